Source: an optimization exercise on an open RTL-to-GDS flow (aim: small area). Production flows keep margins and buffers that such runs may drop.
RTL that was checked went through simulation tests only; none was proved equivalent to the original.
Order is by start time. A run may have started before the one above it ended, and the first run may already hold edits.
Some runs may be left out. An edit can pass the tests and still lose a function that they never use.
For run 1, only the layout was checked, not whether the RTL still works.
In runs 7 to 16 the design's own scripts or RTL, not TritonCTS, make the clock network.
The clock input has no modelled driver; a real chip could not lean on it and would need a root buffer or a full tree.

==> flow/config.mk <==
export PLATFORM = sky130hd
export DESIGN_NAME = top
export DESIGN_NICKNAME = top
export VERILOG_FILES = /design/flow/design.v
export SDC_FILE = /design/flow/constraint.sdc
export NUM_CORES = 4
export LEC_CHECK = 0
export CAP_MARGIN = 20
export CORE_MARGIN = 2
export CORE_UTILIZATION = 40
export SLEW_MARGIN = 20
==> flow/constraint.sdc <==
create_clock -name core_clock -period 10.0 [get_ports {clk}]
set_input_delay 2.0000 -clock core_clock [delete_from_list [all_inputs] [get_ports {clk}]]
set_output_delay 2.0000 -clock core_clock [all_outputs]
set_load 0.01 [all_outputs]
==> flow/design.v <==
module state_timebase #(
    parameter int INC_DEC_INTERVAL = 12000,
    parameter int INC_DEC_MAX      = 167,
    parameter int STATE_COUNT      = 6
)(
    input  logic       clk,            
    input  logic       rst_n,          
    input  logic [2:0] initial_state,  
    output logic       ms_tick,        
    output logic [2:0] current_state   
);
    logic [$clog2(INC_DEC_INTERVAL)-1:0] tick_counter;  
    logic [$clog2(INC_DEC_MAX)-1:0]      inc_dec_counter;  
    assign ms_tick = (tick_counter == INC_DEC_INTERVAL - 1);  
    always_ff @(posedge clk or negedge rst_n) begin
        if (!rst_n) begin
            tick_counter    <= '0;
            inc_dec_counter <= '0;
            current_state   <= initial_state % STATE_COUNT;
        end else begin
            tick_counter <= (tick_counter < INC_DEC_INTERVAL - 1)
                            ? tick_counter + 1
                            : '0;
            if (ms_tick) begin
                inc_dec_counter <= (inc_dec_counter < INC_DEC_MAX - 1)
                                   ? inc_dec_counter + 1
                                   : '0;
                if (inc_dec_counter == INC_DEC_MAX - 1)
                    current_state <= (current_state == STATE_COUNT - 1)
                                     ? 3'd0
                                     : current_state + 1;
            end
        end
    end
endmodule
module pwm_state_lookup #(
    parameter STATE_COUNT = 6
)(
    input  logic [2:0]  state,
    output logic [11:0] base_duty,
    output logic        ramp_enable
);
    always_comb begin
        case (state)
            3'd0: begin base_duty = 0;     ramp_enable = 0; end
            3'd1: begin base_duty = 0;     ramp_enable = 0; end
            3'd2: begin base_duty = 12'd1200;  ramp_enable = 1; end
            3'd3: begin base_duty = 12'd1200;  ramp_enable = 0; end
            3'd4: begin base_duty = 12'd1200;  ramp_enable = 0; end
            3'd5: begin base_duty = 0;     ramp_enable = 1; end
            default: begin base_duty = 0;  ramp_enable = 0; end
        endcase
    end
endmodule
module pwm_duty_engine #(
    parameter int PWM_INTERVAL = 1200,
    parameter int STEP_VAL     = 1200/167
)(
    input  logic       clk,             
    input  logic       rst_n,           
    input  logic       ms_tick,         
    input  logic [2:0] current_state,   
    output logic       variable_duty_pwm   
);
    localparam int DUTY_W = $clog2(PWM_INTERVAL);  
    logic [DUTY_W-1:0] pwm_counter;  
    logic [DUTY_W-1:0] duty_value;  
    logic [11:0] base_duty;
    logic        ramp_enable;
    pwm_state_lookup LUT_I (
        .state(current_state),
        .base_duty(base_duty),
        .ramp_enable(ramp_enable)
    );
    always_ff @(posedge clk or negedge rst_n)
        if (!rst_n) 
            pwm_counter <= '0;
        else 
            pwm_counter <= (pwm_counter < PWM_INTERVAL - 1) ? pwm_counter + 1 : '0;
    always_ff @(posedge clk or negedge rst_n) begin
        if (!rst_n) begin
            duty_value <= 0;
        end else if (ms_tick) begin
            if (ramp_enable) begin
                if (duty_value < base_duty)
                    duty_value <= duty_value + STEP_VAL;    
                else if (duty_value > base_duty)
                    duty_value <= duty_value - STEP_VAL;    
            end else begin
                duty_value <= base_duty;
            end
        end
    end
    assign variable_duty_pwm = (pwm_counter < duty_value);
endmodule
module top #(
    parameter int INC_DEC_INTERVAL = 10_000,     
    parameter int INC_DEC_MAX      = 200,        
    parameter int STATE_COUNT      = 6,          
    parameter int PWM_INTERVAL     = 1200,       
    parameter int STEP_VAL         = (PWM_INTERVAL / INC_DEC_MAX) > 0
                                   ? (PWM_INTERVAL / INC_DEC_MAX) : 1
) (
    input  logic clk,     
    input  logic SW,      
    output logic RGB_R,   
    output logic RGB_G,   
    output logic RGB_B,   
    output logic LED      
);
    wire rst_n = SW;
    logic ms_tick;
    logic [2:0] master_state;
    state_timebase #(
        .INC_DEC_INTERVAL(INC_DEC_INTERVAL),
        .INC_DEC_MAX     (INC_DEC_MAX),
        .STATE_COUNT     (STATE_COUNT)
    ) master_timebase (
        .clk          (clk),
        .rst_n        (rst_n),
        .initial_state(3'd0),
        .ms_tick      (ms_tick),
        .current_state(master_state)
    );
    logic [2:0] state_r, state_g, state_b;
    assign state_r = (master_state + 3'd4) % STATE_COUNT;  
    assign state_g = (master_state + 3'd2) % STATE_COUNT;  
    assign state_b = (master_state + 3'd0);                
    logic pwm_red, pwm_green, pwm_blue;
    pwm_duty_engine #(
        .PWM_INTERVAL (PWM_INTERVAL),
        .STEP_VAL     (STEP_VAL)
    ) red_engine (
        .clk               (clk),
        .rst_n             (rst_n),
        .ms_tick           (ms_tick),
        .current_state     (state_r),
        .variable_duty_pwm (pwm_red)
    );
    pwm_duty_engine #(
        .PWM_INTERVAL (PWM_INTERVAL),
        .STEP_VAL     (STEP_VAL)
    ) green_engine (
        .clk               (clk),
        .rst_n             (rst_n),
        .ms_tick           (ms_tick),
        .current_state     (state_g),
        .variable_duty_pwm (pwm_green)
    );
    pwm_duty_engine #(
        .PWM_INTERVAL (PWM_INTERVAL),
        .STEP_VAL     (STEP_VAL)
    ) blue_engine (
        .clk               (clk),
        .rst_n             (rst_n),
        .ms_tick           (ms_tick),
        .current_state     (state_b),
        .variable_duty_pwm (pwm_blue)
    );
    assign RGB_R = ~pwm_red;
    assign RGB_G = ~pwm_green;
    assign RGB_B = ~pwm_blue;
    assign LED = 1'b1;
endmodule
==> flow/run.sh <==
#!/bin/bash
# synth_recipe.tcl (not shown) runs the flow's synth.tcl, then flattens the netlist and writes it again
# the make line also repeats each setting of config.mk as NAME=value (left out here)
make -C /OpenROAD-flow-scripts/flow DESIGN_CONFIG=/design/flow/config.mk WORK_HOME=/design/flow/orfs CLKGATE_MAP_FILE= SYNTH_SCRIPT=/design/flow/synth_recipe.tcl finish
==> run_results.csv, run 1 <==
group,metric,value,unit
final_layout,multi_input_comb_area,3900,µm²
synth,synth.distinct_cells,65,
global_route,grt_antenna_before_repair,0,
timing,timing.slew.headroom,32.6,%
critical_path,critPathArrivalTime,2.81,ns
floorplanning,die_y,130,µm
synth,synth_sequential_area_ratio,34.8,%
clock_tree,insertion_delay,0.34,ns
flow_run,maxCapViolCount,0,
clock_tree,cts_buffer_depth,2,
route,number_of_detailed_route_iterations_in_the_first_pass,5,
global_route,largest_net_degree_at_the_start_of_global_routing,49,
timing,setup_viol,0,
synth,synthFlopType,"sky130_fd_sc_hd__dfrtp_1",
run_status,status,"no timing/DRC/antenna violations",
worst_hold_path,min-delay-path-class,"reg2reg",
final_layout,finalNetCount,777,
final_layout,post_route_cells_drive_above_1_share,4.43,%
synth,ys_async_rst_share,100,%
timing,rsz0062_at_grt,"no",
route,totalWireLength,12.9,mm
global_route,global_route_wire_length_before_repair,22.3,mm
clock_tree,post-cts-setup-buffers,0,
synth,netlist_area,6320,µm²
clock_tree,cts-resized-gates,0,
timing,final_min_period_over_clock_period,48.1,%
synth,synth_area_leader_cell,"sky130_fd_sc_hd__dfrtp_1",
global_route,grt_use_total,16.3,%
critical_path,timing_worst_setup_path_type,"reg2out",
placed_design,gp_congestion,0.864,
final_layout,final_core_utilization,44.6,%
route,drc,0,
clock_tree,clock_sinks,88,
final_layout,syn2layout_area_growth,8.18,%
synth,synth_edf_count,0,
timing,fin_worst_skew,0.00739,ns
floorplanning,num_io_pins,6,
synth,syn-instance-count,693,
critical_path,end_kind,"output pin",
floorplanning,placement_rows,45,
critical_path,timing.critical_path.required,8.00,ns
timing,finalCriticalPeriod,4.81,ns
timing,fin_tns_setup,0,ns
floorplanning,design.core.area,15300,µm²
synth,ys_seq_elements,88,
synth,post_synth_main_area_contributors,"sky130_fd_sc_hd__dfrtp_1, sky130_fd_sc_hd__ha_1, sky130_fd_sc_hd__xnor2_1",
synth,synthesis.nets,773,
clock_tree,cts_hold_buffers,0,
placed_design,io_buffer_count,4,
route,drtAntennaViolNets,0,
route,detailedRoute.firstIterationViolations,220,
final_layout,mostFrequentLayoutCell,"sky130_fd_sc_hd__dfrtp_1",
synth,yosysWarnings,4,
floorplanning,die-width,130,µm
clock_tree,clockRootBuffer,"sky130_fd_sc_hd__clkbuf_16",
clock_tree,tritoncts,"built",
critical_path,worst_setup_path_start_kind,"register",
clock_tree,ctsHtreeMaxLevel,3,
timing,timing.final.max_slew_violations,0,
clock_tree,cts_made_buffers,9,
route,detailroute.via_count,4937,
critical_path,worst-path-max-fanout,4,
global_route,overflow,0,
timing,max_freq,208,MHz
final_layout,antenna_cell_count,0,
floorplanning,die_area,16800,µm²
route,viasPerCell,5.42,
final_layout,final.fill_count,1461,
final_layout,mostFrequentLayoutCells,"sky130_fd_sc_hd__dfrtp_1, sky130_fd_sc_hd__ha_1, sky130_fd_sc_hd__nor2_1, sky130_fd_sc_hd__nand2_1, sky130_fd_sc_hd__o21ai_0",
timing,tightest_slew,1.01,ns
global_route,vias_in_the_first_global_route,4926,
route,avgRoutedWirePerCell,14.2,µm
floorplanning,initial_core_util,41.3,%
placed_design,place.detailed.hpwl,9.64,mm
clock_tree,cts.clk_slew.worst_paths,0.06,ns
timing,timing.final.hold_violations,0,
synth,syn_avg_cell_area,9.12,µm²
final_layout,area.sequential,2200,µm²
synth,synth.top_cell.area_share,34.8,%
kinds of logic (layout without fill, tap and decap cells):
kind of cell / Yosys count / count (layout) / synth area share [%]
adder cells (fa/ha/maj): 78 / 78 / 15.8
other: 1 / 1 / 0.0593
XOR/XNOR: 54 / 54 / 7.48
AO/OA/AOI/OAI: 160 / 160 / 17.1
buffers and inverters: 56 / 63 / 3.42
multiplexers: 8 / 8 / 1.39
flip-flops: 88 / 88 / 34.8
AND/OR/NAND/NOR: 248 / 248 / 19.9
routing by layer:
layer  vias to the layer above  wire length, µm  track usage, %
met1                      2382             6180            20.8
met2                        55             6210            27.6
met4                         0              277            7.40
met5                         -                0               0
li1                       2476                -               -
met3                        24              282            2.34
cells in the mapped netlist, types with 7 or more instances:
| cell | instances |
|---|---|
| sky130_fd_sc_hd__ha_1 | 75 |
| sky130_fd_sc_hd__xnor2_1 | 30 |
| sky130_fd_sc_hd__nand4_1 | 11 |
| sky130_fd_sc_hd__a21oi_1 | 26 |
| sky130_fd_sc_hd__nand2b_1 | 14 |
| sky130_fd_sc_hd__nand3_1 | 25 |
| sky130_fd_sc_hd__o21a_1 | 13 |
| sky130_fd_sc_hd__clkbuf_1 | 10 |
| sky130_fd_sc_hd__and3_1 | 15 |
| sky130_fd_sc_hd__o21ai_0 | 44 |
| sky130_fd_sc_hd__dfrtp_1 | 88 |
| sky130_fd_sc_hd__nor2_1 | 64 |
| sky130_fd_sc_hd__o31ai_1 | 10 |
| sky130_fd_sc_hd__inv_1 | 43 |
| sky130_fd_sc_hd__nor2b_1 | 19 |
| sky130_fd_sc_hd__nand2_1 | 55 |
| sky130_fd_sc_hd__or3_1 | 7 |
| sky130_fd_sc_hd__xor2_1 | 24 |
| sky130_fd_sc_hd__nor3_1 | 9 |
| sky130_fd_sc_hd__a211oi_1 | 15 |
| sky130_fd_sc_hd__a21o_1 | 16 |
critical path, cell delays in order (launching register included):
cell and delay (ns):
sky130_fd_sc_hd__dfrtp_1 0.40, sky130_fd_sc_hd__inv_1 0.12, sky130_fd_sc_hd__ha_1 0.31, sky130_fd_sc_hd__o21a_1 0.17, sky130_fd_sc_hd__o21a_1 0.15, sky130_fd_sc_hd__o21ai_0 0.15
sky130_fd_sc_hd__a211oi_1 0.10, sky130_fd_sc_hd__a2111oi_0 0.45, sky130_fd_sc_hd__o21bai_1 0.13, sky130_fd_sc_hd__clkdlybuf4s50_1 0.49
path summary, 6_finish.rpt:
| kind | start | to | slack [ns] | depth (start not counted) |
|---|---|---|---|---|
| setup / recovery | green_engine.duty_value[1]$_DFFE_PN0P_ | RGB_G | 5.19 | 9 |
| hold / removal | master_timebase.tick_counter[0]$_DFF_PN0_ | master_timebase.tick_counter[0]$_DFF_PN0_ | 0.45 | 1 |
| setup reg to reg | master_timebase.current_state[0]$_DFFE_PN0P_ | blue_engine.duty_value[10]$_DFFE_PN0P_ | 5.40 | 18 |
| hold reg to reg | master_timebase.tick_counter[0]$_DFF_PN0_ | master_timebase.tick_counter[0]$_DFF_PN0_ | 0.45 | 1 |
| max in group asynchronous | SW | red_engine.pwm_counter[4]$_DFF_PN0_ | 7.32 | 2 |
| min in group asynchronous | SW | blue_engine.pwm_counter[9]$_DFF_PN0_ | 1.63 | 1 |
metrics by stage:
stage	instances	cell area [µm²]	setup slack [ns]	hold WS, ns
floorplan	693	6320	5.66	0.424
global placement	897	6580	5.53	0.439
detailed placement	897	6580	5.42	0.442
CTS	911	6840	5.19	0.450
global route	911	6840	4.97	0.461
finish	911	6840	5.19	0.446
area by class of cell:
cell class,instances,share of cell area [%]
Multi-Input combinational cell,549,57.1
Inverter,43,2.36
Tap cell,211,3.86
Clock inverter,1,0.0732
Clock buffer,13,3.66
Timing Repair Buffer,6,0.769
Sequential cell,88,32.2
sequential cells by signal, indices dropped and copies added, names as in the netlist, 8 cells and up:
signal                           count
blue_engine.duty_value              10
blue_engine.pwm_counter             11
green_engine.duty_value             10
green_engine.pwm_counter            11
master_timebase.inc_dec_counter      8
master_timebase.tick_counter        14
red_engine.duty_value               10
red_engine.pwm_counter              11
Power of run 1 is not shown: the default activity estimate is doubtful for this run.
==> run 2: changes to the inputs <==
==> flow/design.v (replaced) <==
module top #(
    parameter int INC_DEC_INTERVAL = 10_000,
    parameter int INC_DEC_MAX      = 200,
    parameter int STATE_COUNT      = 6,
    parameter int PWM_INTERVAL     = 1200,
    parameter int STEP_VAL         = (PWM_INTERVAL / INC_DEC_MAX) > 0
                                   ? (PWM_INTERVAL / INC_DEC_MAX) : 1
) (
    input  logic clk,
    input  logic SW,
    output logic RGB_R,
    output logic RGB_G,
    output logic RGB_B,
    output logic LED
);
    wire rst_n = SW;
    logic [2:0] p1;        
    logic [7:0] p6;        
    logic [4:0] blk;       
    logic [7:0] J;         
    logic [2:0] m;         
    logic       started;   
    wire p1_1 = ~p1[1] &  p1[0];
    wire p1_3 =  p1[2] &  p1[0];
    wire p1_5 =  p1[2] & ~p1[1];
    wire blk_end = (p6 == 8'd66  && p1_3) ||
                   (p6 == 8'd133 && p1_1) ||
                   (p6 == 8'd199 && p1_5);
    wire tick    = blk_end && blk == 5'd24;
    wire odd     = m[0];
    wire last    = odd ? (J == 8'd1) : (J == 8'd199);
    always_ff @(posedge clk or negedge rst_n)
        if (!rst_n) begin
            p1      <= '0;
            p6      <= '0;
            blk     <= '0;
            J       <= '0;
            m       <= '0;
            started <= 1'b0;
        end else begin
            p1 <= {p1[1:0], ~p1[2]};
            if (p1_5)
                p6 <= (p6 == 8'd199) ? 8'd0 : p6 + 8'd1;
            if (blk_end)
                blk <= (blk == 5'd24) ? 5'd0 : blk + 5'd1;
            if (tick) begin
                started <= 1'b1;
                J <= odd ? J - 8'd1 : J + 8'd1;
                if (last)
                    m <= (m == 3'd5) ? 3'd0 : m + 3'd1;
            end
        end
    wire ramp = p6 < J;
    logic on_r, on_g, on_b;
    always_comb begin
        case (m)
            3'd0: begin on_r = started; on_g = ramp;  on_b = 1'b0; end
            3'd1: begin on_r = ramp;    on_g = 1'b1;  on_b = 1'b0; end
            3'd2: begin on_r = 1'b0;    on_g = 1'b1;  on_b = ramp; end
            3'd3: begin on_r = 1'b0;    on_g = ramp;  on_b = 1'b1; end
            3'd4: begin on_r = ramp;    on_g = 1'b0;  on_b = 1'b1; end
            default: begin on_r = 1'b1; on_g = 1'b0;  on_b = ramp; end
        endcase
    end
    assign RGB_R = ~on_r;
    assign RGB_G = ~on_g;
    assign RGB_B = ~on_b;
    assign LED   = 1'b1;
endmodule
==> run 2 against run 1 <==
Utilization is 0.051 points higher. Clock-buffer cell count down 10. Sequential share of layout area increased by 3.3 points. Clock skew up 0.00057 ns. Cell count decreased by 73%.
==> run_results.csv, run 2 <==
group,metric,value,unit
global_route,largest_net_degree_at_the_start_of_global_routing,29,
global_route,global_route_wire_length_before_repair,6.26,mm
route,drc,0,
clock_tree,clock_sinks,28,
final_layout,syn2layout_area_growth,6.20,%
clock_tree,cts.clk_slew.worst_paths,0.09,ns
route,avgRoutedWirePerCell,13.7,µm
clock_tree,cts-resized-gates,0,
timing,fin_tns_setup,0,ns
clock_tree,cts_buffer_depth,2,
synth,syn_avg_cell_area,9.38,µm²
critical_path,path_cells,"and2_1, ha_1, nor2b_1, a222oi_1, a211o_1, o21ai_0, a2bb2oi_1, clkdlybuf4s50_1",
timing,setup_viol,0,
synth,ys_seq_elements,28,
synth,synth_sequential_area_ratio,37.7,%
floorplanning,die-width,72.2,µm
timing,finalCriticalPeriod,4.65,ns
synth,ys_async_rst_share,100,%
critical_path,critPathArrivalTime,2.65,ns
synth,yosysWarnings,1,
critical_path,end_kind,"output pin",
global_route,grt_use_total,14.9,%
placed_design,gp_congestion,0.845,
critical_path,timing.critical_path.required,8.00,ns
timing,timing.final.hold_violations,0,
synth,netlist_area,1860,µm²
floorplanning,design.core.area,4410,µm²
final_layout,area.sequential,701,µm²
synth,synth.top_cell.area_share,37.7,%
synth,synth_area_leader_cell,"sky130_fd_sc_hd__dfrtp_1",
clock_tree,insertion_delay,0.27,ns
critical_path,timing_worst_setup_path_type,"reg2out",
synth,synth_edf_count,0,
synth,post_synth_main_area_contributors,"sky130_fd_sc_hd__dfrtp_1, sky130_fd_sc_hd__ha_1, sky130_fd_sc_hd__xnor2_1",
synth,synthFlopType,"sky130_fd_sc_hd__dfrtp_1",
floorplanning,num_io_pins,6,
floorplanning,die_area,5210,µm²
placed_design,io_buffer_count,4,
timing,timing.slew.headroom,56.8,%
synth,synth.distinct_cells,51,
global_route,grt_antenna_before_repair,0,
final_layout,antenna_cell_count,0,
clock_tree,cts_made_buffers,3,
critical_path,timing.critical_path.slowest_cell_delay,0.60,ns
final_layout,reg_top3,"J (8), p6 (8), blk (5)",
clock_tree,ctsHtreeMaxLevel,1,
final_layout,finalNetCount,218,
route,viasPerCell,5.48,
run_status,status,"no timing/DRC/antenna violations",
final_layout,final.fill_count,429,
floorplanning,die_y,72.2,µm
route,detailedRoute.firstIterationViolations,68,
synth,top_cells_by_count_synth,"sky130_fd_sc_hd__dfrtp_1, sky130_fd_sc_hd__inv_1, sky130_fd_sc_hd__ha_1",
clock_tree,cts_hold_buffers,0,
timing,final_min_period_over_clock_period,46.5,%
critical_path,worst-path-max-fanout,13,
timing,fin_worst_skew,0.00796,ns
route,drtAntennaViolNets,0,
clock_tree,tritoncts,"built",
synth,post-synth-top-count-cell,"sky130_fd_sc_hd__dfrtp_1",
synth,synthesis.nets,216,
placed_design,place.detailed.hpwl,2.57,mm
global_route,overflow,0,
critical_path,worst_setup_path_start_kind,"register",
floorplanning,placement_rows,24,
worst_hold_path,min-delay-path-class,"reg2reg",
flow_run,maxCapViolCount,0,
route,number_of_detailed_route_iterations_in_the_first_pass,5,
timing,rsz0062_at_grt,"no",
clock_tree,post-cts-setup-buffers,0,
route,totalWireLength,3.42,mm
clock_tree,clockRootBuffer,"sky130_fd_sc_hd__clkbuf_8",
final_layout,mostFrequentLayoutCell,"sky130_fd_sc_hd__dfrtp_1",
final_layout,post_route_cells_drive_above_1_share,8.08,%
route,detailroute.via_count,1369,
timing,tightest_slew,0.649,ns
global_route,vias_in_the_first_global_route,1370,
timing,max_freq,215,MHz
floorplanning,initial_core_util,42.1,%
critical_path,timing.critical_path.slowest_stage_cell,"sky130_fd_sc_hd__dfrtp_1",
timing,timing.final.max_slew_violations,0,
synth,syn-instance-count,198,
final_layout,mostFrequentLayoutCells,"sky130_fd_sc_hd__dfrtp_1, sky130_fd_sc_hd__inv_1, sky130_fd_sc_hd__ha_1, sky130_fd_sc_hd__nand3_1, sky130_fd_sc_hd__nand2_1",
final_layout,multi_input_comb_area,1050,µm²
[run 2: changes by cell type in the layout (fill, tap and decap cells not counted), sizes merged, moves of 15 or more]
| cell | delta |
|---|---|
| xor2 | -23 |
| inv | -26 |
| nand2 | -42 |
| o21ai | -41 |
| a211oi | -15 |
| nor2 | -53 |
| a21oi | -21 |
| dfrtp | -60 |
| ha | -59 |
| xnor2 | -18 |
| nor2b | -15 |
[run 2: cell type report]
type | instances | share of cell area [%]
Timing Repair Buffer | 5 | 2.41
Sequential cell | 28 | 35.5
Clock buffer | 3 | 2.09
Inverter | 17 | 3.23
Multi-Input combinational cell | 145 | 53.5
Tap cell | 52 | 3.30
[run 2: final timing paths]
check,startpoint,end,slack (ns),cells past startpoint
setup / recovery,m[0]$_DFFE_PN0P_,RGB_R,5.35,8
min in group asynchronous,SW,blk[4]$_DFFE_PN0P_,2.10,2
setup reg to reg,p6[0]$_DFFE_PN0P_,m[2]$_DFFE_PN0P_,7.74,7
hold / removal,p1[0]$_DFF_PN0_,p1[1]$_DFF_PN0_,0.42,0
hold reg to reg,p1[0]$_DFF_PN0_,p1[1]$_DFF_PN0_,0.42,0
max in group asynchronous,SW,p6[7]$_DFFE_PN0P_,7.63,2
[run 2: critical path: cells and delay by family (launching register included)]
family | cells | cell delay, ns
AO/OA/AOI/OAI | 4 | 0.76
adder cells (fa/ha/maj) | 1 | 0.20
buffers and inverters | 1 | 0.55
flip-flops | 1 | 0.60
AND/OR/NAND/NOR | 2 | 0.27
[run 2: kinds of logic after synthesis]
group | after synthesis | share of synthesized area (%)
multiplexers | 6 | 3.57
buffers and inverters | 25 | 5.52
flip-flops | 28 | 37.7
AO/OA/AOI/OAI | 36 | 13.9
XOR/XNOR | 13 | 6.13
adder cells (fa/ha/maj) | 16 | 10.8
AND/OR/NAND/NOR | 73 | 22.2
other | 1 | 0.202
[run 2: per-stage QoR]
stage	util, %	hold slack (ns)	setup slack, ns	instances	instance area (µm²)
floorplan	-	0.367	6.16	198	1860
finish	44.7	0.421	5.35	250	1970
CTS	44.7	0.421	5.35	250	1970
global placement	43.8	0.395	5.66	247	1930
global route	44.7	0.432	5.12	250	1970
detailed placement	43.8	0.395	5.68	247	1930
[run 2: per-layer routing]
| layer | track usage (%) | part of all wire, % | up-vias |
|---|---|---|---|
| li1 | - | - | 707 |
| met1 | 21.3 | 51 | 651 |
| met2 | 23.3 | 46 | 7 |
| met3 | 1.67 | 1.5 | 4 |
| met4 | 5.24 | 1.3 | 0 |
| met5 | 0 | 0 | - |
Power of run 2 is not shown: the default activity estimate is doubtful for this run.
==> run 3: changes to the inputs <==
==> flow/design.v (replaced) <==
module top #(
    parameter int INC_DEC_INTERVAL = 10_000,
    parameter int INC_DEC_MAX      = 200,
    parameter int STATE_COUNT      = 6,
    parameter int PWM_INTERVAL     = 1200,
    parameter int STEP_VAL         = (PWM_INTERVAL / INC_DEC_MAX) > 0
                                   ? (PWM_INTERVAL / INC_DEC_MAX) : 1
) (
    input  logic clk,
    input  logic SW,
    output logic RGB_R,
    output logic RGB_G,
    output logic RGB_B,
    output logic LED
);
    wire rst_n = SW;
    logic [2:0] p1;        
    logic [7:0] p6;        
    logic [4:0] blk;       
    logic [7:0] J;         
    logic       par;       
    logic [1:0] k;         
    wire p1_1 = ~p1[1] &  p1[0];
    wire p1_3 =  p1[2] &  p1[0];
    wire p1_5 =  p1[2] & ~p1[1];
    wire blk_end = (p6 == 8'd66  && p1_3) ||
                   (p6 == 8'd133 && p1_1) ||
                   (p6 == 8'd199 && p1_5);
    wire tick    = blk_end && blk == 5'd24;
    wire odd     = par;
    wire last    = odd ? (J == 8'd1) : (J == 8'd199);
    wire start   = k[1] & k[0];
    always_ff @(posedge clk or negedge rst_n)
        if (!rst_n) begin
            p1      <= '0;
            p6      <= '0;
            blk     <= '0;
            J       <= '0;
            par     <= 1'b0;
            k       <= 2'b11;
        end else begin
            p1 <= {p1[1:0], ~p1[2]};
            if (p1_5)
                p6 <= (p6 == 8'd199) ? 8'd0 : p6 + 8'd1;
            if (blk_end)
                blk <= (blk == 5'd24) ? 5'd0 : blk + 5'd1;
            if (tick) begin
                J <= odd ? J - 8'd1 : J + 8'd1;
                if (last)
                    par <= ~par;
                if (last || start)
                    k <= {k[0] & ~k[1], ~(k[1] | k[0])};
            end
        end
    wire ramp = p6 < J;
    wire k0 = ~(k[1] ^ k[0]);
    wire k1 = k[0] & ~k[1];
    wire k2 = k[1] & ~k[0];
    wire on_g = k0 ? ramp : (k1 ?  par : ~par);
    wire on_r = k1 ? ramp : (k2 ?  par : ~par & ~k[0]);
    wire on_b = k2 ? ramp : (k0 ?  par : ~par);
    assign RGB_R = ~on_r;
    assign RGB_G = ~on_g;
    assign RGB_B = ~on_b;
    assign LED   = 1'b1;
endmodule
==> flow/flow/run.sh (new file) <==
#!/bin/bash
# Layout flow: the standard synthesis, then an area-oriented re-synthesis
# of the combinational logic only (registers untouched, same names and cells),
# then the standard layout from floorplan to finish.
set -euo pipefail
HERE=$(pwd)
MAKE_ARGS=()
[[ -f flow/settings.sh ]] && source flow/settings.sh
R=$HERE/orfs/results/$FLOW_PLATFORM/top/base
YOSYS=$FLOW_HOME/../tools/install/yosys/bin/yosys
LIB=$FLOW_HOME/platforms/sky130hd/lib/sky130_fd_sc_hd__tt_025C_1v80.lib

bash standard.sh synth > std_synth.log 2>&1
cp $R/1_2_yosys.v $HERE/std_netlist.v

# Re-synthesise the combinational logic with a few random seeds, keep the smallest.
DU=$(grep -o -- "-dont_use [^ ]*" $HERE/orfs/logs/$FLOW_PLATFORM/top/base/1_2_yosys.log | sort -u | tr '\n' ' ')
SEEDS="${RESYN_SEEDS:-1 2 3 4}"
for s in $SEEDS; do
  echo "strash; &get -n; &deepsyn -T ${RESYN_TIME:-90} -S $s; &put; dch -f; amap" > resyn_$s.abc
  cat > resyn_$s.ys <<EOT
read_liberty -ignore_miss_func $LIB
read_verilog $HERE/std_netlist.v
hierarchy -top $FLOW_TOP
setattr -set keep_hierarchy 1 t:sky130_fd_sc_hd__df* t:sky130_fd_sc_hd__conb_1
flatten
delete t:\$scopeinfo
abc -liberty $LIB $DU -script $HERE/resyn_$s.abc
opt_clean -purge
tee -o resyn_$s.stat stat -liberty $LIB
select $FLOW_TOP
write_verilog -noattr -nohex -nodec -selected resyn_$s.v
EOT
  $YOSYS -s resyn_$s.ys > resyn_$s.log 2>&1 &
done
wait
best=""; bestA=""
for s in $SEEDS; do
  a=$(grep "Chip area for module" resyn_$s.stat | awk '{print $NF}') || true
  [[ -n "$a" ]] || continue
  if [[ -z "$bestA" ]] || awk -v a=$a -v b=$bestA 'BEGIN{exit !(a<b)}'; then best=$s; bestA=$a; fi
done
echo "best seed $best area $bestA" > resyn_choice.txt
cp resyn_$best.v $R/1_2_yosys.v
rm -f $R/1_synth.odb $R/1_synth.sdc

bash standard.sh "${MAKE_ARGS[@]}" finish > std_finish.log 2>&1
==> flow/flow/settings.sh (new file) <==
RESYN_TIME=20
==> flow/standard.sh (new file) <==
#!/bin/bash
# synth_recipe.tcl (not shown) runs the flow's synth.tcl, then flattens the netlist and writes it again
# the make line also repeats each setting of config.mk as NAME=value (left out here)
make -C /OpenROAD-flow-scripts/flow DESIGN_CONFIG=/design/flow/config.mk WORK_HOME=/design/flow/orfs CLKGATE_MAP_FILE= SYNTH_SCRIPT=/design/flow/synth_recipe.tcl "${@:-finish}"
--- a/flow/config.mk
+++ b/flow/config.mk
@@ -8,4 +8,5 @@
 export CAP_MARGIN = 20
 export CORE_MARGIN = 2
 export CORE_UTILIZATION = 40
+export CTS_BUF_LIST = sky130_fd_sc_hd__clkbuf_8
 export SLEW_MARGIN = 20
removed: flow/run.sh
==> run 3 against run 2 <==
Still clean on timing, DRC and antenna. Worst setup slack gained 0.013 ns. Synthesized cell count shrank 23%. Clock-buffer cell count is the same. Utilization up 2.7 points. Synthesized area fell by 30%. Wire length shrank 25%. Clock skew decreased by 0.0035 ns. Non-clock buffer count up 1. Sequential cell count fell by 1. Critical path depth is 4 higher. Cell count decreased by 17%. Critical path type unchanged. Highest routed layer unchanged.
==> run_results.csv, run 3 <==
group,metric,value,unit
run_status,status,"no timing/DRC/antenna violations",
timing,max_freq,216,MHz
final_layout,reg_top3,"J (8), p6 (8), blk (5)",
floorplanning,die_y,61.1,µm
timing,timing.final.hold_violations,0,
critical_path,timing.critical_path.slowest_stage_cell,"sky130_fd_sc_hd__clkdlybuf4s50_1",
timing,whs,0.422,ns
global_route,grt_antenna_before_repair,0,
route,drtAntennaViolNets,0,
route,viasPerCell,5.41,
flow_run,maxCapViolCount,0,
critical_path,path_cells,"clkinv_1, a211oi_1, o22ai_1, o21ai_0, o211ai_1, o221ai_1, o221ai_1, o221ai_1, o21ai_0, o22ai_1, o32ai_1, clkdlybuf4s50_1",
floorplanning,die_area,3740,µm²
final_layout,antenna_cell_count,0,
route,drc,0,
critical_path,worst-path-max-fanout,5,
critical_path,timing.critical_path.required,8.00,ns
route,detailedRoute.firstIterationViolations,66,
route,detailroute.via_count,1119,
synth,synthesis.nets,155,
placed_design,numPlacedInstances,203,
clock_tree,cts.clk_slew.worst_paths,0.09,ns
final_layout,post_route_cells_drive_above_1_share,4.29,%
critical_path,critical-path-top-cell-by-count,"sky130_fd_sc_hd__o221ai_1",
global_route,largest_net_degree_at_the_start_of_global_routing,28,
clock_tree,tritoncts,"built",
floorplanning,design.core.area,3080,µm²
floorplanning,placement_rows,20,
timing,setup_viol,0,
final_layout,final_cell_count_no_fill,207,
clock_tree,clockRootBuffer,"sky130_fd_sc_hd__clkbuf_8",
clock_tree,clock_sinks,27,
route,number_of_detailed_route_iterations_in_the_first_pass,4,
worst_hold_path,min-delay-path-class,"reg2reg",
timing,finalCriticalPeriod,4.63,ns
placed_design,place.detailed.hpwl,1.96,mm
final_layout,final.fill_count,310,
critical_path,end_kind,"output pin",
critical_path,critical_path.top_delay_family,"compound AO/OA/AOI/OAI gates",
global_route,grt_use_total,15.8,%
floorplanning,initial_core_util,42.4,%
route,totalWireLength,2.55,mm
timing,fin_tns_setup,0,ns
critical_path,cp_num_buf_inv,2,
critical_path,timing.critical_path.slowest_cell_delay,0.48,ns
synth,syn-instance-count,153,
placed_design,io_buffer_count,4,
route,avgRoutedWirePerCell,12.3,µm
clock_tree,cts_hold_buffers,0,
critical_path,critPathArrivalTime,2.63,ns
clock_tree,cts-resized-gates,0,
clock_tree,cts_buffer_depth,2,
placed_design,gp_congestion,0.785,
clock_tree,cts_made_buffers,3,
timing,rsz0062_at_grt,"no",
floorplanning,die-width,61.1,µm
critical_path,timing_worst_setup_path_type,"reg2out",
final_layout,final_core_utilization,47.4,%
global_route,global_route_wire_length_before_repair,4.41,mm
clock_tree,ctsHtreeMaxLevel,1,
final_layout,finalNetCount,166,
timing,fin_worst_skew,0.00442,ns
timing,final_min_period_over_clock_period,46.3,%
synth,netlist_area,1310,µm²
global_route,overflow,0,
final_layout,mostFrequentLayoutCells,"sky130_fd_sc_hd__clkinv_1, sky130_fd_sc_hd__dfrtp_1, sky130_fd_sc_hd__nor2_1, sky130_fd_sc_hd__nand2_1, sky130_fd_sc_hd__o21ai_0",
clock_tree,insertion_delay,0.27,ns
floorplanning,num_io_pins,6,
global_route,vias_in_the_first_global_route,1048,
synth,syn_avg_cell_area,8.53,µm²
clock_tree,post-cts-setup-buffers,0,
critical_path,worst_setup_path_start_kind,"register",
timing,timing.final.max_slew_violations,0,
final_layout,mostFrequentLayoutCell,"sky130_fd_sc_hd__clkinv_1",
final_layout,syn2layout_area_growth,11.9,%
synth,yosysWarnings,1,
==> run 3: layer usage <==
| metal | up-vias | wire, µm | global-route usage (%) |
|---|---|---|---|
| li1 | 560 | - | - |
| met1 | 532 | 1250 | 20.3 |
| met2 | 20 | 1160 | 26.3 |
| met3 | 7 | 82 | 1.89 |
| met4 | 0 | 58 | 7.45 |
| met5 | - | 0 | 0 |
==> run 3: final cells by class <==
cell class,instances,area [µm²],area share (%)
Multi-Input combinational cell,99,526,36.0
Clock inverter,1,3.75,0.257
Clock buffer,3,41.3,2.83
Timing Repair Buffer,6,55.1,3.77
Tap cell,44,55.1,3.77
Sequential cell,27,678,46.4
Inverter,27,101,6.94
==> run 3: path summary, 6_finish.rpt <==
| check | from | cells past startpoint | endpoint | slack [ns] |
|---|---|---|---|---|
| setup / recovery | J[1]$_DFFE_PN0P_ | 12 | RGB_G | 5.37 |
| hold / removal | p1[0]$_DFF_PN0_ | 0 | p1[1]$_DFF_PN0_ | 0.42 |
| setup reg to reg | p6[6]$_DFFE_PN0N_ | 14 | J[7]$_DFFE_PN0P_ | 7.04 |
| hold reg to reg | p1[0]$_DFF_PN0_ | 0 | p1[1]$_DFF_PN0_ | 0.42 |
| max in group asynchronous | SW | 2 | k[0]$_DFFE_PN1P_ | 7.61 |
| min in group asynchronous | SW | 2 | p6[6]$_DFFE_PN0N_ | 2.09 |
==> run 3: stage by stage <==
stage | cell area [µm²] | worst slack [ns]
floorplan | 1310 | 6.28
global placement | 1420 | 5.76
detailed placement | 1420 | 5.67
CTS | 1460 | 5.37
global route | 1460 | 5.09
finish | 1460 | 5.37
Power of run 3 is not shown: the default activity estimate is doubtful for this run.
==> run 4: changes to the inputs <==
--- a/flow/config.mk
+++ b/flow/config.mk
@@ -8,5 +8,7 @@
 export CAP_MARGIN = 20
 export CORE_MARGIN = 2
 export CORE_UTILIZATION = 40
-export CTS_BUF_LIST = sky130_fd_sc_hd__clkbuf_8
+export CTS_BUF_LIST = sky130_fd_sc_hd__clkbuf_16
+export CTS_CLUSTER_DIAMETER = 200
+export CTS_CLUSTER_SIZE = 30
 export SLEW_MARGIN = 20
==> run 4 against run 3 <==
Critical endpoint unchanged. Cell count unchanged. Design area up 2.3%. Maximum frequency down 1.4%. Non-clock buffer count stayed put. Largest cell class unchanged. Global-route usage is 0.18 points higher. Highest routed layer unchanged. Clock-buffer cell count stayed put. Via count fell by 2.6%. Still clean. Synthesized area did not move. Sequential cell count did not move.
==> run_results.csv, run 4 <==
group,metric,value,unit
run_status,status,"no timing/DRC/antenna violations",
critical_path,r2r-start,"p6[6]$_DFFE_PN0N_",
timing,finalCriticalPeriod,4.70,ns
critical_path,worst_setup_sp,"J[1]$_DFFE_PN0P_",
floorplanning,die_area,3740,µm²
critical_path,timing.critical_path.required,8.00,ns
clock_tree,tritoncts,"built",
timing,final_min_period_over_clock_period,47.0,%
floorplanning,die-width,61.1,µm
final_layout,syn2layout_area_growth,14.5,%
clock_tree,cts_buffer_depth,2,
critical_path,timing.rr.end,"J[7]$_DFFE_PN0P_",
placed_design,io_buffer_count,4,
worst_hold_path,hold_depth,0,
critical_path,critPathArrivalTime,2.70,ns
route,drtAntennaViolNets,0,
clock_tree,clockRootBuffer,"sky130_fd_sc_hd__clkbuf_16",
global_route,vias_in_the_first_global_route,1042,
final_layout,final_core_utilization,48.5,%
critical_path,critical_path.top_delay_family,"compound AO/OA/AOI/OAI gates",
critical_path,timing.critical_path.slowest_stage_cell,"sky130_fd_sc_hd__clkdlybuf4s50_1",
clock_tree,cts-resized-gates,0,
critical_path,cp_num_buf_inv,2,
timing,timing.final.max_slew_violations,0,
flow_run,maxCapViolCount,0,
final_layout,post_route_cells_drive_above_1_share,4.29,%
placed_design,place.detailed.hpwl,1.96,mm
synth,yosysWarnings,1,
route,viasPerCell,5.27,
floorplanning,placement_rows,20,
critical_path,critical-path-top-cell-by-count,"sky130_fd_sc_hd__o221ai_1",
global_route,grt_antenna_before_repair,0,
global_route,largest_net_degree_at_the_start_of_global_routing,28,
timing,timing.final.hold_violations,0,
global_route,busiest_layer,"met2",
final_layout,mostFrequentLayoutCells,"sky130_fd_sc_hd__clkinv_1, sky130_fd_sc_hd__dfrtp_1, sky130_fd_sc_hd__nor2_1, sky130_fd_sc_hd__nand2_1, sky130_fd_sc_hd__o21ai_0",
timing,max_freq,213,MHz
floorplanning,design.core.area,3080,µm²
final_layout,reg_top3,"J (8), p6 (8), blk (5)",
critical_path,timing.critical_path.slowest_cell_delay,0.48,ns
synth,synthesis.nets,155,
clock_tree,post-cts-setup-buffers,0,
global_route,grt_use_total,15.9,%
floorplanning,num_io_pins,6,
clock_tree,clock_sinks,27,
critical_path,worst_r2r_path_cells,14,
synth,netlist_area,1310,µm²
final_layout,antenna_cell_count,0,
route,totalWireLength,2.60,mm
clock_tree,ctsHtreeMaxLevel,1,
critical_path,end_kind,"output pin",
synth,syn-instance-count,153,
critical_path,rrSetupSlack,7.04,ns
timing,setup_viol,0,
timing,fin_worst_skew,0.00371,ns
global_route,gr-usage-met3,1.89,%
final_layout,final.fill_count,303,
clock_tree,cts_hold_buffers,0,
placed_design,post_dp_cell_area,1420,µm²
floorplanning,initial_core_util,42.4,%
critical_path,worst_setup_path_start_kind,"register",
global_route,global_route.usage.met1,21.3,%
timing,fin_tns_setup,0,ns
clock_tree,cts.clk_slew.worst_paths,0.06,ns
timing,rsz0062_at_grt,"no",
clock_tree,cts_made_buffers,3,
worst_hold_path,min-delay-path-class,"reg2reg",
final_layout,finalNetCount,166,
route,avgRoutedWirePerCell,12.6,µm
global_route,global_route_wire_length_before_repair,4.46,mm
critical_path,crit_path_capture,"RGB_G",
synth,syn_avg_cell_area,8.53,µm²
critical_path,worst-path-max-fanout,5,
critical_path,path_cells,"clkinv_1, a211oi_1, o22ai_1, o21ai_0, o211ai_1, o221ai_1, o221ai_1, o221ai_1, o21ai_0, o22ai_1, o32ai_1, clkdlybuf4s50_1",
placed_design,gp_congestion,0.785,
global_route,global_route.usage.met2,26.3,%
route,detailroute.via_count,1090,
final_layout,mostFrequentLayoutCell,"sky130_fd_sc_hd__clkinv_1",
final_layout,fin_area,1490,µm²
critical_path,crit_cells,12,
route,number_of_detailed_route_iterations_in_the_first_pass,4,
clock_tree,insertion_delay,0.26,ns
route,detailedRoute.firstIterationViolations,49,
global_route,overflow,0,
route,drc,0,
critical_path,timing_worst_setup_path_type,"reg2out",
floorplanning,die_y,61.1,µm
## run 4: cell types whose count changed in the layout (fill, tap and decap cells not counted)
| cell | change |
|---|---|
| sky130_fd_sc_hd__clkbuf_16 | +3 |
| sky130_fd_sc_hd__clkbuf_8 | -3 |
## run 4: final cells by class
cell class,count,area [µm²],area share [%]
clock buffers,3,75.1,5.03
clock inverters,1,3.75,0.251
inverters,27,101,6.78
multi-input cells,99,526,35.2
flip-flops and latches,27,678,45.4
well taps,44,55.1,3.69
repair buffers,6,55.1,3.69
## run 4: worst register-to-register path, delay by kind of cell, from the launching register on
kind | cells | cell delay [ns]
buffers and inverters | 4 | 0.65
AOI/OAI and AO/OA | 4 | 0.39
DFF | 1 | 0.42
and+or+nand+nor | 6 | 1.38
## run 4: worst min-delay path by stage
stage               slack [ns]            start               to
finish                    0.41  p1[1]$_DFF_PN0_  p1[2]$_DFF_PN0_
global route              0.44  p1[0]$_DFF_PN0_  p1[1]$_DFF_PN0_
CTS                       0.42  p1[1]$_DFF_PN0_  p1[2]$_DFF_PN0_
detailed placement        0.40  p1[1]$_DFF_PN0_  p1[2]$_DFF_PN0_
global placement          0.40  p1[0]$_DFF_PN0_  p1[1]$_DFF_PN0_
floorplan                 0.38  p1[0]$_DFF_PN0_  p1[1]$_DFF_PN0_
## run 4: per-layer routing
layer / wire [µm] / share of wire (%)
met1: 1290 / 50
met3: 78 / 3.0
met4: 40 / 1.5
met5: 0 / 0
met2: 1190 / 46
## run 4: metrics by stage
stage	hold slack, ns	instances	setup WS (ns)
final	0.414	207	5.30
after global routing	0.438	207	5.08
after CTS	0.420	207	5.35
after detailed placement	0.403	203	5.67
after global placement	0.397	203	5.76
after floorplan	0.375	153	6.28
Power of run 4 is not shown: the default activity estimate is doubtful for this run.
==> run 5: changes to the inputs <==
==> flow/flow/settings.sh (replaced) <==
RESYN_TIME=20
MAKE_ARGS=("BUFFER_PORTS_ARGS=-buffer_cell sky130_fd_sc_hd__buf_1")
--- a/flow/config.mk
+++ b/flow/config.mk
@@ -8,7 +8,5 @@
 export CAP_MARGIN = 20
 export CORE_MARGIN = 2
 export CORE_UTILIZATION = 40
-export CTS_BUF_LIST = sky130_fd_sc_hd__clkbuf_16
-export CTS_CLUSTER_DIAMETER = 200
-export CTS_CLUSTER_SIZE = 30
+export CTS_BUF_LIST = sky130_fd_sc_hd__clkbuf_8
 export SLEW_MARGIN = 20
==> run 5 against run 4 <==
Still clean. Worst hold slack improved by 0.011 ns. Maximum frequency rose by 7.7%. Die area stayed put. Design area is 3.7% lower. Critical path depth did not move. Global-route usage is 0.17 points higher. Sequential share of layout area rose by 1.7 points. Synthesized area did not move.
==> run_results.csv, run 5 <==
group,metric,value,unit
route,drc,0,
clock_tree,insertion_delay,0.28,ns
critical_path,timing.critical_path.slowest_stage_cell,"sky130_fd_sc_hd__dfrtp_1",
route,detailedRoute.firstIterationViolations,32,
critical_path,timing.critical_path.slowest_cell_delay,0.42,ns
synth,yosysWarnings,1,
timing,finalCriticalPeriod,4.36,ns
route,totalWireLength,2.52,mm
critical_path,timing_worst_setup_path_type,"reg2out",
floorplanning,num_io_pins,6,
final_layout,antenna_cell_count,0,
placed_design,gp_congestion,0.777,
clock_tree,cts.clk_slew.worst_paths,0.10,ns
clock_tree,cts_made_buffers,3,
global_route,overflow,0,
global_route,largest_net_degree_at_the_start_of_global_routing,28,
critical_path,worst-path-max-fanout,5,
timing,fin_worst_skew,0.00225,ns
timing,rsz0062_at_grt,"no",
critical_path,path_cells,"clkinv_1, a211oi_1, o22ai_1, o21ai_0, o211ai_1, o221ai_1, o221ai_1, o221ai_1, o21ai_0, o22ai_1, o32ai_1, buf_1",
floorplanning,design.core.area,3080,µm²
timing,setup_viol,0,
timing,timing.final.max_slew_violations,0,
critical_path,critPathArrivalTime,2.36,ns
final_layout,post_route_cells_drive_above_1_share,4.91,%
route,viasPerCell,5.31,
floorplanning,die_area,3740,µm²
global_route,vias_in_the_first_global_route,1075,
placed_design,io_buffer_count,4,
run_status,status,"no timing/DRC/antenna violations",
floorplanning,placement_rows,20,
synth,synthesis.nets,155,
floorplanning,die-width,61.1,µm
floorplanning,die_y,61.1,µm
timing,fin_tns_setup,0,ns
clock_tree,clockRootBuffer,"sky130_fd_sc_hd__clkbuf_8",
clock_tree,cts_hold_buffers,0,
floorplanning,initial_core_util,42.4,%
worst_hold_path,min-delay-path-class,"reg2reg",
timing,final_min_period_over_clock_period,43.6,%
final_layout,mostFrequentLayoutCell,"sky130_fd_sc_hd__clkinv_1",
global_route,grt_use_total,16.1,%
final_layout,reg_top3,"J (8), p6 (8), blk (5)",
synth,syn-instance-count,153,
final_layout,area.sequential,678,µm²
clock_tree,tritoncts,"built",
clock_tree,post-cts-setup-buffers,0,
clock_tree,cts_buffer_depth,2,
clock_tree,clock_sinks,27,
timing,timing.final.hold_violations,0,
synth,syn_avg_cell_area,8.53,µm²
synth,netlist_area,1310,µm²
timing,fin_ws,5.64,ns
final_layout,syn2layout_area_growth,10.3,%
global_route,grt_antenna_before_repair,0,
clock_tree,cts-resized-gates,0,
placed_design,place.detailed.hpwl,1.95,mm
critical_path,timing.critical_path.required,8.00,ns
route,detailroute.via_count,1099,
route,number_of_detailed_route_iterations_in_the_first_pass,4,
flow_run,maxCapViolCount,0,
critical_path,critical-path-top-cell-by-count,"sky130_fd_sc_hd__o221ai_1",
timing,max_freq,229,MHz
route,avgRoutedWirePerCell,12.2,µm
critical_path,end_kind,"output pin",
final_layout,mostFrequentLayoutCells,"sky130_fd_sc_hd__clkinv_1, sky130_fd_sc_hd__dfrtp_1, sky130_fd_sc_hd__nor2_1, sky130_fd_sc_hd__nand2_1, sky130_fd_sc_hd__o21ai_0",
placed_design,pre_cts_ws,6.02,ns
final_layout,finalNetCount,166,
final_layout,multi_input_comb_area,526,µm²
final_layout,final.fill_count,315,
clock_tree,ctsHtreeMaxLevel,1,
critical_path,worst_setup_path_start_kind,"register",
route,drtAntennaViolNets,0,
global_route,global_route_wire_length_before_repair,4.48,mm
run 5: through the flow:
stage / instances / util [%] / hold slack [ns] / area (µm²)
finish: 207 / 46.7 / 0.425 / 1440
global route: 207 / 46.7 / 0.438 / 1440
CTS: 207 / 46.7 / 0.430 / 1440
detailed placement: 203 / 45.2 / 0.411 / 1390
global placement: 203 / 45.2 / 0.396 / 1390
floorplan: 153 / - / 0.375 / 1310
run 5: metal layers:
metal | part of all wire, % | wire length [µm] | GRT usage (%)
met2 | 47 | 1190 | 26.9
met4 | 1.5 | 37 | 7.45
met3 | 1.8 | 46 | 2.10
met5 | 0 | 0 | 0
met1 | 49 | 1250 | 20.7
run 5: area by class of cell:
cell class | instances | area share (%)
inverter | 27 | 7.04
tap | 44 | 3.83
sequential | 27 | 47.1
clock buffer | 3 | 2.87
timing repair buffer | 6 | 2.09
clock inverter | 1 | 0.522
multi-input combinational | 99 | 36.5
run 5: final timing paths:
check                                     to               from  slack (ns)  depth (start not counted)
min                          p1[2]$_DFF_PN0_    p1[1]$_DFF_PN0_        0.43                          0
min in group asynchronous  p6[0]$_DFFE_PN0N_                 SW        1.70                          2
max                                    RGB_G   J[1]$_DFFE_PN0P_        5.64                         12
max in group asynchronous   k[0]$_DFFE_PN1P_                 SW        7.99                          2
min reg2reg                  p1[2]$_DFF_PN0_    p1[1]$_DFF_PN0_        0.43                          0
max reg2reg                 J[7]$_DFFE_PN0P_  p6[6]$_DFFE_PN0N_        7.11                         14
run 5: critical path, delay by kind of cell, from the launching register on:
kind / cells / cell delay [ns]
compound gates: 10 / 1.37
flops: 1 / 0.42
buf+inv: 2 / 0.30
Power of run 5 is not shown: the default activity estimate is doubtful for this run.
==> run 6: changes to the inputs <==
==> flow/flow/settings.sh (replaced) <==
MAKE_ARGS=("BUFFER_PORTS_ARGS=-buffer_cell sky130_fd_sc_hd__buf_1")
==> run 6 against run 5 <==
Sequential share of layout area unchanged. Cell count unchanged. Register-to-register slack about the same. Die area unchanged. Synthesized area unchanged.
==> run_results.csv, run 6 <==
group,metric,value,unit
final_layout,syn2layout_area_growth,10.3,%
route,viasPerCell,5.31,
final_layout,post_route_cells_drive_above_1_share,4.91,%
critical_path,timing_worst_setup_path_type,"reg2out",
global_route,grt_antenna_before_repair,0,
final_layout,finalNetCount,166,
final_layout,mostFrequentLayoutCells,"sky130_fd_sc_hd__clkinv_1, sky130_fd_sc_hd__dfrtp_1, sky130_fd_sc_hd__nor2_1, sky130_fd_sc_hd__nand2_1, sky130_fd_sc_hd__o21ai_0",
floorplanning,die_y,61.1,µm
route,drc,0,
global_route,largest_net_degree_at_the_start_of_global_routing,28,
clock_tree,cts-resized-gates,0,
route,drtAntennaViolNets,0,
clock_tree,post-cts-setup-buffers,0,
global_route,vias_in_the_first_global_route,1075,
global_route,overflow,0,
synth,netlist_area,1310,µm²
critical_path,worst_setup_path_start_kind,"register",
global_route,grt_use_total,16.1,%
critical_path,critPathArrivalTime,2.36,ns
clock_tree,clockRootBuffer,"sky130_fd_sc_hd__clkbuf_8",
clock_tree,ctsHtreeMaxLevel,1,
critical_path,timing.critical_path.required,8.00,ns
final_layout,reg_top3,"J (8), p6 (8), blk (5)",
floorplanning,design.core.area,3080,µm²
route,detailedRoute.firstIterationViolations,32,
flow_run,maxCapViolCount,0,
clock_tree,cts.clk_slew.worst_paths,0.10,ns
run_status,status,"no timing/DRC/antenna violations",
worst_hold_path,min-delay-path-class,"reg2reg",
global_route,global_route_wire_length_before_repair,4.48,mm
final_layout,final_core_utilization,46.7,%
placed_design,pre_cts_ws,6.02,ns
critical_path,timing.critical_path.slowest_cell_delay,0.42,ns
critical_path,worst_setup_sp,"J[1]$_DFFE_PN0P_",
final_layout,multi_input_comb_area,526,µm²
placed_design,gp_congestion,0.777,
critical_path,worst-path-max-fanout,5,
final_layout,area.sequential,678,µm²
critical_path,critical_path.top_delay_family,"compound AO/OA/AOI/OAI gates",
floorplanning,placement_rows,20,
critical_path,r2r-start,"p6[6]$_DFFE_PN0N_",
worst_hold_path,min-delay-start,"p1[1]$_DFF_PN0_",
critical_path,critical-path-top-cell-by-count,"sky130_fd_sc_hd__o221ai_1",
timing,timing.final.hold_violations,0,
final_layout,mostFrequentLayoutCell,"sky130_fd_sc_hd__clkinv_1",
placed_design,io_buffer_count,4,
timing,fin_ws,5.64,ns
timing,fin_tns_setup,0,ns
floorplanning,die-width,61.1,µm
timing,fin_worst_skew,0.00225,ns
synth,syn_avg_cell_area,8.53,µm²
critical_path,end_kind,"output pin",
timing,setup_viol,0,
clock_tree,cts_hold_buffers,0,
route,number_of_detailed_route_iterations_in_the_first_pass,4,
synth,synthesis.nets,155,
clock_tree,cts_made_buffers,3,
clock_tree,clock_sinks,27,
critical_path,timing.critical_path.slowest_stage_cell,"sky130_fd_sc_hd__dfrtp_1",
timing,final_min_period_over_clock_period,43.6,%
route,avgRoutedWirePerCell,12.2,µm
clock_tree,insertion_delay,0.28,ns
timing,rsz0062_at_grt,"no",
floorplanning,num_io_pins,6,
timing,timing.final.max_slew_violations,0,
timing,finalCriticalPeriod,4.36,ns
clock_tree,tritoncts,"built",
placed_design,place.detailed.hpwl,1.95,mm
critical_path,cp_num_buf_inv,2,
final_layout,final.fill_count,315,
critical_path,path_cells,"clkinv_1, a211oi_1, o22ai_1, o21ai_0, o211ai_1, o221ai_1, o221ai_1, o221ai_1, o21ai_0, o22ai_1, o32ai_1, buf_1",
clock_tree,cts_buffer_depth,2,
synth,syn-instance-count,153,
floorplanning,die_area,3740,µm²
route,totalWireLength,2.52,mm
floorplanning,initial_core_util,42.4,%
timing,max_freq,229,MHz
route,detailroute.via_count,1099,
final_layout,antenna_cell_count,0,
synth,yosysWarnings,1,
-- run 6: path summary, 6_finish.rpt --
check	slack (ns)	cells past startpoint	endpoint
min reg2reg	0.43	0	p1[2]$_DFF_PN0_
min in group asynchronous	1.70	2	p6[0]$_DFFE_PN0N_
max	5.64	12	RGB_G
min	0.43	0	p1[2]$_DFF_PN0_
max reg2reg	7.11	14	J[7]$_DFFE_PN0P_
max in group asynchronous	7.99	2	k[0]$_DFFE_PN1P_
-- run 6: per-layer routing --
layer,wire length (µm),track usage (%)
met5,0,0
met4,37,7.45
met3,46,2.10
met2,1190,26.9
met1,1250,20.7
-- run 6: area by class of cell --
| class | count | share of cell area [%] |
|---|---|---|
| clock buffers | 3 | 2.87 |
| multi-input cells | 99 | 36.5 |
| repair buffers | 6 | 2.09 |
| inverters | 27 | 7.04 |
| clock inverters | 1 | 0.522 |
| flip-flops and latches | 27 | 47.1 |
| well taps | 44 | 3.83 |
-- run 6: through the flow --
stage          cell area (µm²)  hold WS, ns  cells
3_5_place_dp              1390        0.411    203
4_1_cts                   1440        0.430    207
6_report                  1440        0.425    207
2_1_floorplan             1310        0.375    153
5_1_grt                   1440        0.438    207
3_3_place_gp              1390        0.396    203
Power of run 6 is not shown: the default activity estimate is doubtful for this run.
==> run 7: changes to the inputs <==
--- a/flow/design.v
+++ b/flow/design.v
@@ -26,7 +26,7 @@
     wire blk_end = (p6 == 8'd66  && p1_3) ||
                    (p6 == 8'd133 && p1_1) ||
                    (p6 == 8'd199 && p1_5);
-    wire tick    = blk_end && blk == 5'd24;
+    wire tick    = blk_end && blk == 5'd31;
     wire odd     = par;
     wire last    = odd ? (J == 8'd1) : (J == 8'd199);
     wire start   = k[1] & k[0];
@@ -34,7 +34,7 @@
         if (!rst_n) begin
             p1      <= '0;
             p6      <= '0;
-            blk     <= '0;
+            blk     <= 5'd7;
             J       <= '0;
             par     <= 1'b0;
             k       <= 2'b11;
@@ -43,7 +43,7 @@
             if (p1_5)
                 p6 <= (p6 == 8'd199) ? 8'd0 : p6 + 8'd1;
             if (blk_end)
-                blk <= (blk == 5'd24) ? 5'd0 : blk + 5'd1;
+                blk <= (blk == 5'd31) ? 5'd7 : blk + 5'd1;
             if (tick) begin
                 J <= odd ? J - 8'd1 : J + 8'd1;
                 if (last)
==> flow/flow/run.sh (replaced) <==
#!/bin/bash
# Layout flow: the standard synthesis, then an area-oriented re-synthesis
# of the combinational logic only (registers untouched: same names and
# cells), then the standard layout from floorplan to finish, with small
# port buffers and a flat clock tree of a few buffers.
set -euo pipefail
HERE=$(pwd)
RESYN_TIME=20
RESYN_ROUNDS="1 2 3 4 5 6 7 8"
CLOCK_BUF_CELL=sky130_fd_sc_hd__clkbuf_8
CLOCK_BUF_COUNT=2
[[ -f flow/settings.sh ]] && source flow/settings.sh
export CLOCK_BUF_CELL CLOCK_BUF_COUNT
R=$HERE/orfs/results/$FLOW_PLATFORM/top/base
YOSYS=$FLOW_HOME/../tools/install/yosys/bin/yosys
LIB=$FLOW_HOME/platforms/sky130hd/lib/sky130_fd_sc_hd__tt_025C_1v80.lib

bash standard.sh synth > std_synth.log 2>&1
cp $R/1_2_yosys.v $HERE/std_netlist.v

# Re-synthesise the combinational logic with several random seeds; keep the smallest.
DU=$(grep -o -- "-dont_use [^ ]*" $HERE/orfs/logs/$FLOW_PLATFORM/top/base/1_2_yosys.log | sort -u | tr '\n' ' ')
resyn() {
  local s=$1
  echo "strash; &get -n; &deepsyn -T $RESYN_TIME -S $s; &put; dch -f; amap" > resyn_$s.abc
  cat > resyn_$s.ys <<EOT
read_liberty -ignore_miss_func $LIB
read_verilog $HERE/std_netlist.v
hierarchy -top $FLOW_TOP
setattr -set keep_hierarchy 1 t:sky130_fd_sc_hd__df* t:sky130_fd_sc_hd__conb_1
flatten
delete t:\$scopeinfo
abc -liberty $LIB $DU -script $HERE/resyn_$s.abc
opt_clean -purge
tee -o resyn_$s.stat stat -liberty $LIB
select $FLOW_TOP
write_verilog -noattr -nohex -nodec -selected resyn_$s.v
EOT
  $YOSYS -s resyn_$s.ys > resyn_$s.log 2>&1 || true
}
n=0
for s in $RESYN_ROUNDS; do
  resyn $s &
  n=$((n+1)); if (( n % ${NUM_CORES:-4} == 0 )); then wait; fi
done
wait
best=""; bestA=""
for s in $RESYN_ROUNDS; do
  a=$(grep "Chip area for module" resyn_$s.stat 2>/dev/null | awk '{print $NF}') || true
  [[ -n "$a" ]] || continue
  echo "seed $s area $a" >> resyn_choice.txt
  if [[ -z "$bestA" ]] || awk -v a=$a -v b=$bestA 'BEGIN{exit !(a<b)}'; then best=$s; bestA=$a; fi
done
echo "best seed $best area $bestA" >> resyn_choice.txt
if [[ -n "$best" ]]; then
  cp resyn_$best.v $R/1_2_yosys.v
  rm -f $R/1_synth.odb $R/1_synth.sdc
fi

bash standard.sh "BUFFER_PORTS_ARGS=-buffer_cell sky130_fd_sc_hd__buf_1" \
  "POST_CTS_TCL=$HERE/flow/post_cts.tcl" finish > std_finish.log 2>&1
==> flow/flow/clockbuf.tcl (new file) <==
# Replace the clock tree that CTS built by N buffers of one cell type, each
# driven by the clock port and driving a group of sinks split by position.
proc replace_clock_tree { clk_name cell nbuf } {
  set block [ord::get_db_block]
  set clk_net [$block findNet $clk_name]
  set sinks {}
  set tree_insts {}
  set tree_nets {}
  set todo [list $clk_net]
  while {[llength $todo]} {
    set n [lindex $todo 0]; set todo [lrange $todo 1 end]
    foreach it [$n getITerms] {
      if {[$it isOutputSignal]} continue
      set inst [$it getInst]
      set m [[$inst getMaster] getName]
      if {[string match "sky130_fd_sc_hd__clkbuf_*" $m] || [string match "sky130_fd_sc_hd__clkinvlp_*" $m]} {
        if {[lsearch -exact $tree_insts $inst] < 0} { lappend tree_insts $inst }
        foreach o [$inst getITerms] {
          if {[$o isOutputSignal] && [$o getNet] ne "NULL"} { lappend todo [$o getNet]; lappend tree_nets [$o getNet] }
        }
      } else {
        lappend sinks $it
      }
    }
  }
  puts "replace_clock_tree: [llength $sinks] sinks, removing [llength $tree_insts] tree cells"
  # sort sinks by x (then split into nbuf groups of equal size)
  set keyed {}
  foreach it $sinks {
    set b [[$it getInst] getBBox]
    lappend keyed [list [expr {([$b xMin]+[$b xMax])/2}] [expr {([$b yMin]+[$b yMax])/2}] $it]
  }
  set keyed [lsort -integer -index 0 $keyed]
  foreach it $sinks { $it disconnect }
  foreach inst $tree_insts { odb::dbInst_destroy $inst }
  foreach n [lsort -unique $tree_nets] { odb::dbNet_destroy $n }
  set master [[ord::get_db] findMaster $cell]
  set total [llength $keyed]
  for {set g 0} {$g < $nbuf} {incr g} {
    set lo [expr {$g * $total / $nbuf}]
    set hi [expr {($g + 1) * $total / $nbuf - 1}]
    set grp [lrange $keyed $lo $hi]
    set sx 0; set sy 0
    foreach e $grp { set sx [expr {$sx + [lindex $e 0]}]; set sy [expr {$sy + [lindex $e 1]}] }
    set cx [expr {$sx / [llength $grp]}]; set cy [expr {$sy / [llength $grp]}]
    set buf [odb::dbInst_create $block $master clkbuf_leaf_$g]
    set leaf [odb::dbNet_create $block clknet_leaf_$g]
    $leaf setSigType CLOCK
    [$buf findITerm A] connect $clk_net
    [$buf findITerm X] connect $leaf
    foreach e $grp { [lindex $e 2] connect $leaf }
    $buf setLocation $cx $cy
    $buf setPlacementStatus PLACED
  }
}
==> flow/flow/post_cts.tcl (new file) <==
# Runs at the end of ORFS's CTS step (POST_CTS_TCL): swap the clock tree for
# a few clock buffers fed by the clock port, then legalise the placement.
source [file join [file dirname [info script]] clockbuf.tcl]
replace_clock_tree clk $::env(CLOCK_BUF_CELL) $::env(CLOCK_BUF_COUNT)
detailed_placement
check_placement -verbose
--- a/flow/config.mk
+++ b/flow/config.mk
@@ -8,5 +8,4 @@
 export CAP_MARGIN = 20
 export CORE_MARGIN = 2
 export CORE_UTILIZATION = 40
-export CTS_BUF_LIST = sky130_fd_sc_hd__clkbuf_8
 export SLEW_MARGIN = 20
removed: flow/flow/settings.sh
==> run 7 against run 6 <==
Wire length decreased by 5.4%. Worst hold slack got worse by 0.011 ns. First-iteration DRC count increased by 100%. Clock skew increased by 0.0077 ns. Worst setup slack improved by 0.11 ns. Register-to-register slack got worse by 0.43 ns. Design area decreased by 2.9%. Sequential cell count unchanged. Via count decreased by 4.8%. Global-route usage decreased by 0.30 points. Maximum frequency increased by 2.6%. Largest cell class unchanged. Highest routed layer unchanged.
==> run_results.csv, run 7 <==
group,metric,value,unit
critical_path,critical-path-top-cell-by-count,"sky130_fd_sc_hd__o21ai_0",
final_layout,post_route_cells_drive_above_1_share,4.94,%
route,detailroute.via_count,1046,
critical_path,critPathArrivalTime,2.25,ns
floorplanning,initial_core_util,42.3,%
synth,synthesis.nets,157,
route,avgRoutedWirePerCell,11.6,µm
timing,fin_tns_setup,0,ns
critical_path,timing.critical_path.slowest_cell_delay,0.45,ns
synth,yosysWarnings,1,
final_layout,mostFrequentLayoutCells,"sky130_fd_sc_hd__nor2_1, sky130_fd_sc_hd__clkinv_1, sky130_fd_sc_hd__dfrtp_1, sky130_fd_sc_hd__nand2_1",
floorplanning,die-width,60.8,µm
final_layout,antenna_cell_count,0,
timing,rsz0062_at_grt,"no",
timing,max_freq,235,MHz
route,drtAntennaViolNets,0,
floorplanning,design.core.area,3050,µm²
floorplanning,die_area,3700,µm²
global_route,grt_antenna_before_repair,0,
final_layout,area.sequential,682,µm²
clock_tree,cts.clk_slew.worst_paths,0.09,ns
timing,fin_worst_skew,0.00999,ns
critical_path,timing.critical_path.slowest_stage_cell,"sky130_fd_sc_hd__dfrtp_1",
critical_path,timing_worst_setup_path_type,"reg2out",
timing,setup_viol,0,
timing,timing.final.hold_violations,0,
floorplanning,die_y,60.8,µm
route,number_of_detailed_route_iterations_in_the_first_pass,5,
critical_path,rrSetupSlack,6.68,ns
clock_tree,clock_sinks,27,
route,detailedRoute.firstIterationViolations,64,
flow_run,maxCapViolCount,0,
timing,timing.final.max_slew_violations,0,
global_route,overflow,0,
clock_tree,insertion_delay,0.15,ns
critical_path,path_cells,"clkinv_1, nor2_1, o22ai_1, a222oi_1, a221oi_1, a221oi_1, a21oi_1, o21ai_0, o221ai_1, o21ai_0, o21ai_0, buf_1",
run_status,status,"no timing/DRC/antenna violations",
final_layout,mostFrequentLayoutCell,"sky130_fd_sc_hd__nor2_1",
placed_design,place.detailed.hpwl,1.83,mm
route,totalWireLength,2.39,mm
floorplanning,num_io_pins,6,
critical_path,worst-path-max-fanout,6,
final_layout,multi_input_comb_area,513,µm²
critical_path,end_kind,"output pin",
timing,finalCriticalPeriod,4.25,ns
synth,syn-instance-count,155,
final_layout,syn2layout_area_growth,8.13,%
final_layout,reg_top3,"J (8), p6 (8), blk (5)",
critical_path,timing.critical_path.required,8.00,ns
global_route,largest_net_degree_at_the_start_of_global_routing,28,
final_layout,final.fill_count,313,
worst_hold_path,min-delay-path-class,"reg2reg",
route,drc,0,
global_route,grt_use_total,15.8,%
global_route,vias_in_the_first_global_route,996,
synth,netlist_area,1290,µm²
timing,final_min_period_over_clock_period,42.5,%
placed_design,gp_congestion,0.849,
final_layout,finalNetCount,166,
placed_design,io_buffer_count,4,
route,viasPerCell,5.08,
global_route,global_route_wire_length_before_repair,4.37,mm
synth,syn_avg_cell_area,8.34,µm²
critical_path,worst_setup_path_start_kind,"register",
floorplanning,placement_rows,20,
[run 7: changes by cell type in the layout (fill, tap and decap cells not counted), sizes merged, moves of 2 or more]
cell	change
dfrtp	-3
nor2	+8
o32ai	-2
a211oi	-2
a21oi	+5
o211ai	-2
dfstp	+3
o221ai	-2
nand3	-2
a221oi	+2
o22ai	-3
[run 7: through the flow]
stage	cell area [µm²]	hold WS (ns)	setup WS (ns)	instances	utilization, %
after global routing	1400	0.438	5.44	206	45.8
final	1400	0.414	5.75	206	45.8
after floorplan	1290	0.375	6.22	155	-
after detailed placement	1370	0.398	5.93	204	44.9
after global placement	1370	0.395	6.01	204	44.9
[run 7: worst paths after layout]
path,end,cells after the start,start
worst max-delay path,RGB_G,12,J[0]$_DFFE_PN0P_
worst min-delay path,p1[1]$_DFF_PN0_,0,p1[0]$_DFF_PN0_
worst max register to register,J[7]$_DFFE_PN0P_,17,p6[7]$_DFFE_PN0N_
worst min register to register,p1[1]$_DFF_PN0_,0,p1[0]$_DFF_PN0_
max in group asynchronous,blk[0]$_DFFE_PN1P_,2,SW
min in group asynchronous,par$_DFFE_PN0P_,2,SW
[run 7: area by class of cell]
cell class	instances	share of cell area, %
flip-flops and latches	27	48.8
multi-input cells	102	36.7
inverters	26	6.98
well taps	44	3.94
plain buffers	2	1.97
repair buffers	5	1.61
[run 7: worst max-delay path: cells and delay by family, from the launching register on]
family	cells	cell delay [ns]
AND/OR/NAND/NOR	1	0.14
buffers and inverters	2	0.33
AO/OA/AOI/OAI	9	1.18
flip-flops	1	0.45
[run 7: per-layer routing]
layer / vias to the layer above / share of wire [%] / global-route usage [%] / routed length, µm
met3: 2 / 3.2 / 3.84 / 76
met1: 474 / 50 / 21.4 / 1180
met4: 0 / 1.1 / 3.73 / 27
met2: 15 / 46 / 25.8 / 1100
met5: - / 0 / 0 / 0
li1: 555 / - / - / -
Power of run 7 is not shown: the default activity estimate is doubtful for this run.
==> run 8: changes to the inputs <==
==> flow/flow/settings.sh (new file) <==
RESYN_ROUNDS="2"
CLOCK_BUF_CELL=sky130_fd_sc_hd__clkbuf_4
CLOCK_BUF_COUNT=3
==> flow/config.mk (replaced) <==
export PLATFORM = sky130hd
export DESIGN_NAME = top
export DESIGN_NICKNAME = top
export VERILOG_FILES = /design/flow/design.v
export SDC_FILE = /design/flow/constraint.sdc
export NUM_CORES = 4
export LEC_CHECK = 0
export CAP_MARGIN = 0
export CORE_MARGIN = 2
export CORE_UTILIZATION = 75
export SLEW_MARGIN = 0
==> run 8 against run 7 <==
Worst hold slack improved by 0.0055 ns. Die area fell by 44%. Via count rose by 12%. Worst setup slack got worse by 0.061 ns. Design area fell by 2.9%. Clock skew rose by 0.0011 ns. Cell count fell by 13%. Synthesized cell count did not move. Register-to-register slack got worse by 0.34 ns. Maximum frequency fell by 1.4%. Critical path type unchanged. Largest cell class unchanged.
==> run_results.csv, run 8 <==
group,metric,value,unit
critical_path,timing.critical_path.required,8.00,ns
floorplanning,num_io_pins,6,
timing,finalCriticalPeriod,4.31,ns
critical_path,r2r-start,"p6[7]$_DFFE_PN0N_",
critical_path,worst_setup_sp,"J[0]$_DFFE_PN0P_",
run_status,status,"no timing/DRC/antenna violations",
floorplanning,initial_core_util,82.9,%
critical_path,timing_worst_setup_path_type,"reg2out",
final_layout,mostFrequentLayoutCells,"sky130_fd_sc_hd__nor2_1, sky130_fd_sc_hd__clkinv_1, sky130_fd_sc_hd__dfrtp_1, sky130_fd_sc_hd__nand2_1",
critical_path,worst_setup_path_start_kind,"register",
timing,fin_tns_setup,0,ns
route,detailedRoute.firstIterationViolations,53,
global_route,vias_in_the_first_global_route,1084,
placed_design,gp_congestion,0.899,
route,drc,0,
synth,synthesis.nets,157,
floorplanning,die-width,45.5,µm
timing,final_min_period_over_clock_period,43.1,%
timing,setup_viol,0,
clock_tree,cts.clk_slew.worst_paths,0.09,ns
final_layout,antenna_cell_count,0,
floorplanning,design.core.area,1560,µm²
timing,max_freq,232,MHz
clock_tree,insertion_delay,0.16,ns
floorplanning,die_y,45.5,µm
synth,syn-instance-count,155,
final_layout,finalNetCount,167,
global_route,largest_net_degree_at_the_start_of_global_routing,28,
timing,rsz0062_at_grt,"no",
synth,netlist_area,1290,µm²
critical_path,rrSetupSlack,6.34,ns
worst_hold_path,hold_depth,0,
final_layout,mostFrequentLayoutCell,"sky130_fd_sc_hd__nor2_1",
final_layout,syn2layout_area_growth,5.03,%
critical_path,worst-path-max-fanout,6,
critical_path,critPathArrivalTime,2.31,ns
final_layout,reg_top3,"J (8), p6 (8), blk (5)",
synth,syn_avg_cell_area,8.34,µm²
timing,whs,0.420,ns
global_route,global_route_wire_length_before_repair,4.65,mm
route,totalWireLength,2.61,mm
route,number_of_detailed_route_iterations_in_the_first_pass,4,
global_route,overflow,0,
floorplanning,die_area,2070,µm²
flow_run,maxCapViolCount,0,
global_route,grt_use_total,31.7,%
critical_path,end_kind,"output pin",
clock_tree,clock_sinks,27,
global_route,grt_antenna_before_repair,0,
route,drtAntennaViolNets,0,
placed_design,io_buffer_count,4,
final_layout,post_route_cells_drive_above_1_share,5.52,%
route,avgRoutedWirePerCell,14.6,µm
timing,timing.final.hold_violations,0,
route,detailroute.via_count,1167,
timing,timing.final.max_slew_violations,0,
route,viasPerCell,6.52,
timing,fin_worst_skew,0.0111,ns
placed_design,place.detailed.hpwl,1.99,mm
synth,yosysWarnings,1,
critical_path,timing.rr.end,"J[7]$_DFFE_PN0P_",
worst_hold_path,min-delay-path-class,"reg2reg",
floorplanning,placement_rows,14,
critical_path,crit_path_capture,"RGB_G",
critical_path,worst_r2r_path_cells,17,
-- run 8: critical path: stages (launching register included) --
cell and delay, ns:
sky130_fd_sc_hd__dfrtp_1 0.45, sky130_fd_sc_hd__clkinv_1 0.20, sky130_fd_sc_hd__nor2_1 0.15, sky130_fd_sc_hd__o22ai_1 0.09, sky130_fd_sc_hd__a222oi_1 0.26, sky130_fd_sc_hd__a221oi_1 0.08, sky130_fd_sc_hd__a221oi_1 0.22, sky130_fd_sc_hd__a21oi_1 0.07
sky130_fd_sc_hd__o21ai_0 0.09, sky130_fd_sc_hd__o221ai_1 0.13, sky130_fd_sc_hd__o21ai_0 0.15, sky130_fd_sc_hd__o21ai_0 0.13, sky130_fd_sc_hd__buf_1 0.14
-- run 8: worst min path at each step --
stage	startpoint	end	slack, ns
5_1_grt	p1[0]$_DFF_PN0_	p1[1]$_DFF_PN0_	0.43
2_1_floorplan	p1[0]$_DFF_PN0_	p1[1]$_DFF_PN0_	0.38
3_3_place_gp	p1[0]$_DFF_PN0_	p1[1]$_DFF_PN0_	0.40
6_report	p1[1]$_DFF_PN0_	p1[2]$_DFF_PN0_	0.42
3_5_place_dp	p1[0]$_DFF_PN0_	p1[1]$_DFF_PN0_	0.40
-- run 8: layout make-up --
class | instances | area [µm²]
buffer | 3 | 22.5
timing repair buffer | 5 | 22.5
inverter | 26 | 97.6
tap | 16 | 20.0
multi-input combinational | 102 | 513
fill | 88 | 201
sequential | 27 | 682
-- run 8: per-layer routing --
| layer | up-vias | GRT usage [%] | part of all wire, % |
|---|---|---|---|
| met2 | 72 | 49.9 | 47 |
| met1 | 517 | 39.8 | 42 |
| met3 | 16 | 9.52 | 7.4 |
| li1 | 562 | - | - |
| met4 | 0 | 14.7 | 3.8 |
| met5 | - | 0 | 0 |
-- run 8: metrics by stage --
| stage | std cells | util (%) | cell area [µm²] | setup WS [ns] |
|---|---|---|---|---|
| 2_1_floorplan | 155 | - | 1290 | 6.22 |
| 3_3_place_gp | 176 | 85.6 | 1340 | 6.04 |
| 3_5_place_dp | 176 | 85.6 | 1340 | 5.94 |
| 5_1_grt | 179 | 87.1 | 1360 | 5.55 |
| 6_report | 179 | 87.1 | 1360 | 5.69 |
Power of run 8 is not shown: the default activity estimate is doubtful for this run.
==> run 9: changes to the inputs <==
==> flow/flow/settings.sh (replaced) <==
RESYN_ROUNDS="2"
CLOCK_BUF_CELL=sky130_fd_sc_hd__clkbuf_16
CLOCK_BUF_COUNT=1
==> run 9 against run 8 <==
Cell count is 1.1% lower. Global-route usage fell by 0.084 points. Synthesized area unchanged. Register-to-register slack better by 0.11 ns. Still clean. Critical path depth unchanged. Synthesized cell count stayed put. Sequential share of layout area down 0.092 points. Wire length up 1.9%. Worst hold slack improved by 0.0036 ns. Clock skew shrank 0.0071 ns. Die area unchanged. Design area grew 0.18%.
==> run_results.csv, run 9 <==
group,metric,value,unit
route,detailedRoute.firstIterationViolations,68,
route,detail_route.wirelength.met1,1.11,mm
synth,syn-instance-count,155,
clock_tree,clock_sinks,27,
flow_run,maxCapViolCount,0,
route,sum_of_met3_wire_segment_lengths_after_detailed_routing,193,µm
timing,max_freq,230,MHz
critical_path,timing.critical_path.slowest_cell_delay,0.45,ns
final_layout,antenna_cell_count,0,
route,viasPerCell,6.50,
critical_path,critical-path-top-cell-by-count,"sky130_fd_sc_hd__o21ai_0",
global_route,largest_net_degree_at_the_start_of_global_routing,28,
synth,yosysWarnings,1,
route,drc,0,
worst_hold_path,min-delay-path-class,"reg2reg",
route,drtAntennaViolNets,0,
run_status,status,"no timing/DRC/antenna violations",
placed_design,numPlacedInstances,176,
floorplanning,placement_rows,14,
floorplanning,die_area,2070,µm²
final_layout,syn2layout_area_growth,5.23,%
global_route,global_route_wire_length_before_repair,4.71,mm
clock_tree,insertion_delay,0.16,ns
final_layout,final.fill_count,87,
critical_path,path_cells,"clkinv_1, nor2_1, o22ai_1, a222oi_1, a221oi_1, a221oi_1, a21oi_1, o21ai_0, o221ai_1, o21ai_0, o21ai_0, buf_1",
placed_design,place.detailed.hpwl,1.99,mm
floorplanning,die_y,45.5,µm
floorplanning,die-width,45.5,µm
final_layout,final_cell_count_no_fill,177,
final_layout,finalNetCount,165,
placed_design,io_buffer_count,4,
global_route,vias_in_the_first_global_route,1103,
route,number_of_detailed_route_iterations_in_the_first_pass,4,
critical_path,timing_worst_setup_path_type,"reg2out",
route,routed.top_layer,"met4",
timing,final_min_period_over_clock_period,43.5,%
timing,rsz0062_at_grt,"no",
floorplanning,initial_core_util,82.9,%
route,avgRoutedWirePerCell,15.0,µm
synth,netlist_area,1290,µm²
final_layout,reg_top3,"J (8), p6 (8), blk (5)",
critical_path,end_kind,"output pin",
floorplanning,num_io_pins,6,
route,detailroute.via_count,1151,
critical_path,timing.critical_path.required,8.00,ns
global_route,overflow,0,
synth,syn_avg_cell_area,8.34,µm²
critical_path,worst-path-max-fanout,6,
final_layout,mostFrequentLayoutCell,"sky130_fd_sc_hd__nor2_1",
route,met2RoutedLength,1.28,mm
timing,fin_tns_setup,0,ns
final_layout,mostFrequentLayoutCells,"sky130_fd_sc_hd__nor2_1, sky130_fd_sc_hd__clkinv_1, sky130_fd_sc_hd__dfrtp_1, sky130_fd_sc_hd__nand2_1",
timing,fin_worst_skew,0.00402,ns
timing,timing.final.hold_violations,0,
critical_path,timing.critical_path.slowest_stage_cell,"sky130_fd_sc_hd__dfrtp_1",
timing,finalCriticalPeriod,4.35,ns
final_layout,post_route_cells_drive_above_1_share,4.35,%
timing,timing.final.max_slew_violations,0,
clock_tree,cts.clk_slew.worst_paths,0.10,ns
placed_design,gp_congestion,0.899,
critical_path,worst_setup_path_start_kind,"register",
critical_path,critPathArrivalTime,2.35,ns
route,totalWireLength,2.66,mm
timing,setup_viol,0,
floorplanning,design.core.area,1560,µm²
synth,synthesis.nets,157,
global_route,grt_use_total,31.6,%
global_route,grt_antenna_before_repair,0,
[run 9: changes by cell type in the layout (fill, tap and decap cells not counted), sizes merged]
cell and change:
clkbuf -2
[run 9: area by class of cell]
type,instances,area [µm²],area share (%)
Sequential cell,27,682,50.1
Multi-Input combinational cell,102,513,37.7
Inverter,26,97.6,7.18
Buffer,1,25.0,1.84
Timing Repair Buffer,5,22.5,1.66
Tap cell,16,20.0,1.47
[run 9: per-stage QoR]
stage / utilization [%] / cell area (µm²) / setup WS [ns] / hold WS (ns)
2_1_floorplan: - / 1290 / 6.22 / 0.375
3_3_place_gp: 85.6 / 1340 / 6.04 / 0.403
3_5_place_dp: 85.6 / 1340 / 5.94 / 0.403
5_1_grt: 87.2 / 1360 / 5.50 / 0.435
6_report: 87.2 / 1360 / 5.65 / 0.424
[run 9: routing by layer]
metal / vias up / GRT usage [%]
met2: 62 / 50.1
met3: 14 / 7.54
met1: 528 / 40.4
li1: 547 / -
met5: - / 0
met4: 0 / 15.3
[run 9: path summary, 6_finish.rpt]
kind,cells after the start,start,slack [ns],to
max in group asynchronous,2,SW,7.89,k[0]$_DFFE_PN1P_
setup reg to reg,17,p6[7]$_DFFE_PN0N_,6.45,J[7]$_DFFE_PN0P_
min in group asynchronous,2,SW,1.81,par$_DFFE_PN0P_
setup / recovery,12,J[0]$_DFFE_PN0P_,5.65,RGB_G
hold reg to reg,0,p1[0]$_DFF_PN0_,0.42,p1[1]$_DFF_PN0_
hold / removal,0,p1[0]$_DFF_PN0_,0.42,p1[1]$_DFF_PN0_
[run 9: critical path: cells and delay by family, from the launching register on]
kind                   cells  cell delay [ns]
buffers and inverters      2             0.34
DFF                        1             0.45
and+or+nand+nor            1             0.15
AOI/OAI and AO/OA          9             1.24
Power of run 9 is not shown: the default activity estimate is doubtful for this run.
==> run 10: changes to the inputs <==
==> flow/flow/settings.sh (replaced) <==
RESYN_ROUNDS="2"
CLOCK_BUF_CELL=sky130_fd_sc_hd__clkbuf_4
CLOCK_BUF_COUNT=3
--- a/flow/config.mk
+++ b/flow/config.mk
@@ -8,4 +8,5 @@
 export CAP_MARGIN = 0
 export CORE_MARGIN = 2
 export CORE_UTILIZATION = 75
+export GPL_TIMING_DRIVEN = 0
 export SLEW_MARGIN = 0
==> run 10 against run 9 <==
Via count fell by 2.4%. Critical path depth is the same. Register-to-register slack better by 0.06 ns. Synthesized cell count stayed put. First-iteration DRC count fell by 10%. Worst hold slack better by 0.014 ns. Clock skew increased by 0.024 ns.
==> run_results.csv, run 10 <==
group,metric,value,unit
critical_path,r2r-start,"p6[7]$_DFFE_PN0N_",
final_layout,mostFrequentLayoutCells,"sky130_fd_sc_hd__nor2_1, sky130_fd_sc_hd__clkinv_1, sky130_fd_sc_hd__dfrtp_1, sky130_fd_sc_hd__nand2_1",
synth,yosysWarnings,1,
timing,fin_tns_setup,0,ns
final_layout,finalNetCount,166,
route,totalWireLength,2.77,mm
final_layout,fin_area,1360,µm²
critical_path,timing.critical_path.required,8.00,ns
floorplanning,die-width,45.5,µm
clock_tree,cts.clk_slew.worst_paths,0.10,ns
timing,timing.final.hold_violations,0,
global_route,busiest_layer,"met2",
final_layout,post_route_cells_drive_above_1_share,6.13,%
worst_hold_path,hold_depth,0,
critical_path,rrSetupSlack,6.51,ns
global_route,grt_antenna_before_repair,0,
route,drtAntennaViolNets,0,
final_layout,final_cell_count_no_fill,179,
timing,timing.slew.headroom,57.8,%
final_layout,mostFrequentLayoutCell,"sky130_fd_sc_hd__nor2_1",
global_route,gr-usage-met3,6.75,%
timing,fin_worst_skew,0.0276,ns
critical_path,timing_worst_setup_path_type,"reg2out",
global_route,global_route.usage.met1,36.1,%
critical_path,worst_setup_path_start_kind,"register",
clock_tree,insertion_delay,0.18,ns
global_route,overflow,0,
critical_path,timing.critical_path.slowest_stage_cell,"sky130_fd_sc_hd__dfrtp_1",
global_route,global_route_wire_length_before_repair,4.39,mm
final_layout,area.sequential,682,µm²
run_status,status,"no timing/DRC/antenna violations",
final_layout,syn2layout_area_growth,4.94,%
global_route,grt_use_total,30.6,%
floorplanning,die_area,2070,µm²
synth,netlist_area,1290,µm²
timing,tightest_slew,0.633,ns
final_layout,final.fill_count,86,
final_layout,antenna_cell_count,0,
critical_path,critical-path-top-cell-by-count,"sky130_fd_sc_hd__o21ai_0",
floorplanning,die_y,45.5,µm
route,detailedRoute.firstIterationViolations,61,
timing,rsz0062_at_grt,"no",
placed_design,post_dp_cell_area,1330,µm²
route,detailroute.via_count,1123,
flow_run,maxCapViolCount,0,
route,avgRoutedWirePerCell,15.5,µm
clock_tree,clock_sinks,27,
floorplanning,placement_rows,14,
route,number_of_detailed_route_iterations_in_the_first_pass,4,
critical_path,worst-path-max-fanout,6,
critical_path,timing.critical_path.slowest_cell_delay,0.46,ns
critical_path,critPathArrivalTime,2.61,ns
global_route,largest_net_degree_at_the_start_of_global_routing,28,
placed_design,gp_congestion,0.916,
timing,finalCriticalPeriod,4.61,ns
global_route,global_route.usage.met2,52.7,%
synth,syn_avg_cell_area,8.34,µm²
worst_hold_path,min-delay-path-class,"reg2reg",
placed_design,place.detailed.hpwl,1.99,mm
final_layout,multi_input_comb_area,513,µm²
synth,synthesis.nets,157,
floorplanning,initial_core_util,82.9,%
timing,timing.final.max_slew_violations,0,
floorplanning,num_io_pins,6,
worst_hold_path,min_delay_worst_endpoint,"p1[2]$_DFF_PN0_",
critical_path,worst_r2r_path_cells,17,
timing,setup_viol,0,
timing,final_min_period_over_clock_period,46.1,%
timing,whs,0.438,ns
critical_path,timing.rr.end,"J[7]$_DFFE_PN0P_",
critical_path,path_cells,"clkinv_1, nor2_1, o22ai_1, a222oi_1, a221oi_1, a221oi_1, a21oi_1, o21ai_0, o221ai_1, o21ai_0, o21ai_0, buf_1",
final_layout,reg_top3,"J (8), p6 (8), blk (5)",
critical_path,end_kind,"output pin",
floorplanning,design.core.area,1560,µm²
timing,max_freq,217,MHz
placed_design,io_buffer_count,4,
global_route,vias_in_the_first_global_route,1022,
placed_design,numPlacedInstances,175,
route,drc,0,
route,viasPerCell,6.27,
synth,syn-instance-count,155,
worst_hold_path,min-delay-start,"p1[1]$_DFF_PN0_",
## run 10: layout make-up
type / count / share of cell area [%]
flip-flops and latches: 27 / 50.3
repair buffers: 4 / 1.20
well taps: 16 / 1.48
multi-input cells: 102 / 37.8
inverters: 26 / 7.20
clock inverters: 1 / 0.369
plain buffers: 3 / 1.66
## run 10: worst max-delay path, delay by kind of cell (launching register included)
| kind | cells | cell delay, ns |
|---|---|---|
| AO/OA/AOI/OAI | 9 | 1.44 |
| AND/OR/NAND/NOR | 1 | 0.18 |
| buffers and inverters | 2 | 0.35 |
| flip-flops | 1 | 0.46 |
## run 10: per-layer routing
metal / vias to the layer above / share of wire [%]
met3: 15 / 5.0
met2: 51 / 50
met5: - / 0
met1: 505 / 41
met4: 0 / 4.2
li1: 552 / -
## run 10: how the worst max path moves through the flow
stage | slack, ns | end | start | depth (start not counted)
floorplan | 6.22 | RGB_B | J[0]$_DFFE_PN0P_ | 11
global placement | 5.88 | RGB_G | J[0]$_DFFE_PN0P_ | 12
detailed placement | 5.71 | RGB_G | J[0]$_DFFE_PN0P_ | 12
global route | 5.34 | RGB_G | J[0]$_DFFE_PN0P_ | 12
finish | 5.39 | RGB_G | J[0]$_DFFE_PN0P_ | 12
## run 10: stage by stage
stage	utilization, %	setup slack [ns]
after floorplan	-	6.22
after global routing	87.0	5.34
after detailed placement	85.2	5.71
final	87.0	5.39
after global placement	85.2	5.88
Power of run 10 is not shown: the default activity estimate is doubtful for this run.
==> run 11: changes to the inputs <==
--- a/flow/flow/run.sh
+++ b/flow/flow/run.sh
@@ -6,11 +6,12 @@
 set -euo pipefail
 HERE=$(pwd)
 RESYN_TIME=20
-RESYN_ROUNDS="1 2 3 4 5 6 7 8"
+RESYN_ROUNDS="1 2 3 4 5 6 7 8 9 10 11 12 13 14 15 16"
 CLOCK_BUF_CELL=sky130_fd_sc_hd__clkbuf_8
 CLOCK_BUF_COUNT=2
+INPUT_BUF_CELL=sky130_fd_sc_hd__buf_2
 [[ -f flow/settings.sh ]] && source flow/settings.sh
-export CLOCK_BUF_CELL CLOCK_BUF_COUNT
+export CLOCK_BUF_CELL CLOCK_BUF_COUNT INPUT_BUF_CELL
 R=$HERE/orfs/results/$FLOW_PLATFORM/top/base
 YOSYS=$FLOW_HOME/../tools/install/yosys/bin/yosys
 LIB=$FLOW_HOME/platforms/sky130hd/lib/sky130_fd_sc_hd__tt_025C_1v80.lib
@@ -57,5 +58,6 @@
   rm -f $R/1_synth.odb $R/1_synth.sdc
 fi
 
-bash standard.sh "BUFFER_PORTS_ARGS=-buffer_cell sky130_fd_sc_hd__buf_1" \
+bash standard.sh "BUFFER_PORTS_ARGS=-outputs -buffer_cell sky130_fd_sc_hd__buf_1" \
+  "PRE_GLOBAL_PLACE_TCL=$HERE/flow/pre_place.tcl" \
   "POST_CTS_TCL=$HERE/flow/post_cts.tcl" finish > std_finish.log 2>&1
==> flow/flow/pre_place.tcl (new file) <==
# Runs before ORFS's global placement (PRE_GLOBAL_PLACE_TCL): buffer the input
# ports with a cell strong enough to drive the reset net; ORFS then buffers
# the output ports with BUFFER_PORTS_ARGS.
buffer_ports -inputs -buffer_cell $::env(INPUT_BUF_CELL)
--- a/flow/config.mk
+++ b/flow/config.mk
@@ -8,5 +8,4 @@
 export CAP_MARGIN = 0
 export CORE_MARGIN = 2
 export CORE_UTILIZATION = 75
-export GPL_TIMING_DRIVEN = 0
 export SLEW_MARGIN = 0
==> run 11 against run 10 <==
Still clean. Sequential share of layout area up 0.37 points. Maximum frequency rose by 5.0%. Sequential cell count did not move. Utilization shrank 0.64 points. Via count rose by 1.7%. Die area unchanged. First-iteration DRC count decreased by 8.2%. Critical path type unchanged. Critical endpoint unchanged. Largest cell class unchanged.
==> run_results.csv, run 11 <==
group,metric,value,unit
clock_tree,cts.clk_slew.worst_paths,0.10,ns
floorplanning,die-width,45.5,µm
critical_path,timing.critical_path.required,8.00,ns
timing,fin_worst_skew,0.0181,ns
global_route,grt_antenna_before_repair,0,
route,met2RoutedLength,1.30,mm
route,detailroute.via_count,1142,
critical_path,end_kind,"output pin",
route,number_of_detailed_route_iterations_in_the_first_pass,4,
critical_path,timing_worst_setup_path_type,"reg2out",
route,avgRoutedWirePerCell,14.7,µm
global_route,global_route_wire_length_before_repair,4.40,mm
global_route,largest_net_degree_at_the_start_of_global_routing,28,
route,totalWireLength,2.60,mm
synth,syn_avg_cell_area,8.34,µm²
placed_design,gp_congestion,0.876,
final_layout,mostFrequentLayoutCell,"sky130_fd_sc_hd__nor2_1",
timing,fin_tns_setup,0,ns
final_layout,syn2layout_area_growth,4.16,%
clock_tree,insertion_delay,0.16,ns
route,routed.top_layer,"met4",
route,drc,0,
route,detail_route.wirelength.met1,1.09,mm
floorplanning,placement_rows,14,
critical_path,critPathArrivalTime,2.39,ns
final_layout,mostFrequentLayoutCells,"sky130_fd_sc_hd__nor2_1, sky130_fd_sc_hd__clkinv_1, sky130_fd_sc_hd__dfrtp_1, sky130_fd_sc_hd__nand2_1",
run_status,status,"no timing/DRC/antenna violations",
critical_path,worst_setup_path_start_kind,"register",
critical_path,worst-path-max-fanout,6,
final_layout,final_core_utilization,86.4,%
floorplanning,die_y,45.5,µm
route,viasPerCell,6.45,
worst_hold_path,min-delay-path-class,"reg2reg",
route,sum_of_met3_wire_segment_lengths_after_detailed_routing,197,µm
route,drtAntennaViolNets,0,
critical_path,rrSetupSlack,6.66,ns
synth,yosysWarnings,1,
synth,syn-instance-count,155,
floorplanning,num_io_pins,6,
final_layout,antenna_cell_count,0,
synth,synthesis.nets,157,
timing,timing.final.max_slew_violations,0,
timing,setup_viol,0,
global_route,vias_in_the_first_global_route,1036,
timing,finalCriticalPeriod,4.39,ns
final_layout,post_route_cells_drive_above_1_share,4.97,%
global_route,overflow,0,
flow_run,maxCapViolCount,0,
global_route,grt_use_total,30.0,%
floorplanning,die_area,2070,µm²
timing,max_freq,228,MHz
timing,final_min_period_over_clock_period,43.9,%
synth,netlist_area,1290,µm²
timing,timing.final.hold_violations,0,
route,detailedRoute.firstIterationViolations,56,
clock_tree,clock_sinks,27,
placed_design,place.detailed.hpwl,1.95,mm
timing,rsz0062_at_grt,"no",
final_layout,reg_top3,"J (8), p6 (8), blk (5)",
floorplanning,initial_core_util,82.9,%
final_layout,finalNetCount,165,
floorplanning,design.core.area,1560,µm²
placed_design,io_buffer_count,4,
run 11: changes by cell type in the layout (fill, tap and decap cells not counted), sizes merged:
| cell | change |
|---|---|
| clkinv | -1 |
| clkbuf | -1 |
run 11: routing by layer:
| layer | vias to the layer above | track usage, % |
|---|---|---|
| li1 | 551 | - |
| met1 | 529 | 37.7 |
| met2 | 57 | 50.4 |
| met3 | 5 | 7.54 |
| met4 | 0 | 10.0 |
| met5 | - | 0 |
run 11: final cells by class:
type	count	area [µm²]
multi-input cells	102	513
well taps	16	20.0
flip-flops and latches	27	682
fillers	81	213
repair buffers	3	11.3
inverters	26	97.6
plain buffers	3	22.5
run 11: worst paths after layout:
kind	startpoint	endpoint	cells after the start
worst max register to register	p6[7]$_DFFE_PN0N_	J[7]$_DFFE_PN0P_	17
worst max-delay path	J[0]$_DFFE_PN0P_	RGB_G	12
min in group asynchronous	SW	J[7]$_DFFE_PN0P_	0
worst min register to register	p1[1]$_DFF_PN0_	p1[2]$_DFF_PN0_	0
max in group asynchronous	SW	blk[0]$_DFFE_PN1P_	0
worst min-delay path	p1[1]$_DFF_PN0_	p1[2]$_DFF_PN0_	0
run 11: critical path, cell delays in order, from the launching register on:
cell                       delay (ns)
sky130_fd_sc_hd__dfrtp_1         0.46
sky130_fd_sc_hd__clkinv_1        0.21
sky130_fd_sc_hd__nor2_1          0.15
sky130_fd_sc_hd__o22ai_1         0.10
sky130_fd_sc_hd__a222oi_1        0.26
sky130_fd_sc_hd__a221oi_1        0.08
sky130_fd_sc_hd__a221oi_1        0.21
sky130_fd_sc_hd__a21oi_1         0.06
sky130_fd_sc_hd__o21ai_0         0.09
sky130_fd_sc_hd__o221ai_1        0.14
sky130_fd_sc_hd__o21ai_0         0.16
sky130_fd_sc_hd__o21ai_0         0.15
sky130_fd_sc_hd__buf_1           0.14
run 11: through the flow:
step / hold WS, ns / worst slack, ns / instances / area, µm²
after floorplan: 0.375 / 6.22 / 155 / 1290
after global placement: 0.404 / 6.04 / 174 / 1320
after detailed placement: 0.397 / 5.85 / 174 / 1320
after global routing: 0.431 / 5.34 / 177 / 1350
final: 0.425 / 5.61 / 177 / 1350
Power of run 11 is not shown: the default activity estimate is doubtful for this run.
==> run 12: changes to the inputs <==
==> flow/flow/run.sh (replaced) <==
#!/bin/bash
# Layout flow: the standard synthesis; then an iterated, area-oriented
# re-synthesis of the combinational logic only (registers untouched: same
# names and cells); then the standard layout from floorplan to finish,
# with small port buffers and a flat clock tree of a few buffers.
set -euo pipefail
HERE=$(pwd)
RESYN_ROUNDS=8
RESYN_PAR=${NUM_CORES:-4}
RESYN_TIME=20
CLOCK_BUF_CELL=sky130_fd_sc_hd__clkbuf_4
CLOCK_BUF_COUNT=3
INPUT_BUF_CELL=sky130_fd_sc_hd__buf_2
[[ -f flow/settings.sh ]] && source flow/settings.sh
export CLOCK_BUF_CELL CLOCK_BUF_COUNT INPUT_BUF_CELL
R=$HERE/orfs/results/$FLOW_PLATFORM/top/base
export YOSYS=$FLOW_HOME/../tools/install/yosys/bin/yosys
export LIB=$FLOW_HOME/platforms/$FLOW_PLATFORM/lib/sky130_fd_sc_hd__tt_025C_1v80.lib
export TOP=$FLOW_TOP

bash standard.sh synth > std_synth.log 2>&1
cp $R/1_2_yosys.v $HERE/std_netlist.v

# Same dont-use list as the standard synthesis gave ABC.
export DU=$(grep -o -- "-dont_use [^ ]*" $HERE/orfs/logs/$FLOW_PLATFORM/top/base/1_2_yosys.log | sort -u | tr '\n' ' ')
bash flow/resyn.sh $HERE/std_netlist.v $HERE/resyn_netlist.v $HERE/resyn $RESYN_ROUNDS $RESYN_PAR $RESYN_TIME > resyn.log 2>&1
cp $HERE/resyn/choice.txt resyn_choice.txt
if grep -q "^module $FLOW_TOP" $HERE/resyn_netlist.v; then
  cp $HERE/resyn_netlist.v $R/1_2_yosys.v
  rm -f $R/1_synth.odb $R/1_synth.sdc
fi

bash standard.sh "BUFFER_PORTS_ARGS=-outputs -buffer_cell sky130_fd_sc_hd__buf_1" \
  "PRE_GLOBAL_PLACE_TCL=$HERE/flow/pre_place.tcl" \
  "POST_CTS_TCL=$HERE/flow/post_cts.tcl" finish > std_finish.log 2>&1
==> flow/flow/resyn.sh (new file) <==
#!/bin/bash
# Iterated re-synthesis of the combinational logic of a mapped netlist.
# usage: resyn.sh IN.v OUT.v WORKDIR ROUNDS PAR TIME
# Each round re-runs ABC (deepsyn + area mapping) with PAR different seeds
# on the best netlist so far and keeps the smallest result. Registers and
# the tie cell are kept as they are.
set -uo pipefail
IN=$1; OUT=$2; W=$3; ROUNDS=$4; PAR=$5; T=$6
YOSYS=${YOSYS:-$FLOW_HOME/../tools/install/yosys/bin/yosys}
LIB=${LIB:-$FLOW_HOME/platforms/sky130hd/lib/sky130_fd_sc_hd__tt_025C_1v80.lib}
DU=${DU:-}
TOP=${TOP:-top}
mkdir -p $W
cp $IN $W/best.v
bestA=""
seed=1
for ((r = 1; r <= ROUNDS; r++)); do
  for ((p = 0; p < PAR; p++)); do
    s=$seed; seed=$((seed + 1))
    echo "strash; &get -n; &deepsyn -T $T -S $((s % 101)); &put; dch -f; amap" > $W/r$s.abc
    cat > $W/r$s.ys <<EOT
read_liberty -ignore_miss_func $LIB
read_verilog $W/best.v
hierarchy -top $TOP
setattr -set keep_hierarchy 1 t:sky130_fd_sc_hd__df* t:sky130_fd_sc_hd__conb_1
flatten
delete t:\$scopeinfo
abc -liberty $LIB $DU -script $W/r$s.abc
opt_clean -purge
tee -o $W/r$s.stat stat -liberty $LIB
select $TOP
write_verilog -noattr -nohex -nodec -selected $W/r$s.v
EOT
    $YOSYS -s $W/r$s.ys > $W/r$s.log 2>&1 &
  done
  wait
  for ((s2 = seed - PAR; s2 < seed; s2++)); do
    a=$(grep "Chip area for module" $W/r$s2.stat 2>/dev/null | awk '{print $NF}')
    [[ -n "$a" ]] || continue
    echo "round $r seed $s2 area $a" >> $W/choice.txt
    if [[ -z "$bestA" ]] || awk -v a=$a -v b=$bestA 'BEGIN{exit !(a<b)}'; then bestA=$a; cp $W/r$s2.v $W/best.v; echo "  new best $a" >> $W/choice.txt; fi
  done
done
cp $W/best.v $OUT
echo "final $bestA" >> $W/choice.txt
removed: flow/flow/settings.sh
==> run 12 against run 11 <==
Sequential cell count unchanged. Cell count down 2.3%. Global-route usage grew 0.12 points. Register-to-register slack better by 0.32 ns. Worst setup slack gained 0.098 ns. Die area down 0.53%. Critical path type unchanged. Worst hold slack improved by 0.0025 ns. Design area shrank 0.56%. Synthesized area down 0.58%. Clock skew down 0.0055 ns. Synthesized cell count shrank 2.6%. First-iteration DRC count is the same.
==> run_results.csv, run 12 <==
group,metric,value,unit
critical_path,rrSetupSlack,6.98,ns
final_layout,final.fill_count,84,
route,number_of_detailed_route_iterations_in_the_first_pass,5,
route,detailroute.via_count,1113,
floorplanning,num_io_pins,6,
critical_path,worst_setup_path_start_kind,"register",
route,totalWireLength,2.53,mm
critical_path,crit_path_capture,"RGB_B",
floorplanning,die_y,45.4,µm
synth,netlist_area,1280,µm²
clock_tree,clock_sinks,27,
route,viasPerCell,6.43,
route,avgRoutedWirePerCell,14.6,µm
timing,fin_worst_skew,0.0126,ns
timing,timing.final.hold_violations,0,
clock_tree,cts.clk_slew.worst_paths,0.09,ns
placed_design,gp_congestion,0.853,
route,detailedRoute.firstIterationViolations,56,
critical_path,worst_r2r_path_cells,13,
global_route,overflow,0,
final_layout,finalNetCount,161,
timing,timing.final.max_slew_violations,0,
clock_tree,insertion_delay,0.16,ns
critical_path,end_kind,"output pin",
critical_path,critPathArrivalTime,2.29,ns
final_layout,syn2layout_area_growth,4.19,%
synth,yosysWarnings,1,
run_status,status,"no timing/DRC/antenna violations",
timing,fin_tns_setup,0,ns
placed_design,io_buffer_count,4,
final_layout,reg_top3,"J (8), p6 (8), blk (5)",
timing,setup_viol,0,
worst_hold_path,min-delay-path-class,"reg2reg",
final_layout,antenna_cell_count,0,
floorplanning,die_area,2060,µm²
critical_path,timing.critical_path.required,8.00,ns
global_route,global_route_wire_length_before_repair,4.40,mm
timing,max_freq,233,MHz
global_route,largest_net_degree_at_the_start_of_global_routing,28,
route,drtAntennaViolNets,0,
global_route,grt_antenna_before_repair,0,
synth,syn-instance-count,151,
critical_path,r2r-start,"p6[7]$_DFFE_PN0N_",
final_layout,mostFrequentLayoutCells,"sky130_fd_sc_hd__nor2_1, sky130_fd_sc_hd__dfrtp_1, sky130_fd_sc_hd__clkinv_1, sky130_fd_sc_hd__a21oi_1",
final_layout,post_route_cells_drive_above_1_share,5.10,%
global_route,grt_use_total,30.1,%
floorplanning,placement_rows,14,
synth,syn_avg_cell_area,8.51,µm²
flow_run,maxCapViolCount,0,
timing,final_min_period_over_clock_period,42.9,%
critical_path,worst-path-max-fanout,4,
floorplanning,initial_core_util,82.4,%
synth,synthesis.nets,153,
timing,finalCriticalPeriod,4.29,ns
floorplanning,design.core.area,1560,µm²
placed_design,place.detailed.hpwl,1.87,mm
critical_path,timing.rr.end,"J[7]$_DFFE_PN0P_",
critical_path,worst_setup_sp,"p6[1]$_DFFE_PN0N_",
route,drc,0,
timing,rsz0062_at_grt,"no",
global_route,vias_in_the_first_global_route,1078,
floorplanning,die-width,45.4,µm
critical_path,timing_worst_setup_path_type,"reg2out",
final_layout,mostFrequentLayoutCell,"sky130_fd_sc_hd__nor2_1",
-- run 12: worst max-delay path, cell delays in order (launching register included) --
cell and delay (ns):
sky130_fd_sc_hd__dfrtp_1 0.43, sky130_fd_sc_hd__clkinv_1 0.13, sky130_fd_sc_hd__nor2_1 0.17, sky130_fd_sc_hd__o32ai_1 0.11, sky130_fd_sc_hd__a222oi_1 0.28, sky130_fd_sc_hd__a211oi_1 0.09
sky130_fd_sc_hd__a211oi_1 0.17, sky130_fd_sc_hd__a221oi_1 0.07, sky130_fd_sc_hd__o22ai_1 0.19, sky130_fd_sc_hd__clkinv_1 0.11, sky130_fd_sc_hd__a211oi_1 0.22, sky130_fd_sc_hd__buf_1 0.17
-- run 12: layout make-up --
| cell class | instances | area [µm²] | area share (%) |
|---|---|---|---|
| flip-flops and latches | 27 | 682 | 50.9 |
| multi-input cells | 102 | 520 | 38.9 |
| inverters | 22 | 82.6 | 6.17 |
| plain buffers | 3 | 22.5 | 1.68 |
| well taps | 16 | 20.0 | 1.50 |
| repair buffers | 3 | 11.3 | 0.841 |
-- run 12: worst min-delay path by stage --
stage,endpoint,cells after the start,start,slack [ns]
final,p1[1]$_DFF_PN0_,0,p1[0]$_DFF_PN0_,0.43
after global routing,p1[1]$_DFF_PN0_,0,p1[0]$_DFF_PN0_,0.45
after detailed placement,p1[2]$_DFF_PN0_,0,p1[1]$_DFF_PN0_,0.41
after global placement,p1[1]$_DFF_PN0_,0,p1[0]$_DFF_PN0_,0.39
after floorplan,p1[2]$_DFF_PN0_,0,p1[1]$_DFF_PN0_,0.38
-- run 12: metrics by stage --
stage	setup WS, ns	instance area (µm²)	util, %	std cells	hold WS [ns]
after floorplan	6.20	1280	-	151	0.375
after global placement	6.02	1320	84.4	170	0.388
after detailed placement	6.01	1320	84.4	170	0.409
after global routing	5.55	1340	85.9	173	0.448
final	5.71	1340	85.9	173	0.427
-- run 12: metal layers --
layer,up-vias,track usage [%],share of wire [%]
met3,7,9.13,6.0
met4,0,9.41,1.9
met2,45,50.7,50
met5,-,0,0
met1,519,37.1,42
li1,542,-,-
Power of run 12 is not shown: the default activity estimate is doubtful for this run.
==> run 13: changes to the inputs <==
==> flow/flow/settings.sh (new file) <==
RESYN_ROUNDS=2
--- a/flow/config.mk
+++ b/flow/config.mk
@@ -7,5 +7,6 @@
 export LEC_CHECK = 0
 export CAP_MARGIN = 0
 export CORE_MARGIN = 2
-export CORE_UTILIZATION = 75
+export CORE_UTILIZATION = 40
+export PLACE_DENSITY = 0.85
 export SLEW_MARGIN = 0
==> run 13 against run 12 <==
Design area up 3.2%. First-iteration DRC count up 30%. Synthesized area up 0.58%. Worst hold slack worse by 0.0021 ns. Critical path type unchanged. Sequential share of layout area down 1.6 points. Still clean. Utilization down 41 points. Sequential cell count unchanged.
==> run_results.csv, run 13 <==
group,metric,value,unit
critical_path,critPathArrivalTime,2.32,ns
global_route,global_route_wire_length_before_repair,4.01,mm
route,drc,0,
global_route,overflow,0,
timing,timing.final.max_slew_violations,0,
critical_path,end_kind,"output pin",
timing,max_freq,232,MHz
timing,finalCriticalPeriod,4.32,ns
final_layout,reg_top3,"J (8), p6 (8), blk (5)",
placed_design,gp_congestion,0.896,
final_layout,syn2layout_area_growth,6.87,%
placed_design,place.detailed.hpwl,1.81,mm
timing,rsz0062_at_grt,"no",
final_layout,antenna_cell_count,0,
timing,fin_worst_skew,0.00939,ns
critical_path,worst_setup_path_start_kind,"register",
worst_hold_path,min-delay-path-class,"reg2reg",
floorplanning,num_io_pins,6,
clock_tree,clock_sinks,27,
critical_path,timing.critical_path.required,8.00,ns
run_status,status,"no timing/DRC/antenna violations",
timing,fin_tns_setup,0,ns
timing,whs,0.425,ns
final_layout,mostFrequentLayoutCells,"sky130_fd_sc_hd__nor2_1, sky130_fd_sc_hd__clkinv_1, sky130_fd_sc_hd__dfrtp_1, sky130_fd_sc_hd__nand2_1",
clock_tree,insertion_delay,0.16,ns
clock_tree,cts.clk_slew.worst_paths,0.09,ns
route,detailroute.via_count,1076,
floorplanning,initial_core_util,42.3,%
global_route,vias_in_the_first_global_route,930,
flow_run,maxCapViolCount,0,
timing,timing.final.hold_violations,0,
placed_design,io_buffer_count,4,
timing,final_min_period_over_clock_period,43.2,%
synth,yosysWarnings,1,
critical_path,timing_worst_setup_path_type,"reg2out",
floorplanning,die-width,60.8,µm
final_layout,finalNetCount,165,
route,totalWireLength,2.34,mm
final_layout,final_core_utilization,45.2,%
final_layout,mostFrequentLayoutCell,"sky130_fd_sc_hd__nor2_1",
floorplanning,placement_rows,20,
global_route,grt_antenna_before_repair,0,
synth,netlist_area,1290,µm²
final_layout,post_route_cells_drive_above_1_share,4.97,%
critical_path,critical-path-top-cell-by-count,"sky130_fd_sc_hd__o21ai_0",
route,avgRoutedWirePerCell,11.4,µm
route,detailedRoute.firstIterationViolations,73,
synth,syn-instance-count,155,
floorplanning,design.core.area,3050,µm²
floorplanning,die_y,60.8,µm
global_route,grt_use_total,14.4,%
synth,syn_avg_cell_area,8.34,µm²
route,number_of_detailed_route_iterations_in_the_first_pass,4,
floorplanning,die_area,3700,µm²
route,viasPerCell,5.25,
global_route,largest_net_degree_at_the_start_of_global_routing,28,
route,drtAntennaViolNets,0,
critical_path,path_cells,"clkinv_1, nor2_1, o22ai_1, a222oi_1, a221oi_1, a221oi_1, a21oi_1, o21ai_0, o221ai_1, o21ai_0, o21ai_0, buf_1",
critical_path,timing.critical_path.slowest_stage_cell,"sky130_fd_sc_hd__dfrtp_1",
timing,setup_viol,0,
synth,synthesis.nets,157,
critical_path,timing.critical_path.slowest_cell_delay,0.44,ns
critical_path,worst-path-max-fanout,6,
[run 13: final timing paths]
kind,from,endpoint,slack (ns),depth (start not counted)
hold / removal,p1[1]$_DFF_PN0_,p1[2]$_DFF_PN0_,0.43,0
setup reg to reg,p6[7]$_DFFE_PN0N_,J[7]$_DFFE_PN0P_,6.76,17
hold reg to reg,p1[1]$_DFF_PN0_,p1[2]$_DFF_PN0_,0.43,0
max in group asynchronous,SW,blk[0]$_DFFE_PN1P_,8.30,0
min in group asynchronous,SW,blk[3]$_DFFE_PN0P_,1.51,0
setup / recovery,J[0]$_DFFE_PN0P_,RGB_G,5.68,12
[run 13: final cells by class]
cell class | count | area, µm²
multi-input combinational | 102 | 513
inverter | 26 | 97.6
tap | 44 | 55.1
fill | 300 | 1670
buffer | 3 | 22.5
timing repair buffer | 3 | 11.3
sequential | 27 | 682
[run 13: through the flow]
stage	setup WS, ns	instance area (µm²)	instances
5_1_grt	5.39	1380	205
2_1_floorplan	6.22	1290	155
3_5_place_dp	5.90	1360	202
6_report	5.68	1380	205
3_3_place_gp	6.05	1360	202
[run 13: critical path: cells and delay by family, from the launching register on]
kind	cells	cell delay (ns)
and+or+nand+nor	1	0.15
DFF	1	0.44
buffers and inverters	2	0.33
AOI/OAI and AO/OA	9	1.25
[run 13: routing by layer]
layer / vias up / GRT usage (%) / wire length (µm)
met5: - / 0 / 0
met2: 33 / 24.3 / 1090
met3: 5 / 3.84 / 141
met1: 489 / 18.3 / 1070
li1: 549 / - / -
met4: 0 / 3.73 / 32
Power of run 13 is not shown: the default activity estimate is doubtful for this run.
==> run 14: changes to the inputs <==
==> flow/flow/settings.sh (replaced) <==
RESYN_ROUNDS=2
CLOCK_BUF_CELL=sky130_fd_sc_hd__clkbuf_16
CLOCK_BUF_COUNT=1
--- a/flow/config.mk
+++ b/flow/config.mk
@@ -8,5 +8,4 @@
 export CAP_MARGIN = 0
 export CORE_MARGIN = 2
 export CORE_UTILIZATION = 40
-export PLACE_DENSITY = 0.85
 export SLEW_MARGIN = 0
==> run 14 against run 13 <==
First-iteration DRC count is 16% lower. Critical path type unchanged. Utilization up 0.082 points. Via count down 2.1%. Still clean. Critical endpoint unchanged. Largest cell class unchanged. Wire length rose by 4.5%. Synthesized cell count unchanged. Worst setup slack gained 0.017 ns. Highest routed layer unchanged. Maximum frequency grew 0.40%. Register-to-register slack got worse by 0.05 ns. Cell count down 0.98%. Synthesized area unchanged.
==> run_results.csv, run 14 <==
group,metric,value,unit
floorplanning,design.core.area,3050,µm²
synth,synthesis.nets,157,
global_route,grt_use_total,15.5,%
route,detailroute.via_count,1053,
final_layout,post_route_cells_drive_above_1_share,3.77,%
worst_hold_path,hold_depth,0,
final_layout,mostFrequentLayoutCells,"sky130_fd_sc_hd__nor2_1, sky130_fd_sc_hd__clkinv_1, sky130_fd_sc_hd__dfrtp_1, sky130_fd_sc_hd__nand2_1",
critical_path,end_kind,"output pin",
timing,setup_viol,0,
critical_path,timing_worst_setup_path_type,"reg2out",
clock_tree,cts.clk_slew.worst_paths,0.10,ns
floorplanning,die_y,60.8,µm
floorplanning,die_area,3700,µm²
global_route,largest_net_degree_at_the_start_of_global_routing,28,
synth,syn_avg_cell_area,8.34,µm²
final_layout,reg_top3,"J (8), p6 (8), blk (5)",
route,detailedRoute.firstIterationViolations,61,
placed_design,gp_congestion,0.866,
critical_path,crit_cells,12,
global_route,global_route_wire_length_before_repair,4.42,mm
route,number_of_detailed_route_iterations_in_the_first_pass,4,
critical_path,timing.critical_path.slowest_cell_delay,0.45,ns
critical_path,timing.critical_path.required,8.00,ns
global_route,vias_in_the_first_global_route,1008,
placed_design,io_buffer_count,4,
timing,rsz0062_at_grt,"no",
critical_path,worst_r2r_path_cells,17,
clock_tree,clock_sinks,27,
synth,netlist_area,1290,µm²
route,totalWireLength,2.44,mm
synth,syn-instance-count,155,
timing,fin_tns_setup,0,ns
synth,yosysWarnings,1,
timing,final_min_period_over_clock_period,43.0,%
critical_path,rrSetupSlack,6.71,ns
timing,timing.final.max_slew_violations,0,
critical_path,cp_num_buf_inv,2,
floorplanning,num_io_pins,6,
critical_path,worst-path-max-fanout,6,
run_status,status,"no timing/DRC/antenna violations",
final_layout,antenna_cell_count,0,
flow_run,maxCapViolCount,0,
floorplanning,placement_rows,20,
final_layout,finalNetCount,163,
route,viasPerCell,5.19,
clock_tree,insertion_delay,0.16,ns
worst_hold_path,min-delay-path-class,"reg2reg",
timing,fin_worst_skew,0.00500,ns
timing,timing.final.hold_violations,0,
timing,finalCriticalPeriod,4.30,ns
critical_path,critical-path-top-cell-by-count,"sky130_fd_sc_hd__o21ai_0",
route,avgRoutedWirePerCell,12.0,µm
critical_path,critical_path.top_delay_family,"compound AO/OA/AOI/OAI gates",
timing,max_freq,232,MHz
final_layout,final.fill_count,308,
global_route,grt_antenna_before_repair,0,
placed_design,place.detailed.hpwl,1.91,mm
critical_path,path_cells,"clkinv_1, nor2_1, o22ai_1, a222oi_1, a221oi_1, a221oi_1, a21oi_1, o21ai_0, o221ai_1, o21ai_0, o21ai_0, buf_1",
route,drc,0,
route,drtAntennaViolNets,0,
critical_path,critPathArrivalTime,2.30,ns
floorplanning,die-width,60.8,µm
critical_path,timing.critical_path.slowest_stage_cell,"sky130_fd_sc_hd__dfrtp_1",
final_layout,syn2layout_area_growth,7.07,%
floorplanning,initial_core_util,42.3,%
global_route,overflow,0,
final_layout,mostFrequentLayoutCell,"sky130_fd_sc_hd__nor2_1",
critical_path,worst_setup_path_start_kind,"register",
==> run 14: layout make-up <==
| cell class | instances | area, µm² | area share [%] |
|---|---|---|---|
| flip-flops and latches | 27 | 682 | 49.3 |
| multi-input cells | 102 | 513 | 37.1 |
| inverters | 26 | 97.6 | 7.05 |
| well taps | 44 | 55.1 | 3.98 |
| plain buffers | 1 | 25.0 | 1.81 |
| repair buffers | 3 | 11.3 | 0.814 |
==> run 14: per-layer routing <==
layer | share of wire, % | track usage [%] | wire length (µm)
met5 | 0 | 0 | 0
met1 | 49 | 20.2 | 1190
met3 | 2.9 | 2.99 | 70
met2 | 47 | 27.5 | 1160
met4 | 0.94 | 1.86 | 23
==> run 14: through the flow <==
stage,area [µm²],hold slack [ns],cells,utilization (%),setup WS (ns)
floorplan,1290,0.375,155,-,6.22
global placement,1360,0.399,202,44.5,6.02
detailed placement,1360,0.401,202,44.5,5.90
global route,1380,0.451,203,45.3,5.38
finish,1380,0.419,203,45.3,5.70
==> run 14: path summary, 6_finish.rpt <==
kind,from,endpoint
worst max-delay path,J[0]$_DFFE_PN0P_,RGB_G
worst min-delay path,p1[0]$_DFF_PN0_,p1[1]$_DFF_PN0_
worst max register to register,p6[7]$_DFFE_PN0N_,J[7]$_DFFE_PN0P_
worst min register to register,p1[0]$_DFF_PN0_,p1[1]$_DFF_PN0_
max in group asynchronous,SW,blk[2]$_DFFE_PN1P_
min in group asynchronous,SW,J[0]$_DFFE_PN0P_
==> run 14: worst reg2reg max path: stages (launching register included) <==
cell and delay (ns):
sky130_fd_sc_hd__dfrtp_1 0.42, sky130_fd_sc_hd__clkinv_1 0.16, sky130_fd_sc_hd__nor3_1 0.23, sky130_fd_sc_hd__o2111ai_1 0.16
sky130_fd_sc_hd__nor3_1 0.24, sky130_fd_sc_hd__and2_0 0.22, sky130_fd_sc_hd__nand2_1 0.10, sky130_fd_sc_hd__nor2_1 0.12
sky130_fd_sc_hd__and2_0 0.19, sky130_fd_sc_hd__nand2_1 0.19, sky130_fd_sc_hd__clkinv_1 0.18, sky130_fd_sc_hd__nand2_1 0.08
sky130_fd_sc_hd__nor2_1 0.18, sky130_fd_sc_hd__clkinv_1 0.11, sky130_fd_sc_hd__o22ai_1 0.24, sky130_fd_sc_hd__o221ai_1 0.19
sky130_fd_sc_hd__nand2_1 0.09, sky130_fd_sc_hd__o21ai_0 0.07
Power of run 14 is not shown: the default activity estimate is doubtful for this run.
==> run 15: changes to the inputs <==
==> flow/flow/settings.sh (replaced) <==
RESYN_ROUNDS=12
--- a/flow/config.mk
+++ b/flow/config.mk
@@ -6,6 +6,7 @@
 export NUM_CORES = 4
 export LEC_CHECK = 0
 export CAP_MARGIN = 0
-export CORE_MARGIN = 2
-export CORE_UTILIZATION = 40
+export CORE_AREA = 2 2 60 60
+export DIE_AREA = 0 0 62 62
+export PLACE_DENSITY = 0.85
 export SLEW_MARGIN = 0
==> run 15 against run 14 <==
Synthesized area fell by 0.58%. Die area rose by 3.8%. Maximum frequency is 0.26% higher. Critical path depth is 1 lower. Cell count unchanged. Critical path type unchanged. Worst setup slack better by 0.011 ns. Sequential cell count did not move. Via count rose by 2.1%. Wire length down 4.1%. Still clean. Worst hold slack improved by 0.0029 ns.
==> run_results.csv, run 15 <==
group,metric,value,unit
global_route,grt_antenna_before_repair,0,
final_layout,antenna_cell_count,0,
synth,synthesis.nets,153,
run_status,status,"no timing/DRC/antenna violations",
floorplanning,die_y,62,µm
route,number_of_detailed_route_iterations_in_the_first_pass,4,
floorplanning,design.core.area,3280,µm²
timing,timing.final.max_slew_violations,0,
global_route,gr-usage-met3,3.93,%
final_layout,reg_top3,"J (8), p6 (8), blk (5)",
critical_path,r2r-start,"p6[2]$_DFFE_PN0N_",
timing,fin_tns_setup,0,ns
clock_tree,cts.clk_slew.worst_paths,0.09,ns
floorplanning,placement_rows,21,
critical_path,end_kind,"output pin",
clock_tree,clock_sinks,27,
final_layout,mostFrequentLayoutCells,"sky130_fd_sc_hd__nor2_1, sky130_fd_sc_hd__dfrtp_1, sky130_fd_sc_hd__clkinv_1, sky130_fd_sc_hd__a21oi_1",
worst_hold_path,min-delay-path-class,"reg2reg",
route,drc,0,
final_layout,mostFrequentLayoutCell,"sky130_fd_sc_hd__nor2_1",
synth,syn_avg_cell_area,8.51,µm²
final_layout,area.sequential,682,µm²
timing,final_min_period_over_clock_period,42.9,%
critical_path,worst-path-max-fanout,4,
route,viasPerCell,5.30,
synth,netlist_area,1280,µm²
final_layout,multi_input_comb_area,520,µm²
critical_path,rrSetupSlack,7.10,ns
global_route,global_route_wire_length_before_repair,3.88,mm
worst_hold_path,hold_depth,0,
timing,finalCriticalPeriod,4.29,ns
timing,timing.final.hold_violations,0,
critical_path,timing.critical_path.required,8.00,ns
global_route,global_route.usage.met2,20.7,%
global_route,grt_use_total,13.7,%
final_layout,final.fill_count,326,
timing,max_freq,233,MHz
floorplanning,die_area,3840,µm²
global_route,vias_in_the_first_global_route,920,
synth,yosysWarnings,1,
critical_path,timing.rr.end,"J[7]$_DFFE_PN0P_",
placed_design,io_buffer_count,4,
critical_path,timing_worst_setup_path_type,"reg2out",
route,avgRoutedWirePerCell,11.5,µm
synth,syn-instance-count,151,
timing,fin_worst_skew,0.00366,ns
route,detailroute.via_count,1075,
final_layout,finalNetCount,161,
route,totalWireLength,2.34,mm
final_layout,syn2layout_area_growth,7.11,%
critical_path,worst_r2r_path_cells,12,
floorplanning,num_io_pins,6,
global_route,overflow,0,
worst_hold_path,min-delay-start,"p1[0]$_DFF_PN0_",
placed_design,place.detailed.hpwl,1.77,mm
placed_design,gp_congestion,0.886,
clock_tree,insertion_delay,0.15,ns
global_route,busiest_layer,"met2",
route,drtAntennaViolNets,0,
worst_hold_path,min_delay_worst_endpoint,"p1[1]$_DFF_PN0_",
final_layout,post_route_cells_drive_above_1_share,5.10,%
critical_path,worst_setup_sp,"p6[1]$_DFFE_PN0N_",
timing,rsz0062_at_grt,"no",
critical_path,critPathArrivalTime,2.29,ns
critical_path,worst_setup_path_start_kind,"register",
flow_run,maxCapViolCount,0,
timing,setup_viol,0,
floorplanning,initial_core_util,39.1,%
global_route,largest_net_degree_at_the_start_of_global_routing,28,
route,detailedRoute.firstIterationViolations,52,
floorplanning,die-width,62,µm
global_route,global_route.usage.met1,18.4,%
run 15: layout make-up:
cell class	count	area share [%]
well taps	46	4.18
repair buffers	3	0.818
multi-input cells	102	37.8
flip-flops and latches	27	49.5
inverters	22	6.00
plain buffers	3	1.64
run 15: through the flow:
step                std cells  cell area (µm²)  utilization [%]  hold slack (ns)  setup WS, ns
floorplan                 151             1280                -            0.375          6.20
global placement          200             1350             41.2            0.394          6.00
detailed placement        200             1350             41.2            0.395          5.88
global route              203             1380             41.9            0.419          5.45
finish                    203             1380             41.9            0.422          5.71
run 15: worst max-delay path by stage:
stage / slack (ns) / depth (start not counted) / to
floorplan: 6.20 / 10 / RGB_B
global placement: 6.00 / 11 / RGB_B
finish: 5.71 / 11 / RGB_B
global route: 5.45 / 11 / RGB_B
detailed placement: 5.88 / 11 / RGB_B
run 15: critical path, stage by stage (launching register included):
cell and delay [ns]:
sky130_fd_sc_hd__dfrtp_1 0.41, sky130_fd_sc_hd__clkinv_1 0.13, sky130_fd_sc_hd__nor2_1 0.10, sky130_fd_sc_hd__o32ai_1 0.09
sky130_fd_sc_hd__a222oi_1 0.31, sky130_fd_sc_hd__a211oi_1 0.10, sky130_fd_sc_hd__a211oi_1 0.21, sky130_fd_sc_hd__a221oi_1 0.08
sky130_fd_sc_hd__o22ai_1 0.19, sky130_fd_sc_hd__clkinv_1 0.10, sky130_fd_sc_hd__a211oi_1 0.24, sky130_fd_sc_hd__buf_1 0.18
run 15: per-layer routing:
| metal | wire, µm | share of wire [%] |
|---|---|---|
| met1 | 1100 | 47 |
| met2 | 1030 | 44 |
| met3 | 130 | 5.6 |
| met4 | 74 | 3.2 |
| met5 | 0 | 0 |
Power of run 15 is not shown: the default activity estimate is doubtful for this run.
==> run 16: changes to the inputs <==
--- a/flow/design.v
+++ b/flow/design.v
@@ -23,33 +23,35 @@
     wire p1_1 = ~p1[1] &  p1[0];
     wire p1_3 =  p1[2] &  p1[0];
     wire p1_5 =  p1[2] & ~p1[1];
+    wire p6_199  = p6[7] & p6[6] & p6[2] & p6[1] & p6[0];
     wire blk_end = (p6 == 8'd66  && p1_3) ||
                    (p6 == 8'd133 && p1_1) ||
-                   (p6 == 8'd199 && p1_5);
-    wire tick    = blk_end && blk == 5'd31;
+                   (p6_199 && p1_5);
+    wire blk_24  = blk[4] & blk[3];
+    wire tick    = blk_end && blk_24;
     wire odd     = par;
-    wire last    = odd ? (J == 8'd1) : (J == 8'd199);
-    wire start   = k[1] & k[0];
+    wire last    = odd ? (J[7:1] == 7'd0) : (J[7] & J[6] & J[2] & J[1] & J[0]);
+    wire start   = ~k[1] & ~k[0];
     always_ff @(posedge clk or negedge rst_n)
         if (!rst_n) begin
             p1      <= '0;
             p6      <= '0;
-            blk     <= 5'd7;
+            blk     <= 5'd0;
             J       <= '0;
             par     <= 1'b0;
-            k       <= 2'b11;
+            k       <= 2'b00;
         end else begin
             p1 <= {p1[1:0], ~p1[2]};
             if (p1_5)
-                p6 <= (p6 == 8'd199) ? 8'd0 : p6 + 8'd1;
+                p6 <= p6_199 ? 8'd0 : p6 + 8'd1;
             if (blk_end)
-                blk <= (blk == 5'd31) ? 5'd7 : blk + 5'd1;
+                blk <= blk_24 ? 5'd0 : blk + 5'd1;
             if (tick) begin
                 J <= odd ? J - 8'd1 : J + 8'd1;
                 if (last)
                     par <= ~par;
                 if (last || start)
-                    k <= {k[0] & ~k[1], ~(k[1] | k[0])};
+                    k <= {~(k[1] & k[0]), k[1] | ~k[0]};
             end
         end
     wire ramp = p6 < J;
@@ -57,7 +59,7 @@
     wire k1 = k[0] & ~k[1];
     wire k2 = k[1] & ~k[0];
     wire on_g = k0 ? ramp : (k1 ?  par : ~par);
-    wire on_r = k1 ? ramp : (k2 ?  par : ~par & ~k[0]);
+    wire on_r = k1 ? ramp : (k2 ?  par : ~par & k[0]);
     wire on_b = k2 ? ramp : (k0 ?  par : ~par);
     assign RGB_R = ~on_r;
     assign RGB_G = ~on_g;
==> run 16 against run 15 <==
Maximum frequency increased by 5.3%. Critical path depth increased by 1. Critical path type unchanged. Via count decreased by 1.5%. Register-to-register slack improved by 0.05 ns.
==> run_results.csv, run 16 <==
group,metric,value,unit
run_status,status,"no timing/DRC/antenna violations",
critical_path,critPathArrivalTime,2.07,ns
timing,timing.final.hold_violations,0,
route,sum_of_met3_wire_segment_lengths_after_detailed_routing,111,µm
clock_tree,cts.clk_slew.worst_paths,0.10,ns
global_route,largest_net_degree_at_the_start_of_global_routing,28,
floorplanning,die_area,3840,µm²
critical_path,rrSetupSlack,7.15,ns
global_route,grt_antenna_before_repair,0,
final_layout,post_route_cells_drive_above_1_share,2.58,%
final_layout,antenna_cell_count,0,
clock_tree,clock_sinks,27,
final_layout,area.sequential,676,µm²
clock_tree,insertion_delay,0.17,ns
global_route,overflow,0,
final_layout,syn2layout_area_growth,7.54,%
timing,final_min_period_over_clock_period,40.7,%
flow_run,maxCapViolCount,0,
final_layout,multi_input_comb_area,515,µm²
synth,syn_avg_cell_area,8.63,µm²
critical_path,end_kind,"output pin",
critical_path,worst-path-max-fanout,5,
floorplanning,die_y,62,µm
route,viasPerCell,5.27,
worst_hold_path,min-delay-path-class,"reg2reg",
timing,setup_viol,0,
route,drc,0,
final_layout,mostFrequentLayoutCells,"sky130_fd_sc_hd__dfrtp_1, sky130_fd_sc_hd__clkinv_1, sky130_fd_sc_hd__nor2_1, sky130_fd_sc_hd__nand2_1, sky130_fd_sc_hd__o21ai_0",
timing,timing.slew.headroom,62.6,%
final_layout,reg_top3,"J (8), p6 (8), blk (5)",
route,number_of_detailed_route_iterations_in_the_first_pass,4,
final_layout,mostFrequentLayoutCell,"sky130_fd_sc_hd__dfrtp_1",
critical_path,worst_setup_path_start_kind,"register",
route,met2RoutedLength,1.13,mm
global_route,grt_use_total,13.1,%
timing,fin_worst_skew,0.0169,ns
timing,max_freq,245,MHz
synth,syn-instance-count,148,
floorplanning,initial_core_util,38.9,%
route,drtAntennaViolNets,0,
timing,finalCriticalPeriod,4.07,ns
timing,fin_tns_setup,0,ns
floorplanning,num_io_pins,6,
route,detail_route.wirelength.met1,1.12,mm
route,totalWireLength,2.37,mm
global_route,vias_in_the_first_global_route,895,
timing,tightest_slew,0.557,ns
global_route,global_route_wire_length_before_repair,3.71,mm
critical_path,timing.critical_path.required,8.00,ns
synth,yosysWarnings,1,
route,detailedRoute.firstIterationViolations,92,
floorplanning,die-width,62,µm
timing,rsz0062_at_grt,"no",
route,routed.top_layer,"met4",
synth,netlist_area,1280,µm²
route,detailroute.via_count,1059,
final_layout,finalNetCount,158,
critical_path,timing_worst_setup_path_type,"reg2out",
floorplanning,placement_rows,21,
placed_design,io_buffer_count,4,
timing,timing.final.max_slew_violations,0,
placed_design,place.detailed.hpwl,1.80,mm
placed_design,gp_congestion,0.945,
final_layout,final.fill_count,314,
floorplanning,design.core.area,3280,µm²
synth,synthesis.nets,150,
route,avgRoutedWirePerCell,11.8,µm
run 16: layer usage:
metal	up-vias	track usage [%]
li1	541	-
met1	496	16.3
met2	20	22.5
met3	2	4.35
met4	0	1.82
met5	-	0
run 16: area by class of cell:
type	instances	share of cell area (%)
inverters	23	6.28
repair buffers	3	0.820
well taps	46	4.19
plain buffers	3	1.64
clock inverters	1	0.364
flip-flops and latches	27	49.2
multi-input cells	98	37.5
run 16: critical path, cell delays in order (launching register included):
cell and delay [ns]:
sky130_fd_sc_hd__dfrtp_1 0.42, sky130_fd_sc_hd__clkinv_1 0.15, sky130_fd_sc_hd__a211oi_1 0.24, sky130_fd_sc_hd__o21ai_0 0.11
sky130_fd_sc_hd__o21ai_0 0.07, sky130_fd_sc_hd__o221ai_1 0.12, sky130_fd_sc_hd__o221ai_1 0.08, sky130_fd_sc_hd__o21ai_0 0.10
sky130_fd_sc_hd__a21oi_1 0.15, sky130_fd_sc_hd__a21oi_1 0.07, sky130_fd_sc_hd__o22ai_1 0.16, sky130_fd_sc_hd__o32ai_1 0.11
sky130_fd_sc_hd__buf_1 0.14
run 16: worst paths after layout:
check                                      start           endpoint  cells past startpoint
worst max-delay path            J[0]$_DFFE_PN0P_              RGB_G                     12
worst min-delay path             p1[0]$_DFF_PN0_    p1[1]$_DFF_PN0_                      0
worst max register to register   p1[1]$_DFF_PN0_   k[1]$_DFFE_PN0P_                     13
worst min register to register   p1[0]$_DFF_PN0_    p1[1]$_DFF_PN0_                      0
max in group asynchronous                     SW  p6[2]$_DFFE_PN0P_                      0
min in group asynchronous                     SW   J[5]$_DFFE_PN0P_                      0
run 16: through the flow:
stage | util, % | instance area (µm²) | hold WS [ns] | setup slack [ns] | cells
after global placement | 41.0 | 1350 | 0.372 | 6.23 | 197
final | 41.8 | 1370 | 0.396 | 5.93 | 201
after floorplan | - | 1280 | 0.354 | 6.35 | 148
after global routing | 41.8 | 1370 | 0.410 | 5.63 | 201
after detailed placement | 41.0 | 1350 | 0.386 | 6.11 | 197
Power of run 16 is not shown: the default activity estimate is doubtful for this run.

[what the ideal ports hide]
In the flow no input, the clock included, has a driving cell. The finished layouts below were timed again as built, in two steps.
Step 1, drivers: a clkbuf_16 drives clk and a buf_2 each remaining input, both assumed.
Step 2 also shifts input and output timing later by t, the mid clock arrival at the registers, as if the neighbouring blocks saw the same clock.
a / b / c = ideal ports / drivers / drivers and shift; a / b = the first two.
| run | shift t [ns] | setup slack, ns | worst setup path at the end | slew at the worst register clock pin (ns) |
|---|---|---|---|---|
| run 1 | 0.378 | 5.187 / 5.149 / 5.404 | register to register | 0.06 / 0.06 |
| run 2 | 0.293 | 5.354 / 5.330 / 5.623 | register to output | 0.09 / 0.09 |
| run 3 | 0.294 | 5.368 / 5.344 / 5.639 | register to output | 0.09 / 0.09 |
| run 4 | 0.283 | 5.301 / 5.273 / 5.557 | register to output | 0.07 / 0.07 |
| run 5 | 0.299 | 5.636 / 5.613 / 5.912 | register to output | 0.10 / 0.10 |
| run 6 | 0.299 | 5.636 / 5.613 / 5.912 | register to output | 0.10 / 0.10 |
| run 7 | 0.176 | 5.747 / 5.715 / 5.891 | register to output | 0.09 / 0.09 |
| run 8 | 0.183 | 5.685 / 5.653 / 5.836 | register to output | 0.09 / 0.09 |
| run 9 | 0.185 | 5.652 / 5.624 / 5.809 | register to output | 0.10 / 0.10 |
| run 10 | 0.193 | 5.388 / 5.357 / 5.550 | register to output | 0.12 / 0.12 |
| run 11 | 0.183 | 5.607 / 5.577 / 5.760 | register to output | 0.10 / 0.10 |
| run 12 | 0.182 | 5.705 / 5.674 / 5.856 | register to output | 0.10 / 0.10 |
| run 13 | 0.191 | 5.680 / 5.648 / 5.839 | register to output | 0.10 / 0.10 |
| run 14 | 0.190 | 5.698 / 5.669 / 5.858 | register to output | 0.10 / 0.10 |
| run 15 | 0.188 | 5.709 / 5.673 / 5.861 | register to output | 0.09 / 0.09 |
| run 16 | 0.195 | 5.926 / 5.894 / 6.088 | register to output | 0.11 / 0.11 |
After both steps setup and hold are still met in every run listed.
